Background: an optimization exercise with open tools, aiming at small area. Do not read the settings as production practice. RTL that was checked went through simulation tests only; none was proved equivalent to the original. Order is by start time. A run may have started before the one above it ended, and the first run may already hold edits. Not every run is shown, and edits may drop behaviour that the tests do not exercise. Function not checked in runs 2 to 5: the RTL went through the layout flow alone. The flow treats the clock pin as an ideal source, which a real chip does not have. Power and IR drop assume default switching activity.

[flow/constraint.sdc]
create_clock -name core_clock -period 6.0 [get_ports {clock}]
set_input_delay 1.2000 -clock core_clock [delete_from_list [all_inputs] [get_ports {clock}]]
set_output_delay 1.2000 -clock core_clock [all_outputs]
set_load 0.01 [all_outputs]
[flow/config.mk]
export PLATFORM = sky130hd
export DESIGN_NAME = Control_unit
export DESIGN_NICKNAME = Control_unit
export VERILOG_FILES = /design/flow/design.v
export SDC_FILE = /design/flow/constraint.sdc
export NUM_CORES = 4
export LEC_CHECK = 0
export CAP_MARGIN = 20
export CORE_MARGIN = 2
export CORE_UTILIZATION = 40
export PLACE_DENSITY = 0.6
export SLEW_MARGIN = 20
[flow/design.v]
`timescale 1ns / 1ps
module encryption(
input [7:0] bin,
output [7:0] G);
assign G[7] = bin[7];
assign G[6] = bin[7] ^ bin[6];
assign G[5] = bin[6] ^ bin[5];
assign G[4] = bin[5] ^ bin[4];
assign G[3] = bin[4] ^ bin[3];
assign G[2] = bin[3] ^ bin[2];
assign G[1] = bin[2] ^ bin[1];
assign G[0] = bin[1] ^ bin[0];
endmodule
`timescale 1ns / 1ps
module decryption(
input [7:0] G,  
output [7:0] bin    
        );
assign bin[7] =  G[7];
assign bin[6] =  G[7] ^ G[6];
assign bin[5] =  G[7] ^ G[6] ^ G[5];
assign bin[4] =  G[7] ^ G[6] ^ G[5] ^ G[4];
assign bin[3] =  G[7] ^ G[6] ^ G[5] ^ G[4] ^ G[3];
assign bin[2] =  G[7] ^ G[6] ^ G[5] ^ G[4] ^ G[3] ^ G[2];
assign bin[1] =  G[7] ^ G[6] ^ G[5] ^ G[4] ^ G[3] ^ G[2] ^ G[1];
assign bin[0] =  G[7] ^ G[6] ^ G[5] ^ G[4] ^ G[3] ^ G[2] ^ G[1] ^ G[0];
endmodule
`timescale 1ns / 1ps
module winner(votecount1,votecount2,votecount3,votecount4,winner); 
input [7:0]  votecount1,votecount2,votecount3,votecount4;  
output reg [2:0] winner;
always @ (votecount1 or votecount2 or votecount3 or votecount4)
begin 
if((votecount1>votecount2)&(votecount1>votecount3)&(votecount1>votecount4))
winner=3'b001;
else if((votecount2>votecount3)&(votecount2>votecount4)&(votecount2>votecount1))
winner=3'b010;
else if((votecount3>votecount1)&(votecount3>votecount4)&(votecount3>votecount2))
winner=3'b011;
else if((votecount4>votecount1)&(votecount4>votecount2)&(votecount4>votecount3))
winner=3'b100;
else
winner=3'b111;
end 
endmodule
`timescale 1ns / 1ps
module debouncing(
    input clock,
    input Reset,
    input en,
    input din,
    output dout,
    output drise
    );
 reg A, B,C;
always@(posedge clock)
begin
    if(Reset==1)
        begin
            A<=0;
            B<=0;
            C<=0;
        end
    else if(en)
        begin
            A<=din;
            B<=A;
            C<=B;
        end
    end
assign dout=A & B & ~C;
assign drise=en & din & A & ~B;
endmodule
`timescale 1ns / 1ps
module validate_vote(clk,rst,en,person,valid);
input clk,rst,en,person;
output valid;
wire unused_rise;
debouncing ak(clk,rst,en,person,valid,unused_rise);
endmodule
`timescale 1ns / 1ps
module clockdivision(
    input nClk,
    input Reset,
    output Clk190
    );
reg [2:0] Clk_Div;
    always@(posedge nClk)
    begin
        if(Reset==1)
            Clk_Div<=0;
        else
            Clk_Div<=Clk_Div+1;
        end
assign Clk190=(Clk_Div==3'b011);
endmodule
`timescale 1ns / 1ps
module clockdivision_1(
    input clock,
    input reset,
    output Clk2
    );
reg [3:0] Clk_Div;
    always@(posedge clock)
    begin
        if(reset==1)
            Clk_Div<=0;
        else
            Clk_Div<=Clk_Div+1;
        end
assign Clk2=(Clk_Div==4'b0111);
endmodule
`timescale 1ns / 1ps
module balloting_unit(
input clock,
input reset,
input candidate1,
input candidate2,
input candidate3,
input candidate4,
output validvote1,
output validvote2,
output validvote3,
output validvote4);
wire Clk2;
clockdivision_1 da(clock,reset,Clk2);
validate_vote v1(clock,reset,Clk2,candidate1,validvote1);
validate_vote v2(clock,reset,Clk2,candidate2,validvote2);
validate_vote v3(clock,reset,Clk2,candidate3,validvote3);
validate_vote v4(clock,reset,Clk2,candidate4,validvote4);
endmodule
`timescale 1ns / 1ps
module lock(
    input clock,
    input Reset,
    input en,
    input B,
    output reg Correct,
    output reg Incorrect
    );
    reg[3:0] present_state,next_state;
    parameter S0=4'b0000,S1=4'b0001,S2=4'b0010,S3=4'b0011,S4=4'b0100,E1=4'b0101,E2=4'b0110,E3=4'b0111,E4=4'b1000;
    always@(posedge clock)
    begin
    if(Reset==1)
    present_state<=S0;
    else if(en)
    present_state<=next_state;
    end
    always@(*)
    begin
    case (present_state)
    S0:if(B==1)
        next_state=S1;
        else
        next_state=E1;
    S1: if(B==0)
        next_state=S2;
        else
        next_state=E2;
    S2: if(B==1)
        next_state=S3;
        else
        next_state=E3;
    S3: if(B==0)
        next_state=S4;
        else
        next_state=E4;
    S4:next_state=S0;
    E1:next_state=E2;
    E2:next_state=E3;
    E3:next_state=E4;
    E4:next_state=S0;
    default: next_state=S0;
    endcase
    end
    always@(present_state)
    begin
    if(present_state==S4)
    begin
    Correct=1'b1;
    Incorrect=1'b0;
    end
    else if(present_state==E4)
    begin
    Incorrect=1'b1;
    Correct=1'b0;
    end
    else
    begin
    Correct=1'b0;
    Incorrect=1'b0;
    end
    end
endmodule
`timescale 1ns / 1ps
module password(
input clock,
input Reset,
input B0,
input B1,
output Correct,
output Incorrect
    );
    wire Clk190;
    wire ClkFSM;
    wire ClkFSM_rise;
    wire B;
    assign B=B0|B1;
    clockdivision n1(clock, Reset, Clk190);
    debouncing n2(clock,Reset,Clk190,B,ClkFSM,ClkFSM_rise);
    lock n3(clock,Reset,ClkFSM_rise,B1,Correct,Incorrect);
endmodule
`timescale 1ns / 1ps
module Control_unit(clock,reset,candidate1,candidate2,candidate3,candidate4,mode,UID,enter,B0,B1,led,votecount,result,totalvotes,vvpat_votedfor,pwrst,e_total_votes_casted);
input clock,reset,candidate1,candidate2,candidate3,candidate4,mode,B0,B1,enter;
input [5:0] UID;
input pwrst;
output reg [7:0] led;
output reg [3:0]votecount;
output reg [2:0] result;
output reg [7:0] totalvotes;
output reg [7:0] vvpat_votedfor;
output [7:0]e_total_votes_casted;
parameter s0=8'b00000001,s1=8'b00000010,s2=8'b00000011,s3=8'b00000100;
reg open;
reg [63:0]count; 
reg validvoter;
reg [3:0] votecount1,votecount2,votecount3,votecount4;
wire validvote1,validvote2,validvote3,validvote4,validvote;
wire [7:0] e_UID;
wire [7:0]d_total_votes_casted;
wire [7:0] total_votes_casted;
wire [2:0] winner;
wire Clk2;
wire flag,flag2;
clockdivision_1 da(clock,reset,Clk2); 
balloting_unit BU(clock,reset,candidate1,candidate2,candidate3,candidate4,validvote1,validvote2,validvote3,validvote4);
assign validvote=validvote1|validvote2|validvote3|validvote4;
always@(*) 
begin
if(validvote & mode==1 & count[UID]==0 & validvoter)
led[0]<=1'b1;
else
led[0]<=1'b0;
end
always@(*) 
begin
if(mode==1'b1)
led[7]<=1'b1;
else
led[7]<=1'b0;
led[5:1]<=5'b00000; 
end
always@(posedge clock) 
begin
if(reset==1)
begin
 votecount1<=0;
 votecount2<=0;
 votecount3<=0;
 votecount4<=0;
 count<=0;
end
else if(Clk2 && mode==1)
begin
if(validvoter)
begin
if(count[UID]==0)
begin
if(validvote1)
begin
votecount1<=votecount1+1;
count[UID]<=1;
end
else if(validvote2)
begin
votecount2<=votecount2+1;
count[UID]<=1;
end
else if(validvote3)
begin
votecount3<=votecount3+1;
count[UID]<=1;
end
else if(validvote4)
begin
votecount4<=votecount4+1;
count[UID]<=1;
end
end
end
end
end
assign total_votes_casted=votecount1+votecount2+votecount3+votecount4;
encryption e1(total_votes_casted,e_total_votes_casted); 
decryption d1(e_total_votes_casted,d_total_votes_casted);
password pw(clock,pwrst,B0,B1,flag,flag2); 
winner win(votecount1,votecount2,votecount3,votecount4,winner); 
always@(*) 
begin 
if(mode==0 && flag==1)
begin
led[6]<=1'b1;
open<=1;
end
else
begin
led[6]<=1'b0;
open<=0;
end
end
always@(*) 
begin
if(mode==1'b0 && open==1)
begin
result<=winner;
totalvotes=d_total_votes_casted;
if(reset==1)
votecount<=0;
else if(candidate1==1)
votecount<=votecount1;
else if(candidate2==1)
votecount<=votecount2;
else if(candidate3==1)
votecount<=votecount3;
else if(candidate4==1)
votecount<=votecount4;
else 
votecount<=0;
end
else 
begin
result<=0;
totalvotes<=0;
votecount<=0;
end
end
encryption e3({2'b00,UID},e_UID); 
always @(*) 
    begin
    if(reset==1)
    begin
        validvoter=0;
    end
    else if(enter)
      begin
      validvoter=0;
        case(e_UID)
             8'h03:begin validvoter=1; end
             8'h06:begin validvoter=1; end
             8'h05:begin validvoter=1; end
             8'h0C:begin validvoter=1; end
             8'h0F:begin validvoter=1; end
             8'h04:begin validvoter=1; end
             8'h0A:begin validvoter=1; end
             8'h09:begin validvoter=1; end
             8'h18:begin validvoter=1; end
             8'h1B:begin validvoter=1; end
             8'h1E:begin validvoter=1; end
             8'h19:begin validvoter=1; end
             8'h1A:begin validvoter=1; end
             8'h1F:begin validvoter=1; end
             8'h17:begin validvoter=1; end
             8'h22:begin validvoter=1; end
             8'h11:begin validvoter=1; end
             8'h20:begin validvoter=1; end
             8'h13:begin validvoter=1; end
             8'h30:begin validvoter=1; end
             8'h33:begin validvoter=1; end
             8'h23:begin validvoter=1; end
             8'h35:begin validvoter=1; end
             8'h31:begin validvoter=1; end
             8'h32:begin validvoter=1; end
             8'h37:begin validvoter=1; end
             8'h24:begin validvoter=1; end
             8'h34:begin validvoter=1; end
             8'h3F:begin validvoter=1; end
             8'h3A:begin validvoter=1; end
             8'h39:begin validvoter=1; end
             8'h3E:begin validvoter=1; end
             8'h3B:begin validvoter=1; end
             8'h28:begin validvoter=1; end
             8'h29:begin validvoter=1; end
             8'h2A:begin validvoter=1; end 
         default:validvoter=0;                               
      endcase
      end
      else
      validvoter=0;
      end
always@(*) 
begin
if(mode)
begin
if(reset)
vvpat_votedfor<=0;
else if(validvote1 & count[UID]==0 & validvoter)
vvpat_votedfor<=s0;
else if(validvote2 & count[UID]==0 & validvoter)
vvpat_votedfor<=s1;
else if(validvote3 & count[UID]==0 & validvoter)
vvpat_votedfor<=s2;
else if(validvote4 & count[UID]==0 & validvoter)
vvpat_votedfor<=s3;
else 
vvpat_votedfor<=0;
end
else
vvpat_votedfor<=0;
end
endmodule
[flow/run.sh]
#!/bin/bash
# synth_recipe.tcl (not shown) runs the flow's synth.tcl, then flattens the netlist and writes it again
# the make line also repeats each setting of config.mk as NAME=value (left out here)
make -C /OpenROAD-flow-scripts/flow DESIGN_CONFIG=/design/flow/config.mk WORK_HOME=/design/flow/orfs CLKGATE_MAP_FILE= SYNTH_SCRIPT=/design/flow/synth_recipe.tcl finish
==> impl_metrics.toml, run 1 <==
[outcome]
status = "no timing/DRC/antenna violations"

[drt]
drtPass1Iterations = 5
vias = 5410
drtIter0Drc = 482
vias_per_cell = 5.43
post_drt_wl_per_cell_um = 16.2
ant_nets = 0
drc = 0
postRouteWirelength_um = 16200

[worst_hold_path]
whs_path_depth = 1
worstHoldStart = "pw.n1.Clk_Div[0]$_SDFF_PP0_"
min_path_type = "reg2reg"

[clock_network]
clk_latency_ns = 0.36
cts_num_sinks = 109
cts_buffers = 9
cts-htree-levels = 3
clockBufferDepth = 2
clkTransAtPathRegs_ns = 0.07
cts_root_buffer = "clkbuf_16"
cts_tree = "yes"

[critical_path]
r2r_cells = 7
required_ns = 4.80
worst_path_largest_cell_delay_ns = 0.62
crit_path_start_kind = "primary input"
path_common_cell = "clkdlybuf4s50_1"
reg2reg_from = "count[55]$_SDFFE_PP0P_"
cp_max_fo = 25
crit_type = "in2out"
end_kind = "output pin"
critPathLaunch = "UID[0]"
cp_top_family = "buffers and inverters"
arrival_ns = 4.57
cp.depth = 11
slowest_stage = "clkdlybuf4s50_1"
cp_cell_sequence = "clkdlybuf4s50_1 -> buf_12 -> inv_1 -> ha_1 -> a21o_1 -> a21oi_1 -> o211ai_1 -> o31a_1 -> or4b_4 -> a211oi_1 -> clkdlybuf4s50_1"
path_buf_inv = 4

[floorplanning]
die_h_um = 134
coreArea_um2 = 16600
die_w_um = 134
fp-row-count = 47
dieArea_um2 = 18000
ios = 56
initial_core_util_pct = 40.8

[place]
place_congestion = 0.919
io_buffers = 41
hpwl_um = 11900
place_ws_ns = -0.0498

[logic_synthesis]
synth.top_cells.by_area = "dfxtp_1 (32%), ha_1 (8.3%), nand2b_1 (6.2%)"
avgSynthCellArea_um2 = 8.98
synth.distinct_cells = 55
synth_compound_area_share_pct = 14.5
synth_top_family_by_area = "simple AND/OR/NAND/NOR gates"
muxShareOfSynthArea_pct = 10.3
synth_seq_cells = 109
syn_inst = 754
synth-xor-area-share_pct = 2.59
seq_area_frac_synth_pct = 32.2
synth_top_area_share_pct = 32.2
dominantRegCellSynth = "dfxtp_1"
synthesis.area_um2 = 6770
synthSimpleGateAreaFrac_pct = 21.6
synth_adder_area_share_pct = 10.7
async_flop_share_pct = 0
netlist_top_cells_count = "dfxtp_1 (109), nor2_1 (75), nand2b_1 (67), inv_1 (51), ha_1 (45)"
yosysMostFrequentCell = "dfxtp_1"
yosys_warnings = 10
yosys.area.top_type = "dfxtp_1"
synth-edff-count = 0

[power]
pwr_density_cell_nw_per_um2 = 190
irDropWorstVdd_mv = 0.145
leakage_nw = 2.81

[sta]
holdWs_ns = 0.427
max_slew_margin_pct = 45.9
timing.final.ws_setup_ns = 0.227
period_needed_ns = 5.77
period_share_pct = 96.2
finalHoldViolCount = 0
tightest_slew_ns = 0.806
final-setup-viol-count = 0
fin_skew_ns = 0.00886
rsz0062_at_grt = "no"
max_freq_mhz = 173
final-max-slew-violation-count = 0

[flow_run]
maxCapViolCount = 0

[global_route]
grt_max_degree = 77
grt_first_pass_wirelength_um = 26700
antenna_found_initial = 0
grt_overflow_total = 0
grtUsageTotal_pct = 18.6
grt_pass1_vias = 5365

[final_layout]
fin_nets = 842
drive_gt1_share_pct = 9.52
regArea_um2 = 2180
fillers = 1617
final_util_pct = 45.8
multiInputGateArea_um2 = 4110
diodes = 0
area_growth_pct = 12.2
[cell usage in the layout, fill, tap and decap left out, types with 11 or more instances in the layout]
cell               n
a21oi_1           16
nor2b_1           18
mux2i_1           18
nand3_1           11
conb_1            14
o21ai_0           19
mux2_2            16
inv_1             51
nand2b_1          67
nor3_1            15
o31ai_1           44
clkdlybuf4s50_1   40
o32ai_1           16
nand2_1           36
mux4_2            15
nor2_1            75
xnor2_1           13
ha_1              45
buf_4             16
dfxtp_1          109
nor4b_1           14
[power breakdown]
group	internal, W	switching, W
registers	0.000728	0.00000370
logic	0.0000561	0.0000850
clock network	0.000296	0.000276
[what timing repair did]
| item | in CTS | in global routing |
|---|---|---|
| setup endpoints to repair | 1 | 4 |
| hold buffers | 0 | 0 |
| resized for setup | 1 | 3 |
| buffers inserted | 0 | 0 |
| cloned | 0 | 0 |
[flip-flops by register name, summed over array words and instances (netlist names), 3 cells and up]
name                 flops
count                   64
BU.da.Clk_Div            4
da.Clk_Div               4
pw.n3.present_state      4
votecount1               4
votecount2               4
votecount3               4
votecount4               4
pw.n1.Clk_Div            3
[worst paths after layout]
kind,end,slack (ns)
worst max-delay path,vvpat_votedfor[0],0.23
worst min-delay path,pw.n1.Clk_Div[0]$_SDFF_PP0_,0.43
worst max register to register,count[8]$_SDFFE_PP0P_,3.43
worst min register to register,pw.n1.Clk_Div[0]$_SDFF_PP0_,0.43
[metrics by stage]
stage	total power, W	instance area (um^2)	cells	setup TNS [ns]
after floorplan	0.000853	6820	767	0
after global placement	0.000882	7290	981	-0.0340
after detailed placement	0.000887	7290	981	-0.0498
after CTS	0.00146	7580	997	0
after global routing	0.00151	7600	997	0
final	0.00145	7600	997	0
[final cells by class]
cell class | count | area share (%)
clock buffer | 10 | 3.15
clock inverter | 6 | 0.609
inverter | 51 | 2.52
multi-input combinational | 543 | 54.1
sequential | 109 | 28.7
tap | 220 | 3.62
timing repair buffer | 58 | 7.26
[layer usage]
metal	track usage, %	vias to the layer above	wire length [um]
met4	5.56	0	354
met3	3.97	29	708
met2	31.7	121	7860
li1	-	2685	-
met5	0	-	0
met1	23.8	2575	7230
[kinds of logic after synthesis]
group	Yosys count
and+or+nand+nor	272
AOI/OAI and AO/OA	135
buffers and inverters	115
DFF	109
adders and majority gates	53
muxes	49
xor gates and xnor gates	20
other	1
==> run 2, diff against run 1 <==
==> flow/design.v (replaced) <==
`timescale 1ns / 1ps
module Control_unit(clock,reset,candidate1,candidate2,candidate3,candidate4,mode,UID,enter,B0,B1,led,votecount,result,totalvotes,vvpat_votedfor,pwrst,e_total_votes_casted);
input clock,reset,candidate1,candidate2,candidate3,candidate4,mode,B0,B1,enter;
input [5:0] UID;
input pwrst;
output [7:0] led;
output [3:0] votecount;
output [2:0] result;
output [7:0] totalvotes;
output [7:0] vvpat_votedfor;
output [7:0] e_total_votes_casted;
function [3:0] inc4(input [3:0] v);
  inc4 = {v[3] ^ (v[2] & v[1] & v[0]), v[2] ^ (v[1] & v[0]), v[1] ^ v[0], ~v[0]};
endfunction
function gt4(input [3:0] a, input [3:0] b);
  reg c; integer i;
  begin
    c = a[0] & ~b[0];
    for (i = 1; i < 4; i = i + 1) c = (a[i] & ~b[i]) | ((a[i] | ~b[i]) & c);
    gt4 = c;
  end
endfunction
reg [3:0] vdiv;
always @(posedge clock)
  if (reset) vdiv <= 4'd0;
  else       vdiv <= inc4(vdiv);
wire vtick = (vdiv == 4'd7);
reg [3:0] dA, dB, dC;
always @(posedge clock) begin
  if (reset)      dA <= 4'd0;
  else if (vtick) dA <= {candidate4, candidate3, candidate2, candidate1};
  if (vtick) begin
    dB <= dA;
    dC <= dB;
  end
end
wire [3:0] vv = dA & dB & ~dC;
wire anyvote = |vv;
localparam [63:0] VALID = 64'hB10B_7CEF_643F_55D4;
wire [7:0] H, L;
genvar gi, gj;
generate for (gi = 0; gi < 8; gi = gi + 1) begin : g_dec
  assign H[gi] = (UID[5:3] == gi);
  assign L[gi] = (UID[2:0] == gi);
end endgenerate
wire cast;                        
wire [7:0] hc = H & {8{cast}};
wire [7:0] rd;                    
wire [7:0] kn;                    
generate for (gi = 0; gi < 8; gi = gi + 1) begin : g_hi
  wire [7:0] fq;
  for (gj = 0; gj < 8; gj = gj + 1) begin : g_lo
    if (VALID[gi*8+gj]) begin : g_v
      reg f;
      always @(posedge clock)
        f <= (f & ~reset) | (hc[gi] & L[gj]);
      assign fq[gj] = f;
    end else begin : g_n
      assign fq[gj] = 1'b0;
    end
  end
  assign rd[gi] = |(fq & L);
  assign kn[gi] = |(VALID[gi*8 +: 8] & L);
end endgenerate
wire voted = |(rd & H);
wire known = |(kn & H);
wire validvoter = enter & ~reset & known;
wire ok = mode & validvoter & ~voted;
assign cast = vtick & ok & anyvote;
reg [3:0] vc1, vc2, vc3, vc4;
always @(posedge clock)
  if (reset) begin
    vc1 <= 4'd0; vc2 <= 4'd0; vc3 <= 4'd0; vc4 <= 4'd0;
  end else if (cast) begin
    if (vv[0])      vc1 <= inc4(vc1);
    else if (vv[1]) vc2 <= inc4(vc2);
    else if (vv[2]) vc3 <= inc4(vc3);
    else            vc4 <= inc4(vc4);
  end
wire [5:0] total = vc1 + vc2 + vc3 + vc4;
assign e_total_votes_casted = {2'b00, total ^ (total >> 1)};
wire g12 = gt4(vc1, vc2), l12 = gt4(vc2, vc1);
wire g34 = gt4(vc3, vc4), l34 = gt4(vc4, vc3);
wire [3:0] m12 = l12 ? vc2 : vc1;
wire [3:0] m34 = l34 ? vc4 : vc3;
wire gf = gt4(m12, m34), lf = gt4(m34, m12);
wire w1 = gf & g12;
wire w2 = gf & l12;
wire w3 = lf & g34;
wire w4 = lf & l34;
wire [2:0] win = w1 ? 3'd1 : w2 ? 3'd2 : w3 ? 3'd3 : w4 ? 3'd4 : 3'd7;
reg [2:0] pdiv;
always @(posedge clock)
  if (pwrst) pdiv <= 3'd0;
  else       pdiv <= {pdiv[2] ^ (pdiv[1] & pdiv[0]), pdiv[1] ^ pdiv[0], ~pdiv[0]};
wire ptick = (pdiv == 3'd3);
reg pA, pB;
always @(posedge clock) begin
  if (pwrst)      pA <= 1'b0;
  else if (ptick) pA <= B0 | B1;
  if (ptick) pB <= pA;
end
wire press = ptick & (B0 | B1) & pA & ~pB;
reg [2:0] lp;
reg le;
always @(posedge clock)
  if (pwrst) begin
    lp <= 3'd0; le <= 1'b0;
  end else if (press) begin
    lp <= {lp[1] & lp[0], lp[1] ^ lp[0], ~lp[2] & ~lp[0]};
    le <= ~lp[2] & (le | (B1 == lp[0]));
  end
wire unlocked = lp[2] & ~le;
wire open = ~mode & unlocked;
assign led = {mode, open, 5'b00000, ok & anyvote};
assign result = open ? win : 3'd0;
assign totalvotes = open ? {2'b00, total} : 8'd0;
assign votecount = (open & ~reset) ?
                   (candidate1 ? vc1 : candidate2 ? vc2 : candidate3 ? vc3 : candidate4 ? vc4 : 4'd0) : 4'd0;
assign vvpat_votedfor = ok ? {5'b00000, vv[0] ? 3'd1 : vv[1] ? 3'd2 : vv[2] ? 3'd3 : vv[3] ? 3'd4 : 3'd0} : 8'd0;
endmodule
--- a/flow/config.mk
+++ b/flow/config.mk
@@ -6,4 +6,5 @@
 export NUM_CORES = 4
 export LEC_CHECK = 0
+export ABC_AREA = 1
 export CAP_MARGIN = 20
 export CORE_MARGIN = 2
==> run 2 against run 1 <==
Compared with the run above: count of clock-buffer cells in the layout is 1 lower; cell count is 17% lower; routed wire length is 32% lower; combinational power is 52% lower; fmax is 10% higher; sequential cell count is 32 lower; total power is 21% lower; sequential share of layout area is 2.0 points higher; first-iteration DRC count is 53% lower; hold slack better by 0.0015 ns; final area is 30% lower; synthesized cell count is 14% lower; critical path type unchanged; critical endpoint is now vvpat_votedfor[1]; highest routed layer unchanged.
==> impl_metrics.toml, run 2 <==
[outcome]
status = "no timing/DRC/antenna violations"

[sta]
timing.setup.tns_ns = 0
final-setup-viol-count = 0
period_share_pct = 87.2
fin_skew_ns = 0.00950
final-max-slew-violation-count = 0
finalHoldViolCount = 0
max_freq_mhz = 191
timing.final.ws_setup_ns = 0.768
rsz0062_at_grt = "no"
holdWs_ns = 0.428
tightest_slew_ns = 0.741
period_needed_ns = 5.23
max_slew_margin_pct = 50.4

[logic_synthesis]
synth-xor-area-share_pct = 2.90
synth-edff-count = 9
synthSimpleGateAreaFrac_pct = 29.7
synth_adder_area_share_pct = 9.62
muxShareOfSynthArea_pct = 0
yosys.area.top_type = "dfxtp_1"
synth_seq_cells = 77
synth_compound_area_share_pct = 10.8
synth_top_area_share_pct = 30.1
yosysMostFrequentCell = "nand2_1"
yosys_warnings = 1
synth.top_cells.by_area = "dfxtp_1 (30%), nand2_1 (13%), nor2_1 (6.4%)"
synth_top_family_by_area = "simple AND/OR/NAND/NOR gates"
synthesis.area_um2 = 4530
netlist_top_cells_count = "nand2_1 (158), nor2_1 (77), inv_1 (75), dfxtp_1 (68), nand3_1 (57)"
async_flop_share_pct = 0
avgSynthCellArea_um2 = 6.99
seq_area_frac_synth_pct = 36.1
dominantRegCellSynth = "dfxtp_1"
synth.distinct_cells = 33
syn_inst = 647

[floorplanning]
dieArea_um2 = 12200
die_w_um = 110
fp-row-count = 38
initial_core_util_pct = 41.4
die_h_um = 110
coreArea_um2 = 10900
ios = 56

[drt]
vias = 4130
drtPass1Iterations = 5
postRouteWirelength_um = 11000
ant_nets = 0
vias_per_cell = 4.98
post_drt_wl_per_cell_um = 13.2
drc = 0
drtIter0Drc = 226

[clock_network]
clockBufferDepth = 2
cts_num_sinks = 77
cts_resized = 0
cts_root_buffer = "clkbuf_16"
clk_latency_ns = 0.34
holdBufCountCts = 0
cts_setup_buffers = 0
clkTransAtPathRegs_ns = 0.07
cts-htree-levels = 3
cts_tree = "yes"
cts_buffers = 9

[worst_hold_path]
worstHoldStart = "pdiv[0]$_SDFF_PP0_"
holdPathEnd = "pdiv[0]$_SDFF_PP0_"
min_path_type = "reg2reg"
whs_path_depth = 1

[critical_path]
cp_cell_sequence = "clkdlybuf4s50_1 -> inv_2 -> nand2_1 -> nor2_1 -> nand2_1 -> nand3_1 -> o21ai_0 -> inv_1 -> nor2_2 -> inv_1 -> nor4_1 -> clkdlybuf4s50_1"
reg2reg_slack_ns = 3.66
r2r_cells = 10
reg2reg_from = "dB[2]$_DFFE_PN_"
cp_top_family = "buffers and inverters"
cp_max_fo = 15
required_ns = 4.80
crit_type = "in2out"
timing.rr.end = "vc1[0]$_SDFFE_PP0P_"
crit_path_start_kind = "primary input"
slowest_stage = "clkdlybuf4s50_1"
path_buf_inv = 5
critPathLaunch = "UID[0]"
worst_path_largest_cell_delay_ns = 0.82
end_kind = "output pin"
arrival_ns = 4.03

[final_layout]
max_flop_register = "g_hi.g_lo.g_v.f"
area_growth_pct = 17.2
drive_gt1_share_pct = 4.20
regArea_um2 = 1630
multiInputGateArea_um2 = 2450
final_cell_mix = "nand2_1 (158), nor2_1 (77), inv_1 (75), dfxtp_1 (68), nand3_1 (57)"
diodes = 0
fin_nets = 732
final_common_cell = "nand2_1"
largest_reg_flops = 36
fillers = 1124
final_cell_area_um2 = 5300

[global_route]
grt_pass1_vias = 3738
grt_max_degree = 39
antenna_found_initial = 0
grtUsageTotal_pct = 19.0
grt_overflow_total = 0
grt_first_pass_wirelength_um = 17800

[place]
place_ws_ns = 0.803
io_buffers = 41
hpwl_um = 8410
place_area_um2 = 5000
place_congestion = 0.952

[flow_run]
maxCapViolCount = 0

[power]
pwr_density_cell_nw_per_um2 = 214
leakage_nw = 2.26
irDropWorstVdd_mv = 0.149
==> run 2: cell types whose count changed after synthesis, sizes merged, moves of 16 or more <==
cell    delta
clkbuf    -25
inv       +27
nand3     +47
nand2    +122
o32ai     -16
o21ai     +31
mux2i     -18
dfxtp     -41
nor2b     -18
nand2b    -67
mux2      -16
o31ai     -47
ha        -23
==> run 2: where the power goes <==
| group | total (W) | switching, W | internal, W |
|---|---|---|---|
| Combinational | 0.0000682 | 0.0000462 | 0.0000219 |
| Sequential | 0.000526 | 0.00000205 | 0.000524 |
| Clock | 0.000542 | 0.000246 | 0.000295 |
| Total | 0.00114 | 0.000294 | 0.000841 |
==> run 2: worst register-to-register path: cells and delay by family (launching register included) <==
kind | cells | cell delay, ns
simple gates | 8 | 1.67
buf+inv | 1 | 0.15
compound gates | 1 | 0.11
flops | 1 | 0.35
==> run 2: per-layer routing <==
metal | track usage, % | wire (um) | up-vias
met5 | 0 | 0 | -
li1 | - | - | 2141
met2 | 31.6 | 5080 | 117
met3 | 2.65 | 473 | 12
met1 | 25.3 | 5230 | 1860
met4 | 6.34 | 166 | 0
==> run 2: cells by family (layout without fill, tap and decap cells) <==
family | Yosys count | count (layout)
other | 1 | 14
AO/OA/AOI/OAI | 93 | 93
AND/OR/NAND/NOR | 321 | 321
adder cells (fa/ha/maj) | 30 | 30
XOR/XNOR | 15 | 15
buffers and inverters | 110 | 140
flip-flops | 77 | 77
==> run 2: worst max-delay path by stage <==
stage,end,cells after the start
floorplan,vvpat_votedfor[1],12
global placement,vvpat_votedfor[2],14
detailed placement,vvpat_votedfor[1],12
CTS,vvpat_votedfor[1],12
global route,vvpat_votedfor[1],12
finish,vvpat_votedfor[1],12
==> run 2: cell type report <==
class                      count  share of cell area (%)
tap                          140                    3.30
sequential                    77                    30.8
inverter                      78                    5.52
timing repair buffer          46                    8.45
multi-input combinational    473                    46.3
clock buffer                   9                    4.25
clock inverter                 7                    1.42
==> run 2: stage by stage <==
step	instances	util, %	total power (W)
4_1_cts	830	48.5	0.00115
6_report	830	48.5	0.00114
2_1_floorplan	660	-	0.000587
3_3_place_gp	814	45.7	0.000604
5_1_grt	830	48.5	0.00117
3_5_place_dp	814	45.7	0.000606
==> run 3, diff against run 2 <==
==> flow/flow/run.sh (new file) <==
#!/bin/bash
# Standard ORFS layout, but synthesis maps the logic with an area-oriented
# ABC script (flow/abc_area.script) instead of ORFS's default one.
# Everything else (yosys passes, register mapping, flatten, renames) is the
# standard synthesis, so the registers keep their names and cells.
set -euo pipefail
WORK=$(pwd)
rm -rf "$WORK/myscripts"
cp -r "$FLOW_HOME/scripts" "$WORK/myscripts"
cp "$WORK/flow/abc_area.script" "$WORK/myscripts/abc_area.script"
bash standard.sh synth SCRIPTS_DIR="$WORK/myscripts" > "$WORK/synth.log" 2>&1
bash standard.sh > "$WORK/layout.log" 2>&1
==> flow/flow/abc_area.script (new file) <==
strash
dch -f
map -a
mfs2
strash
dch -f
map -a
mfs2
strash
dch -f
map -a
topo
==> flow/standard.sh (new file) <==
#!/bin/bash
# synth_recipe.tcl (not shown) runs the flow's synth.tcl, then flattens the netlist and writes it again
# the make line also repeats each setting of config.mk as NAME=value (left out here)
make -C /OpenROAD-flow-scripts/flow DESIGN_CONFIG=/design/flow/config.mk WORK_HOME=/design/flow/orfs CLKGATE_MAP_FILE= SYNTH_SCRIPT=/design/flow/synth_recipe.tcl "${@:-finish}"
removed: flow/run.sh
==> run 3 against run 2 <==
Compared with the run above: clock power is 29% lower; non-clock buffer count shrank 2; final area decreased by 9.3%; total power is 15% lower; die area shrank 9.3%; utilization up 0.27 points; sequential cell count unchanged; count of clock-buffer cells in the layout is the same; critical path depth unchanged; sequential power is essentially flat; first-iteration DRC count increased by 22%; combinational power fell by 13%.
==> impl_metrics.toml, run 3 <==
[floorplanning]
fp-row-count = 36
die_w_um = 105
die_h_um = 105
initial_core_util_pct = 41.5
dieArea_um2 = 11100
coreArea_um2 = 9860
ios = 56

[final_layout]
max_flop_register = "g_hi.g_lo.g_v.f"
final_common_cell = "clkinv_1"
final_util_pct = 48.8
drive_gt1_share_pct = 3.45
largest_reg_flops = 36
area_growth_pct = 17.6
diodes = 0
final_cell_area_um2 = 4810
fin_nets = 621
instances_no_fill = 712
fillers = 949
final_cell_mix = "clkinv_1 (91), dfxtp_1 (68), nor2_1 (65), nand2_1 (54), o21ai_0 (50)"

[clock_network]
holdBufCountCts = 0
cts_num_sinks = 77
cts-htree-levels = 3
clkTransAtPathRegs_ns = 0.08
clk_latency_ns = 0.36
cts_setup_buffers = 0
cts_root_buffer = "clkbuf_8"
cts_resized = 0
clockBufferDepth = 2
cts_buffers = 9
cts_tree = "yes"

[critical_path]
end_kind = "output pin"
cp_max_fo = 9
reg2reg_from = "g_hi[7].g_lo[5].g_v.f$_DFF_P_"
crit_type = "in2out"
critPathLaunch = "UID[2]"
arrival_ns = 4.06
required_ns = 4.80
crit_path_start_kind = "primary input"

[logic_synthesis]
synth_top_area_share_pct = 33.3
avgSynthCellArea_um2 = 7.84
synth-edff-count = 9
synth.distinct_cells = 29
synthesis.area_um2 = 4090
yosys.area.top_type = "dfxtp_1"
seq_area_frac_synth_pct = 39.9
async_flop_share_pct = 0
yosysMostFrequentCell = "clkinv_1"
yosys_warnings = 1
netlist_top_cells_count = "clkinv_1 (91), dfxtp_1 (68), nor2_1 (65), nand2_1 (54), o21ai_0 (50)"
syn_inst = 522
synth.top_cells.by_area = "dfxtp_1 (33%), clkinv_1 (8.3%), ha_1 (6.7%)"
dominantRegCellSynth = "dfxtp_1"
synth_seq_cells = 77

[drt]
ant_nets = 0
postRouteWirelength_um = 9820
drc = 0
drtIter0Drc = 275
vias_per_cell = 5.17
post_drt_wl_per_cell_um = 13.8
drtPass1Iterations = 4
vias = 3681

[sta]
timing.setup.tns_ns = 0
final-max-slew-violation-count = 0
max_freq_mhz = 190
final-setup-viol-count = 0
period_needed_ns = 5.26
fin_skew_ns = 0.00468
timing.final.ws_setup_ns = 0.741
rsz0062_at_grt = "no"
tightest_slew_ns = 0.932
period_share_pct = 87.7
finalHoldViolCount = 0
max_slew_margin_pct = 37.4

[global_route]
grt_pass1_vias = 3295
grtUsageTotal_pct = 17.8
grt_max_degree = 34
grt_overflow_total = 0
grt_first_pass_wirelength_um = 15800
antenna_found_initial = 0

[power]
leakage_nw = 1.72
clkPwrFrac_pct = 39.7
p_int_w = 0.000734
p_sw_share_pct = 24.4
p_sw_w = 0.000237
pwr_density_cell_nw_per_um2 = 202
irDropWorstVdd_mv = 0.117
pwr-share-comb_pct = 6.1
power_frac_seq_pct = 54.2

[place]
place_area_um2 = 4620
dp_cells = 696
place_ws_ns = 0.793
io_buffers = 41
hpwl_um = 7460
place_congestion = 0.904

[flow_run]
maxCapViolCount = 0

[worst_hold_path]
worstHoldStart = "pdiv[0]$_SDFF_PP0_"
min_path_type = "reg2reg"

[outcome]
status = "no timing/DRC/antenna violations"
## run 3: final timing paths
check	to	slack (ns)	cells after the start
setup reg to reg	vc2[3]$_SDFFE_PP0P_	3.13	16
setup / recovery	vvpat_votedfor[1]	0.74	12
hold / removal	pdiv[0]$_SDFF_PP0_	0.42	1
hold reg to reg	pdiv[0]$_SDFF_PP0_	0.42	1
## run 3: per-layer routing
| layer | GRT usage [%] | vias up | part of all wire, % |
|---|---|---|---|
| met3 | 4.55 | 13 | 5.1 |
| met1 | 23.8 | 1702 | 47 |
| met4 | 6.10 | 0 | 1.4 |
| met2 | 28.1 | 104 | 47 |
| met5 | 0 | - | 0 |
| li1 | - | 1862 | - |
## run 3: metrics by stage
step / power [W] / hold slack [ns]
final: 0.000971 / 0.420
after global routing: 0.00101 / 0.438
after CTS: 0.000979 / 0.424
after detailed placement: 0.000597 / 0.413
after global placement: 0.000596 / 0.407
after floorplan: 0.000575 / 0.395
## run 3: power by group through the flow
stage / Combinational, W / Sequential [W] / Clock [W]
2_1_floorplan: 0.0000380 / 0.000537 / 0
3_3_place_gp: 0.0000580 / 0.000538 / 0
3_5_place_dp: 0.0000589 / 0.000538 / 0
4_1_cts: 0.0000593 / 0.000526 / 0.000394
5_1_grt: 0.0000660 / 0.000526 / 0.000413
6_report: 0.0000596 / 0.000526 / 0.000385
## run 3: final cells by class
| cell class | count | area (um^2) | area share (%) |
|---|---|---|---|
| clock inverters | 7 | 66.3 | 1.38 |
| multi-input cells | 351 | 2050 | 42.6 |
| well taps | 133 | 166 | 3.46 |
| clock buffers | 9 | 124 | 2.58 |
| flip-flops and latches | 77 | 1630 | 33.9 |
| repair buffers | 44 | 433 | 9.00 |
| inverters | 91 | 342 | 7.10 |
## run 3: critical path, cell delays in order
cell             delay [ns]
clkdlybuf4s50_1        0.56
clkinv_1               0.18
nor2_1                 0.27
clkinv_1               0.31
nand2_1                0.14
a21oi_1                0.07
nand4_1                0.10
nand3_1                0.08
nor2_1                 0.21
clkinv_1               0.16
a211oi_1               0.21
clkdlybuf4s50_1        0.57
## run 3: kinds of logic after synthesis
family	share of synthesized area, %
and+or+nand+nor	16.1
AOI/OAI and AO/OA	20.3
buffers and inverters	11.3
DFF	39.9
adders and majority gates	10.6
xor gates and xnor gates	1.71
other	0.0917
==> run 4, diff against run 3 <==
==> flow/flow/run.sh (replaced) <==
#!/bin/bash
# Own layout flow: the standard ORFS flow (standard.sh) with these changes:
#  - synthesis maps the logic with an area-oriented ABC script
#    (flow/abc_area.script) and lets ABC pick only the smallest drive strength;
#    the yosys passes, register mapping, flatten and renames are the standard
#    synthesis, so the registers keep their names and cells;
#  - every port still gets a buffer, but the smallest one (buf_1);
#  - CTS uses small clock buffers and no dummy loads.
# Each tool's full output goes to a log of its own in this folder.
set -euo pipefail
WORK=$(pwd)
LIB=$FLOW_HOME/platforms/sky130hd/lib/sky130_fd_sc_hd__tt_025C_1v80.lib

rm -rf "$WORK/myscripts"
cp -r "$FLOW_HOME/scripts" "$WORK/myscripts"
cp "$WORK/flow/abc_area.script" "$WORK/myscripts/abc_area.script"

# Synthesis: drive strengths above 1 are don't-use for ABC only; the layout
# steps may still size cells up.
DU=$(grep -oE 'cell \("?sky130_fd_sc_hd__[a-z0-9_]+' "$LIB" | sed -E 's/cell \("?//' | grep -vE '_(0|1)$' | tr '\n' ' ')
DU="$DU sky130_fd_sc_hd__probe_p_8 sky130_fd_sc_hd__probec_p_8 sky130_fd_sc_hd__lpflow_bleeder_1 sky130_fd_sc_hd__lpflow_clkbufkapwr_1 sky130_fd_sc_hd__lpflow_clkinvkapwr_1 sky130_fd_sc_hd__lpflow_inputiso0n_1 sky130_fd_sc_hd__lpflow_inputiso0p_1 sky130_fd_sc_hd__lpflow_inputiso1n_1 sky130_fd_sc_hd__lpflow_inputiso1p_1 sky130_fd_sc_hd__lpflow_inputisolatch_1 sky130_fd_sc_hd__lpflow_isobufsrc_1 sky130_fd_sc_hd__lpflow_lsbuf_lh_hl_isowell_tap_1 sky130_fd_sc_hd__lpflow_lsbuf_lh_isowell_tap_1"
bash standard.sh synth SCRIPTS_DIR="$WORK/myscripts" "DONT_USE_CELLS=$DU" > "$WORK/synth.log" 2>&1

bash standard.sh \
  "BUFFER_PORTS_ARGS=-buffer_cell sky130_fd_sc_hd__buf_1" \
  "CTS_ARGS=-sink_clustering_enable -repair_clock_nets -buf_list sky130_fd_sc_hd__clkbuf_4 -root_buf sky130_fd_sc_hd__clkbuf_4 -dont_use_dummy_load" \
  > "$WORK/layout.log" 2>&1
==> run 4 against run 3 <==
Compared with the run above: the flow now stops in synthesis (1_2_yosys).
==> impl_metrics.toml, run 4 <==
[outcome]
status = "did not finish"
firstError = "ERROR: TCL interpreter returned an error: The step that buffers pass-through wires placed cells that are on DONT_USE_CELLS: 16 sky130_fd_sc_hd__buf_4 (a module's cells..."
haltStage = "synthesis (1_2_yosys)"

[logic_synthesis]
yosys_warnings = 1
==> run 5, diff against run 4 <==
--- a/flow/flow/run.sh
+++ b/flow/flow/run.sh
@@ -20,5 +20,5 @@
 DU=$(grep -oE 'cell \("?sky130_fd_sc_hd__[a-z0-9_]+' "$LIB" | sed -E 's/cell \("?//' | grep -vE '_(0|1)$' | tr '\n' ' ')
 DU="$DU sky130_fd_sc_hd__probe_p_8 sky130_fd_sc_hd__probec_p_8 sky130_fd_sc_hd__lpflow_bleeder_1 sky130_fd_sc_hd__lpflow_clkbufkapwr_1 sky130_fd_sc_hd__lpflow_clkinvkapwr_1 sky130_fd_sc_hd__lpflow_inputiso0n_1 sky130_fd_sc_hd__lpflow_inputiso0p_1 sky130_fd_sc_hd__lpflow_inputiso1n_1 sky130_fd_sc_hd__lpflow_inputiso1p_1 sky130_fd_sc_hd__lpflow_inputisolatch_1 sky130_fd_sc_hd__lpflow_isobufsrc_1 sky130_fd_sc_hd__lpflow_lsbuf_lh_hl_isowell_tap_1 sky130_fd_sc_hd__lpflow_lsbuf_lh_isowell_tap_1"
-bash standard.sh synth SCRIPTS_DIR="$WORK/myscripts" "DONT_USE_CELLS=$DU" > "$WORK/synth.log" 2>&1
+bash standard.sh synth SCRIPTS_DIR="$WORK/myscripts" "DONT_USE_CELLS=$DU" "MIN_BUF_CELL_AND_PORTS=sky130_fd_sc_hd__buf_1 A X" > "$WORK/synth.log" 2>&1
 
 bash standard.sh \
==> run 5 against run 4 <==
Compared with the run above: now clean on timing, DRC and antenna.
==> impl_metrics.toml, run 5 <==
[outcome]
status = "no timing/DRC/antenna violations"

[clock_network]
cts_buffers = 9
cts_root_buffer = "clkbuf_4"
cts_setup_buffers = 0
cts-htree-levels = 3
clockBufferDepth = 2
cts_tree = "yes"
holdBufCountCts = 0
clkTransAtPathRegs_ns = 0.12
cts_resized = 0
clk_latency_ns = 0.42
cts_num_sinks = 77

[drt]
vias_per_cell = 5.09
drtIter0Drc = 111
postRouteWirelength_um = 9200
drc = 0
vias = 3527
drtPass1Iterations = 5
ant_nets = 0
post_drt_wl_per_cell_um = 13.3

[logic_synthesis]
netlist_top_cells_count = "clkinv_1 (92), dfxtp_1 (68), nand2_1 (54), o22ai_1 (47), nor2_1 (46)"
seq_area_frac_synth_pct = 40.6
yosys.area.top_type = "dfxtp_1"
syn_inst = 510
synth_top_area_share_pct = 33.9
avgSynthCellArea_um2 = 7.87
async_flop_share_pct = 0
synth-edff-count = 9
synth.distinct_cells = 36
synth_seq_cells = 77
yosys_warnings = 1
dominantRegCellSynth = "dfxtp_1"
yosysMostFrequentCell = "clkinv_1"
synthesis.area_um2 = 4020
synth.top_cells.by_area = "dfxtp_1 (34%), clkinv_1 (8.6%), o22ai_1 (7.3%)"

[sta]
timing.setup.tns_ns = 0
max_slew_margin_pct = 49.4
tightest_slew_ns = 0.751
period_share_pct = 81.1
max_freq_mhz = 206
finalHoldViolCount = 0
fin_skew_ns = 0.0390
final-setup-viol-count = 0
final-max-slew-violation-count = 0
period_needed_ns = 4.87
rsz0062_at_grt = "no"
timing.final.ws_setup_ns = 1.13

[place]
dp_cells = 684
hpwl_um = 7030
place_ws_ns = 1.24
place_congestion = 0.891
io_buffers = 41

[final_layout]
instances_no_fill = 693
drive_gt1_share_pct = 2.14
max_flop_register = "g_hi.g_lo.g_v.f"
fin_nets = 609
area_growth_pct = 9.94
final_cell_mix = "clkinv_1 (92), dfxtp_1 (68), nand2_1 (54), o22ai_1 (47), nor2_1 (46)"
diodes = 0
largest_reg_flops = 36
final_common_cell = "clkinv_1"
fillers = 1055

[critical_path]
critPathLaunch = "vc2[1]$_SDFFE_PP0P_"
cp_max_fo = 8
reg2reg_slack_ns = 3.14
crit_type = "reg2out"
crit_path_start_kind = "register"
required_ns = 4.80
end_kind = "output pin"
reg2reg_from = "g_hi[4].g_lo[7].g_v.f$_DFF_P_"
arrival_ns = 3.67

[global_route]
grt_pass1_vias = 3361
grt_first_pass_wirelength_um = 15700
grt_overflow_total = 0
grtUsageTotal_pct = 17.5
grt_max_degree = 38
antenna_found_initial = 0

[floorplanning]
die_w_um = 104
die_h_um = 104
ios = 56
coreArea_um2 = 9770
initial_core_util_pct = 41.1
dieArea_um2 = 10900
fp-row-count = 36

[power]
irDropWorstVdd_mv = 0.101
finalPower_w = 0.000799
pwr_density_cell_nw_per_um2 = 181
leakage_nw = 1.58

[worst_hold_path]
worstHoldStart = "pdiv[0]$_SDFF_PP0_"
min_path_type = "reg2reg"

[flow_run]
maxCapViolCount = 0
-- run 5: power breakdown --
part	switching, W	leakage (nW)	internal [W]
sequential	0.00000223	0.630	0.000524
clock	0.000152	0.0414	0.0000699
combinational	0.0000376	0.913	0.0000133
total	0.000192	1.58	0.000607
-- run 5: final timing paths --
| kind | endpoint | cells past startpoint |
|---|---|---|
| setup reg to reg | vc2[3]$_SDFFE_PP0P_ | 14 |
| setup / recovery | result[2] | 15 |
| hold / removal | pdiv[0]$_SDFF_PP0_ | 1 |
| hold reg to reg | pdiv[0]$_SDFF_PP0_ | 1 |
-- run 5: critical path: stages, from the launching register on --
cell and delay [ns]:
dfxtp_1 0.48, clkinv_1 0.13, ha_1 0.20, o21ai_0 0.15, a21oi_1 0.08, o21ai_0 0.60
o21ai_0 0.24, o21ai_0 0.32, clkinv_1 0.11, a21o_1 0.16, nand2_1 0.06, clkinv_1 0.09
o21ai_0 0.13, nand2_1 0.11, a221oi_1 0.23, buf_1 0.18
-- run 5: final cells by class --
class	instances	area [um^2]	area share [%]
timing repair buffer	44	176	4.00
tap	133	166	3.77
clock buffer	9	67.6	1.53
sequential	77	1630	37.0
inverter	92	345	7.82
multi-input combinational	338	2030	45.9
-- run 5: logic make-up (layout without fill, tap and decap cells) --
logic type,after synthesis,count (layout),synth area share [%]
simple gates,143,143,15.2
fa+ha+maj,30,30,10.8
mux,1,1,0.249
other cells,1,14,0.0934
buf+inv,108,145,10.1
flops,77,77,40.6
xor+xnor,8,8,1.75
compound gates,142,142,21.2
-- run 5: stage by stage --
| stage | hold slack (ns) | util, % | cell area (um^2) |
|---|---|---|---|
| floorplan | 0.395 | - | 4060 |
| global placement | 0.408 | 44.5 | 4350 |
| detailed placement | 0.413 | 44.5 | 4350 |
| CTS | 0.431 | 45.2 | 4410 |
| global route | 0.448 | 45.2 | 4410 |
| finish | 0.427 | 45.2 | 4410 |
-- run 5: layer usage --
metal	global-route usage, %	share of wire, %
met1	22.1	47
met2	29.8	49
met3	4.64	2.4
met4	4.54	1.5
met5	0	0
==> run 6, diff against run 5 <==
--- a/flow/design.v
+++ b/flow/design.v
@@ -47,5 +47,4 @@
 wire [7:0] hc = H & {8{cast}};
 wire [7:0] rd;                    
-wire [7:0] kn;                    
 generate for (gi = 0; gi < 8; gi = gi + 1) begin : g_hi
   wire [7:0] fq;
@@ -57,14 +56,11 @@
       assign fq[gj] = f;
     end else begin : g_n
-      assign fq[gj] = 1'b0;
+      assign fq[gj] = 1'b1;
     end
   end
   assign rd[gi] = |(fq & L);
-  assign kn[gi] = |(VALID[gi*8 +: 8] & L);
 end endgenerate
-wire voted = |(rd & H);
-wire known = |(kn & H);
-wire validvoter = enter & ~reset & known;
-wire ok = mode & validvoter & ~voted;
+wire blocked = |(rd & H);          
+wire ok = mode & enter & ~reset & ~blocked;
 assign cast = vtick & ok & anyvote;
 reg [3:0] vc1, vc2, vc3, vc4;
==> flow/flow/run.sh (replaced) <==
#!/bin/bash
# Own layout flow: the standard ORFS flow (standard.sh) with these changes:
#  - synthesis maps the logic with an area-oriented ABC script
#    (flow/abc_area.script), lets ABC pick only the smallest drive strength,
#    and leaves adders to ABC instead of mapping them to full/half-adder cells;
#    the yosys passes, register mapping, flatten and renames are the standard
#    synthesis, so the registers keep their names and cells;
#  - every port still gets a buffer, but the smallest one (buf_1);
#  - CTS uses the clock buffers in flow/cts_args.txt and no dummy loads.
# Each tool's full output goes to a log of its own in this folder.
set -euo pipefail
WORK=$(pwd)
LIB=$FLOW_HOME/platforms/sky130hd/lib/sky130_fd_sc_hd__tt_025C_1v80.lib

rm -rf "$WORK/myscripts"
cp -r "$FLOW_HOME/scripts" "$WORK/myscripts"
cp "$WORK/flow/abc_area.script" "$WORK/myscripts/abc_area.script"

# Synthesis: drive strengths above 1 are don't-use for ABC only; the layout
# steps may still size cells up.
DU=$(grep -oE 'cell \("?sky130_fd_sc_hd__[a-z0-9_]+' "$LIB" | sed -E 's/cell \("?//' | grep -vE '_(0|1)$' | tr '\n' ' ')
DU="$DU sky130_fd_sc_hd__probe_p_8 sky130_fd_sc_hd__probec_p_8 sky130_fd_sc_hd__lpflow_bleeder_1 sky130_fd_sc_hd__lpflow_clkbufkapwr_1 sky130_fd_sc_hd__lpflow_clkinvkapwr_1 sky130_fd_sc_hd__lpflow_inputiso0n_1 sky130_fd_sc_hd__lpflow_inputiso0p_1 sky130_fd_sc_hd__lpflow_inputiso1n_1 sky130_fd_sc_hd__lpflow_inputiso1p_1 sky130_fd_sc_hd__lpflow_inputisolatch_1 sky130_fd_sc_hd__lpflow_isobufsrc_1 sky130_fd_sc_hd__lpflow_lsbuf_lh_hl_isowell_tap_1 sky130_fd_sc_hd__lpflow_lsbuf_lh_isowell_tap_1"
bash standard.sh synth SCRIPTS_DIR="$WORK/myscripts" "DONT_USE_CELLS=$DU" "MIN_BUF_CELL_AND_PORTS=sky130_fd_sc_hd__buf_1 A X" ADDER_MAP_FILE= > "$WORK/synth.log" 2>&1

bash standard.sh \
  "BUFFER_PORTS_ARGS=-buffer_cell sky130_fd_sc_hd__buf_1" \
  "CTS_ARGS=$(cat "$WORK/flow/cts_args.txt")" \
  > "$WORK/layout.log" 2>&1
==> flow/flow/cts_args.txt (new file) <==
-sink_clustering_enable -repair_clock_nets -buf_list sky130_fd_sc_hd__clkbuf_4 -root_buf sky130_fd_sc_hd__clkbuf_8 -dont_use_dummy_load -sink_clustering_size 8
==> run 6 against run 5 <==
Compared with the run above: still clean; routed wire length is 4.6% higher; via count is 4.8% higher; register-to-register slack better by 0.20 ns; first-iteration DRC count is 91% higher; hold slack worse by 0.0017 ns; largest cell class unchanged; largest power group unchanged; highest routed layer unchanged.
==> impl_metrics.toml, run 6 <==
[global_route]
grt_first_pass_wirelength_um = 15700
grtUsageTotal_pct = 19.3
antenna_found_initial = 0
grt_max_degree = 37
grt_pass1_vias = 3353
grt_overflow_total = 0

[logic_synthesis]
async_flop_share_pct = 0
dominantRegCellSynth = "dfxtp_1"
netlist_top_cells_count = "clkinv_1 (96), nand2_1 (78), dfxtp_1 (68), nor2_1 (62), o21ai_0 (52)"
yosys_warnings = 1
avgSynthCellArea_um2 = 7.09
yosysMostFrequentCell = "clkinv_1"
synth.distinct_cells = 33
yosys.area.top_type = "dfxtp_1"
seq_area_frac_synth_pct = 42.5
synth.top_cells.by_area = "dfxtp_1 (35%), clkinv_1 (9.4%), nand2_1 (7.6%)"
syn_inst = 541
synth_top_area_share_pct = 35.5
synth-edff-count = 9
synth_seq_cells = 77
synthesis.area_um2 = 3840

[worst_hold_path]
min_path_type = "reg2reg"
whs_path_depth = 1

[final_layout]
drive_gt1_share_pct = 2.20
final_cell_mix = "clkinv_1 (96), nand2_1 (78), dfxtp_1 (68), nor2_1 (62), o21ai_0 (52)"
fin_nets = 611
largest_reg_flops = 36
max_flop_register = "g_hi.g_lo.g_v.f"
final_cell_area_um2 = 4290
area_growth_pct = 11.9
diodes = 0
final_common_cell = "clkinv_1"

[clock_network]
cts_root_buffer = "clkbuf_8"
cts_num_sinks = 77
cts_tree = "yes"
clk_latency_ns = 0.35
clockBufferDepth = 2
clkTransAtPathRegs_ns = 0.06
cts_setup_buffers = 0
cts_resized = 0
cts-htree-levels = 3
holdBufCountCts = 0
cts_buffers = 9

[place]
place_area_um2 = 4170
io_buffers = 41
place_congestion = 0.913
hpwl_um = 7420

[critical_path]
cp_max_fo = 8
crit_path_start_kind = "primary input"
required_ns = 4.80
end_kind = "output pin"
arrival_ns = 3.49
r2r_cells = 14
crit_type = "in2out"

[sta]
finalHoldViolCount = 0
timing.setup.tns_ns = 0
period_share_pct = 78.2
max_freq_mhz = 213
period_needed_ns = 4.69
tightest_slew_ns = 0.665
max_slew_margin_pct = 55.2
rsz0062_at_grt = "no"
final-setup-viol-count = 0
final-max-slew-violation-count = 0
fin_skew_ns = 0.0298

[floorplanning]
initial_core_util_pct = 41.3
die_w_um = 102
coreArea_um2 = 9280
ios = 56
fp-row-count = 35
die_h_um = 102
dieArea_um2 = 10400

[drt]
postRouteWirelength_um = 9620
post_drt_wl_per_cell_um = 13.3
drc = 0
drtIter0Drc = 212
drtPass1Iterations = 5
vias_per_cell = 5.12
ant_nets = 0
vias = 3695

[power]
leakage_nw = 1.42
pwr_density_cell_nw_per_um2 = 204
irDropWorstVdd_mv = 0.120

[flow_run]
maxCapViolCount = 0

[outcome]
status = "no timing/DRC/antenna violations"
==> run 6: cell families (layout without fill, tap and decap cells) <==
group                    after synthesis  in the layout  synth area share [%]
AO/OA/AOI/OAI                        155            155                  23.4
other                                  1             14                0.0978
flip-flops                            77             77                  42.5
buffers and inverters                112            150                  11.0
XOR/XNOR                              14             14                  3.20
AND/OR/NAND/NOR                      180            180                  19.3
adder cells (fa/ha/maj)                2              2                 0.522
==> run 6: worst paths after layout <==
kind                                  from                   to  slack (ns)
max reg2reg  g_hi[2].g_lo[5].g_v.f$_DFF_P_  vc2[3]$_SDFFE_PP0P_        3.34
min reg2reg             vdiv[0]$_SDFF_PP0_   vdiv[0]$_SDFF_PP0_        0.43
min                     vdiv[0]$_SDFF_PP0_   vdiv[0]$_SDFF_PP0_        0.43
max                                 UID[2]    vvpat_votedfor[1]        1.31
==> run 6: cell type report <==
type	count	area [um^2]
fill	983	4990
clock buffer	9	124
timing repair buffer	45	184
inverter	96	360
tap	129	161
multi-input combinational	365	1830
sequential	77	1630
==> run 6: layer usage <==
layer / routed length [um] / global-route usage [%]
met5: 0 / 0
met4: 125 / 6.36
met3: 487 / 3.49
met2: 4560 / 32.9
met1: 4450 / 24.8
==> run 6: power breakdown <==
part            total, W  switching [W]  internal, W
Sequential      0.000526     0.00000224     0.000523
Clock           0.000300       0.000166     0.000134
Combinational  0.0000502      0.0000380    0.0000122
Total           0.000876       0.000206     0.000670
==> run 6: worst max-delay path, stage by stage <==
cell,delay (ns)
buf_1,0.21
clkinv_1,0.24
nor2_1,0.18
clkinv_1,0.10
nor2_1,0.17
clkinv_1,0.23
o21ai_0,0.20
o21ai_0,0.11
nand2_1,0.08
nand4_1,0.20
a2111oi_0,0.38
buf_1,0.19
==> run 6: metrics by stage <==
step                util (%)  cells  hold slack (ns)  power, W  worst slack, ns
floorplan                  -    554            0.395  0.000568             1.86
global placement        44.9    712            0.407  0.000586             1.46
detailed placement      44.9    712            0.414  0.000587             1.32
CTS                     46.3    721            0.428  0.000884             1.33
global route            46.3    721            0.445  0.000911             1.06
finish                  46.3    721            0.425  0.000876             1.31
==> run 7, diff against run 6 <==
--- a/flow/flow/run.sh
+++ b/flow/flow/run.sh
@@ -25,4 +25,5 @@
 bash standard.sh \
   "BUFFER_PORTS_ARGS=-buffer_cell sky130_fd_sc_hd__buf_1" \
+  SKIP_REPAIR_TIE_FANOUT=1 \
   "CTS_ARGS=$(cat "$WORK/flow/cts_args.txt")" \
   > "$WORK/layout.log" 2>&1
==> flow/flow/cts_args.txt (replaced) <==
-sink_clustering_enable -repair_clock_nets -buf_list sky130_fd_sc_hd__clkbuf_16 -root_buf sky130_fd_sc_hd__clkbuf_8 -dont_use_dummy_load -sink_clustering_size 20
==> run 7 against run 6 <==
Compared with the run above: still clean; cell count decreased by 1.8%; die area unchanged; sequential power about the same; clock power decreased by 3%; count of clock-buffer cells in the layout unchanged; non-clock buffer count unchanged; via count decreased by 0.68%; final area decreased by 1.1%; area after synthesis unchanged; register-to-register slack got worse by 0.10 ns; critical endpoint unchanged.
==> impl_metrics.toml, run 7 <==
[final_layout]
final_cell_area_um2 = 4250
area_growth_pct = 10.7
max_flop_register = "g_hi.g_lo.g_v.f"
drive_gt1_share_pct = 2.25
largest_reg_flops = 36
diodes = 0
final_util_pct = 45.7
final_cell_mix = "clkinv_1 (96), nand2_1 (78), dfxtp_1 (68), nor2_1 (62), o21ai_0 (52)"
final_common_cell = "clkinv_1"
fin_nets = 598

[clock_network]
holdBufCountCts = 0
clk_latency_ns = 0.34
cts_resized = 0
cts_root_buffer = "clkbuf_8"
cts_tree = "yes"
cts_buffers = 9
cts-htree-levels = 3
clkTransAtPathRegs_ns = 0.08
cts_num_sinks = 77
clockBufferDepth = 2
cts_setup_buffers = 0

[floorplanning]
dieArea_um2 = 10400
ios = 56
fp-row-count = 35
die_h_um = 102
die_w_um = 102
initial_core_util_pct = 41.3
coreArea_um2 = 9280

[sta]
max_slew_margin_pct = 57.2
final-setup-viol-count = 0
final-max-slew-violation-count = 0
finalHoldViolCount = 0
timing.final.ws_setup_ns = 1.21
period_needed_ns = 4.79
max_freq_mhz = 209
fin_skew_ns = 0.0312
period_share_pct = 79.8
tightest_slew_ns = 0.636
timing.setup.tns_ns = 0
rsz0062_at_grt = "no"

[critical_path]
cp_top_family = "buffers and inverters"
cp_cell_sequence = "buf_1 -> clkinv_1 -> nor2_1 -> clkinv_1 -> nor2_1 -> clkinv_1 -> o21ai_0 -> o21ai_0 -> nand2_1 -> nand4_1 -> a2111oi_0 -> buf_1"
arrival_ns = 3.59
reg2reg_from = "g_hi[5].g_lo[3].g_v.f$_DFF_P_"
worst_path_largest_cell_delay_ns = 0.51
critPathLaunch = "UID[0]"
slowest_stage = "a2111oi_0"
cp_max_fo = 8
path_buf_inv = 5
reg2reg_slack_ns = 3.24
required_ns = 4.80
crit_path_start_kind = "primary input"
crit_type = "in2out"
end_kind = "output pin"
path_common_cell = "clkinv_1"

[global_route]
grt_pass1_vias = 3333
grt_overflow_total = 0
grtUsageTotal_pct = 18.9
grt_first_pass_wirelength_um = 15400
antenna_found_initial = 0
grt_max_degree = 36

[logic_synthesis]
async_flop_share_pct = 0
synth_seq_cells = 77
seq_area_frac_synth_pct = 42.5
avgSynthCellArea_um2 = 7.09
synth.distinct_cells = 33
synth.top_cells.by_area = "dfxtp_1 (35%), clkinv_1 (9.4%), nand2_1 (7.6%)"
yosysMostFrequentCell = "clkinv_1"
netlist_top_cells_count = "clkinv_1 (96), nand2_1 (78), dfxtp_1 (68), nor2_1 (62), o21ai_0 (52)"
synthesis.area_um2 = 3840
yosys.area.top_type = "dfxtp_1"
dominantRegCellSynth = "dfxtp_1"
synth_top_area_share_pct = 35.5
synth-edff-count = 9
yosys_warnings = 1
syn_inst = 541

[drt]
postRouteWirelength_um = 9370
drtIter0Drc = 148
drtPass1Iterations = 5
drc = 0
post_drt_wl_per_cell_um = 13.2
vias_per_cell = 5.18
ant_nets = 0
vias = 3670

[worst_hold_path]
worstHoldStart = "vdiv[0]$_SDFF_PP0_"
min_path_type = "reg2reg"

[power]
leakage_nw = 1.38
irDropWorstVdd_mv = 0.122
pwr_density_cell_nw_per_um2 = 204

[place]
place_area_um2 = 4120
io_buffers = 41
place_congestion = 1.03
place_ws_ns = 1.22
hpwl_um = 7210

[outcome]
status = "no timing/DRC/antenna violations"

[flow_run]
maxCapViolCount = 0
[run 7: cell counts after synthesis]
No cell type changed its count.
[run 7: kinds of logic (layout without fill, tap and decap cells)]
| logic type | count (synthesis) | after routing | share of synthesized area, % |
|---|---|---|---|
| fa+ha+maj | 2 | 2 | 0.522 |
| xor+xnor | 14 | 14 | 3.20 |
| compound gates | 155 | 155 | 23.4 |
| other cells | 1 | 1 | 0.0978 |
| buf+inv | 112 | 150 | 11.0 |
| flops | 77 | 77 | 42.5 |
| simple gates | 180 | 180 | 19.3 |
[run 7: worst paths after layout]
| check | depth (start not counted) | end |
|---|---|---|
| hold / removal | 1 | vdiv[0]$_SDFF_PP0_ |
| setup / recovery | 12 | vvpat_votedfor[1] |
| setup reg to reg | 14 | vc2[3]$_SDFFE_PP0P_ |
| hold reg to reg | 1 | vdiv[0]$_SDFF_PP0_ |
[run 7: routing by layer]
metal | GRT usage (%) | vias to the layer above | share of wire, %
li1 | - | 1902 | -
met1 | 23.7 | 1634 | 46
met2 | 31.8 | 112 | 46
met3 | 4.45 | 22 | 5.7
met4 | 6.67 | 0 | 2.6
met5 | 0 | - | 0
[run 7: worst register-to-register path, delay by kind of cell, from the launching register on]
family | cells | cell delay [ns]
flops | 1 | 0.31
simple gates | 8 | 1.42
compound gates | 5 | 0.85
buf+inv | 1 | 0.10
[run 7: power by group]
group | switching, W | internal (W)
Clock | 0.000156 | 0.000134
Combinational | 0.0000373 | 0.0000122
Sequential | 0.00000218 | 0.000523
[run 7: cell type report]
type	count	area [um^2]
well taps	129	161
fillers	954	5040
multi-input cells	352	1780
flip-flops and latches	77	1630
clock buffers	9	124
inverters	96	360
repair buffers	45	184
[run 7: stage by stage]
step / power [W] / cells / hold WS (ns)
finish: 0.000865 / 708 / 0.432
global placement: 0.000585 / 699 / 0.406
CTS: 0.000877 / 708 / 0.437
global route: 0.000907 / 708 / 0.459
floorplan: 0.000568 / 541 / 0.395
detailed placement: 0.000586 / 699 / 0.416
==> run 8, diff against run 7 <==
==> flow/flow/cts_args.txt (replaced) <==
-sink_clustering_enable -repair_clock_nets -buf_list sky130_fd_sc_hd__clkbuf_4 -root_buf sky130_fd_sc_hd__clkbuf_8 -dont_use_dummy_load -sink_clustering_size 5 -sink_clustering_max_diameter 20 -sink_clustering_levels 2
==> run 8 against run 7 <==
Compared with the run above: hold slack stayed put; non-clock buffer count stayed put; still clean; clock skew stayed put; critical path type unchanged; critical endpoint unchanged; routed wire length stayed put; critical path depth stayed put; utilization stayed put.
==> impl_metrics.toml, run 8 <==
[logic_synthesis]
dominantRegCellSynth = "dfxtp_1"
synth_compound_area_share_pct = 23.4
synth.distinct_cells = 33
synth.top_cells.by_area = "dfxtp_1 (35%), clkinv_1 (9.4%), nand2_1 (7.6%)"
synth-xor-area-share_pct = 3.20
yosys_warnings = 1
syn_inst = 541
synth_top_area_share_pct = 35.5
synth_adder_area_share_pct = 0.522
synthesis.area_um2 = 3840
avgSynthCellArea_um2 = 7.09
muxShareOfSynthArea_pct = 0
async_flop_share_pct = 0
yosysMostFrequentCell = "clkinv_1"
synth-edff-count = 9
synth_top_family_by_area = "compound AO/OA/AOI/OAI gates"
yosys.area.top_type = "dfxtp_1"
synth_seq_cells = 77
synthSimpleGateAreaFrac_pct = 19.3
seq_area_frac_synth_pct = 42.5
netlist_top_cells_count = "clkinv_1 (96), nand2_1 (78), dfxtp_1 (68), nor2_1 (62), o21ai_0 (52)"

[final_layout]
drive_gt1_share_pct = 2.25
final_common_cell = "clkinv_1"
fillers = 954
area_growth_pct = 10.7
fin_nets = 598
diodes = 0
largest_reg_flops = 36
final_cell_mix = "clkinv_1 (96), nand2_1 (78), dfxtp_1 (68), nor2_1 (62), o21ai_0 (52)"
max_flop_register = "g_hi.g_lo.g_v.f"

[critical_path]
crit_type = "in2out"
reg2reg_slack_ns = 3.24
crit_path_start_kind = "primary input"
worst_path_largest_cell_delay_ns = 0.51
arrival_ns = 3.59
cp_cell_sequence = "buf_1 -> clkinv_1 -> nor2_1 -> clkinv_1 -> nor2_1 -> clkinv_1 -> o21ai_0 -> o21ai_0 -> nand2_1 -> nand4_1 -> a2111oi_0 -> buf_1"
cp_max_fo = 8
end_kind = "output pin"
slowest_stage = "a2111oi_0"
required_ns = 4.80
r2r_cells = 14
path_common_cell = "clkinv_1"
timing.rr.end = "vc2[3]$_SDFFE_PP0P_"
reg2reg_from = "g_hi[5].g_lo[3].g_v.f$_DFF_P_"

[clock_network]
cts_num_sinks = 77
cts_root_buffer = "clkbuf_8"
clockBufferDepth = 2
cts-htree-levels = 3
cts_resized = 0
cts_tree = "yes"
clkTransAtPathRegs_ns = 0.08
holdBufCountCts = 0
clk_latency_ns = 0.34
cts_buffers = 9
cts_setup_buffers = 0

[worst_hold_path]
worstHoldStart = "vdiv[0]$_SDFF_PP0_"
whs_path_depth = 1
holdPathEnd = "vdiv[0]$_SDFF_PP0_"
min_path_type = "reg2reg"

[floorplanning]
die_h_um = 102
fp-row-count = 35
die_w_um = 102
coreArea_um2 = 9280
dieArea_um2 = 10400
initial_core_util_pct = 41.3
ios = 56

[drt]
drtIter0Drc = 148
postRouteWirelength_um = 9370
post_drt_wl_per_cell_um = 13.2
dr_wl_met3_um = 532
met1Wirelength_um = 4330
drtPass1Iterations = 5
vias_per_cell = 5.18
drc = 0
wl_met2_um = 4270
vias = 3670
top_layer = "met4"
ant_nets = 0

[sta]
period_needed_ns = 4.79
tightest_slew_ns = 0.636
timing.setup.tns_ns = 0
rsz0062_at_grt = "no"
max_slew_margin_pct = 57.2
final-max-slew-violation-count = 0
fin_skew_ns = 0.0312
finalHoldViolCount = 0
final-setup-viol-count = 0
holdWs_ns = 0.432
max_freq_mhz = 209
period_share_pct = 79.8

[power]
irDropWorstVdd_mv = 0.122
pwr_density_cell_nw_per_um2 = 204
leakage_nw = 1.38

[global_route]
antenna_found_initial = 0
grt_first_pass_wirelength_um = 15400
grt_max_degree = 36
grt_overflow_total = 0
grtUsageTotal_pct = 18.9
grt_pass1_vias = 3333

[place]
hpwl_um = 7210
io_buffers = 41
place_congestion = 1.03

[flow_run]
maxCapViolCount = 0

[outcome]
status = "no timing/DRC/antenna violations"
==> run 8: cell counts in the layout (fill, tap and decap cells not counted) <==
Identical to the previous run, type by type.
==> run 8: worst max-delay path: cells and delay by family <==
| family | cells | cell delay [ns] |
|---|---|---|
| buffers and inverters | 5 | 0.99 |
| AOI/OAI and AO/OA | 3 | 0.81 |
| and+or+nand+nor | 4 | 0.58 |
==> run 8: cell families after synthesis <==
family,after synthesis
simple gates,180
compound gates,155
buf+inv,112
flops,77
xor+xnor,14
fa+ha+maj,2
other cells,1
==> run 8: worst max-delay path by stage <==
stage / from / endpoint / cells past startpoint
after global placement: UID[0] / vvpat_votedfor[1] / 12
after CTS: UID[2] / vvpat_votedfor[1] / 12
after detailed placement: UID[2] / vvpat_votedfor[1] / 12
after global routing: UID[2] / vvpat_votedfor[1] / 12
final: UID[0] / vvpat_votedfor[1] / 12
after floorplan: UID[2] / vvpat_votedfor[1] / 10
==> run 8: stage by stage <==
stage                     cell area (um^2)  utilization [%]  std cells  power [W]  setup slack [ns]
after floorplan                       3840                -        541   0.000568              1.86
after global placement                4120             44.4        699   0.000585              1.28
after detailed placement              4120             44.4        699   0.000586              1.22
after CTS                             4250             45.7        708   0.000877              1.21
after global routing                  4250             45.7        708   0.000907             0.920
final                                 4250             45.7        708   0.000865              1.21
==> run 8: where the power goes <==
part           internal (W)  total (W)  leakage [nW]  switching, W
clock network      0.000134   0.000290        0.0647      0.000156
logic             0.0000122  0.0000495         0.685     0.0000373
registers          0.000523   0.000526         0.629    0.00000218
==> run 8: layout make-up <==
type	instances	area, um^2	area share (%)
tap	129	161	3.80
sequential	77	1630	38.4
clock buffer	9	124	2.92
timing repair buffer	45	184	4.33
inverter	96	360	8.49
multi-input combinational	352	1780	42.0
==> run 8: layer usage <==
layer / up-vias / GRT usage (%)
met3: 22 / 4.45
met5: - / 0
met2: 112 / 31.8
li1: 1902 / -
met4: 0 / 6.67
met1: 1634 / 23.7
==> run 9, diff against run 8 <==
--- a/flow/flow/run.sh
+++ b/flow/flow/run.sh
@@ -7,5 +7,7 @@
 #    synthesis, so the registers keep their names and cells;
 #  - every port still gets a buffer, but the smallest one (buf_1);
-#  - CTS uses the clock buffers in flow/cts_args.txt and no dummy loads.
+#  - the constant outputs share the one tie cell synthesis gives them;
+#  - CTS uses the clock buffers in flow/cts_args.txt and no dummy loads, and
+#    flow/fix_clock.tcl then upsizes the leaf clock buffers with many sinks.
 # Each tool's full output goes to a log of its own in this folder.
 set -euo pipefail
@@ -23,7 +25,11 @@
 bash standard.sh synth SCRIPTS_DIR="$WORK/myscripts" "DONT_USE_CELLS=$DU" "MIN_BUF_CELL_AND_PORTS=sky130_fd_sc_hd__buf_1 A X" ADDER_MAP_FILE= > "$WORK/synth.log" 2>&1
 
-bash standard.sh \
-  "BUFFER_PORTS_ARGS=-buffer_cell sky130_fd_sc_hd__buf_1" \
-  SKIP_REPAIR_TIE_FANOUT=1 \
-  "CTS_ARGS=$(cat "$WORK/flow/cts_args.txt")" \
-  > "$WORK/layout.log" 2>&1
+LAYOUT_VARS=(
+  "BUFFER_PORTS_ARGS=-buffer_cell sky130_fd_sc_hd__buf_1"
+  SKIP_REPAIR_TIE_FANOUT=1
+  "CTS_ARGS=$(cat "$WORK/flow/cts_args.txt")"
+)
+bash standard.sh "${LAYOUT_VARS[@]}" cts > "$WORK/layout_to_cts.log" 2>&1
+RES="$WORK/orfs/results/sky130hd/Control_unit/base" FIX_FANOUT=10 \
+  openroad -no_init -exit "$WORK/flow/fix_clock.tcl" > "$WORK/fix_clock.log" 2>&1
+bash standard.sh "${LAYOUT_VARS[@]}" > "$WORK/layout.log" 2>&1
==> flow/flow/cts_args.txt (replaced) <==
-sink_clustering_enable -repair_clock_nets -buf_list sky130_fd_sc_hd__clkbuf_4 -root_buf sky130_fd_sc_hd__clkbuf_4 -dont_use_dummy_load
==> flow/flow/fix_clock.tcl (new file) <==
# After CTS: a clkbuf_4 leaf that drives many flip-flops gives them slow clock
# edges, so swap each leaf clock buffer with a large fanout for a clkbuf_8,
# then legalise the placement again.
read_db $::env(RES)/4_cts.odb
set block [ord::get_db_block]
set big [[ord::get_db] findMaster sky130_fd_sc_hd__clkbuf_8]
foreach inst [$block getInsts] {
  if {[[$inst getMaster] getName] eq "sky130_fd_sc_hd__clkbuf_4"} {
    set net [[$inst findITerm X] getNet]
    set fanout [expr {[llength [$net getITerms]] - 1}]
    if {$fanout >= $::env(FIX_FANOUT)} {
      puts "upsizing [$inst getName] (fanout $fanout)"
      $inst swapMaster $big
    }
  }
}
detailed_placement
check_placement -verbose
write_db $::env(RES)/4_cts.odb
--- a/flow/config.mk
+++ b/flow/config.mk
@@ -10,4 +10,5 @@
 export CORE_MARGIN = 2
 export CORE_UTILIZATION = 40
+export GPL_TIMING_DRIVEN = 0
 export PLACE_DENSITY = 0.6
 export SLEW_MARGIN = 20
==> run 9 against run 8 <==
Compared with the run above: still clean on timing, DRC and antenna; sequential share of layout area up 0.057 points; critical path depth unchanged; hold slack worse by 0.00077 ns; routed wire length decreased by 0.76%; area after synthesis unchanged; combinational power is 5.9% higher; fmax down 3.4%; sequential power about the same; non-clock buffer count rose by 12; clock power fell by 17%; count of clock-buffer cells in the layout is the same; critical path type unchanged; largest cell class unchanged.
==> impl_metrics.toml, run 9 <==
[global_route]
grt_pass1_vias = 3234
grtUsageTotal_pct = 18.7
antenna_found_initial = 0
grt_overflow_total = 0
grt_max_degree = 37
grt_first_pass_wirelength_um = 15300

[floorplanning]
die_w_um = 102
ios = 56
die_h_um = 102
fp-row-count = 35
coreArea_um2 = 9280
initial_core_util_pct = 41.3
dieArea_um2 = 10400

[power]
leakage_nw = 1.36
p_sw_share_pct = 23.3
pwr-share-comb_pct = 6.4
irDropWorstVdd_mv = 0.132
power_frac_seq_pct = 64.2
finalPower_w = 0.000819
p_int_w = 0.000628
clkPwrFrac_pct = 29.4
pwr_density_cell_nw_per_um2 = 193
p_sw_w = 0.000191

[final_layout]
largest_reg_flops = 36
fin_nets = 610
diodes = 0
area_growth_pct = 10.5
max_flop_register = "g_hi.g_lo.g_v.f"
drive_gt1_share_pct = 1.69
final_cell_mix = "clkinv_1 (96), nand2_1 (78), dfxtp_1 (68), nor2_1 (62), buf_1 (56)"
fillers = 1001
instances_no_fill = 720
final_common_cell = "clkinv_1"

[clock_network]
cts_resized = 0
clk_latency_ns = 0.39
cts_setup_buffers = 0
clkTransAtPathRegs_ns = 0.09
cts_num_sinks = 77
clockBufferDepth = 2
holdBufCountCts = 0
cts_root_buffer = "clkbuf_4"
cts_tree = "yes"
cts_buffers = 9
cts-htree-levels = 3

[drt]
drtIter0Drc = 109
ant_nets = 0
vias = 3688
drtPass1Iterations = 4
drc = 0
vias_per_cell = 5.12
postRouteWirelength_um = 9300
post_drt_wl_per_cell_um = 12.9

[sta]
finalHoldViolCount = 0
max_freq_mhz = 202
final-max-slew-violation-count = 0
rsz0062_at_grt = "no"
timing.setup.tns_ns = 0
max_slew_margin_pct = 31.1
holdWs_ns = 0.431
tightest_slew_ns = 1.03
period_needed_ns = 4.96
final-setup-viol-count = 0
fin_skew_ns = 0.0233
period_share_pct = 82.7

[logic_synthesis]
syn_inst = 541
synth-edff-count = 9
synth.top_cells.by_area = "dfxtp_1 (35%), clkinv_1 (9.4%), nand2_1 (7.6%)"
yosys_warnings = 1
yosys.area.top_type = "dfxtp_1"
synthesis.area_um2 = 3840
synth_top_area_share_pct = 35.5
async_flop_share_pct = 0
yosysMostFrequentCell = "clkinv_1"
netlist_top_cells_count = "clkinv_1 (96), nand2_1 (78), dfxtp_1 (68), nor2_1 (62), o21ai_0 (52)"
dominantRegCellSynth = "dfxtp_1"
synth.distinct_cells = 33
avgSynthCellArea_um2 = 7.09
synth_seq_cells = 77
seq_area_frac_synth_pct = 42.5

[worst_hold_path]
worstHoldStart = "vdiv[0]$_SDFF_PP0_"
min_path_type = "reg2reg"

[critical_path]
reg2reg_slack_ns = 3.20
crit_type = "in2out"
arrival_ns = 3.76
end_kind = "output pin"
required_ns = 4.80
cp_max_fo = 8
reg2reg_from = "g_hi[2].g_lo[5].g_v.f$_DFF_P_"
critPathLaunch = "UID[2]"
crit_path_start_kind = "primary input"

[place]
place_congestion = 0.908
hpwl_um = 7200
io_buffers = 41
dp_cells = 711

[flow_run]
maxCapViolCount = 0

[outcome]
status = "no timing/DRC/antenna violations"
run 9: logic make-up after synthesis:
logic type,synth area share (%)
xor+xnor,3.20
other cells,0.0978
fa+ha+maj,0.522
buf+inv,11.0
compound gates,23.4
flops,42.5
simple gates,19.3
run 9: final cells by class:
type	instances	area, um^2	area share [%]
Multi-Input combinational cell	352	1780	42.1
Sequential cell	77	1630	38.5
Inverter	96	360	8.50
Clock buffer	9	86.3	2.04
Tap cell	129	161	3.81
Buffer	16	60.1	1.42
Timing Repair Buffer	41	155	3.66
run 9: critical path, cell delays in order:
cell	delay, ns
buf_1	0.23
clkinv_1	0.27
nor2_1	0.18
clkinv_1	0.10
nor2_1	0.19
clkinv_1	0.27
o21ai_0	0.21
o21ai_0	0.11
nand2_1	0.08
nand4_1	0.19
a2111oi_0	0.51
buf_1	0.20
run 9: final timing paths:
| check | end | cells past startpoint |
|---|---|---|
| worst max register to register | vc1[3]$_SDFFE_PP0P_ | 12 |
| worst min register to register | vdiv[0]$_SDFF_PP0_ | 1 |
| worst max-delay path | vvpat_votedfor[1] | 12 |
| worst min-delay path | vdiv[0]$_SDFF_PP0_ | 1 |
run 9: metal layers:
layer | GRT usage (%) | vias up | wire, um
met5 | 0 | - | 0
met4 | 4.41 | 0 | 63
met3 | 3.97 | 4 | 413
met2 | 32.9 | 91 | 4410
met1 | 23.5 | 1656 | 4410
li1 | - | 1937 | -
run 9: power groups by stage:
stage / clock network (W) / logic (W) / registers [W]
5_1_grt: 0.000270 / 0.0000597 / 0.000526
6_report: 0.000241 / 0.0000524 / 0.000525
4_1_cts: 0.000229 / 0.0000521 / 0.000526
3_3_place_gp: 0 / 0.0000509 / 0.000537
3_5_place_dp: 0 / 0.0000518 / 0.000537
2_1_floorplan: 0 / 0.0000310 / 0.000537
run 9: through the flow:
step	setup slack (ns)	instance area (um^2)	util [%]
floorplan	1.86	3840	-
global placement	0.249	4150	44.7
detailed placement	1.07	4150	44.7
CTS	1.06	4220	45.5
global route	0.804	4240	45.7
finish	1.04	4240	45.7
==> run 10, diff against run 9 <==
--- a/flow/config.mk
+++ b/flow/config.mk
@@ -7,8 +7,8 @@
 export LEC_CHECK = 0
 export ABC_AREA = 1
-export CAP_MARGIN = 20
+export CAP_MARGIN = 5
 export CORE_MARGIN = 2
 export CORE_UTILIZATION = 40
 export GPL_TIMING_DRIVEN = 0
 export PLACE_DENSITY = 0.6
-export SLEW_MARGIN = 20
+export SLEW_MARGIN = 5
==> run 10 against run 9 <==
Compared with the run above: sequential power barely moved; worst setup slack did not move; area after synthesis did not move; hold slack did not move; first-iteration DRC count did not move; sequential share of layout area did not move; clock skew did not move; count of clock-buffer cells in the layout did not move; utilization did not move.
==> impl_metrics.toml, run 10 <==
[outcome]
status = "no timing/DRC/antenna violations"

[floorplanning]
initial_core_util_pct = 41.3
ios = 56
die_h_um = 102
coreArea_um2 = 9280
dieArea_um2 = 10400
fp-row-count = 35
die_w_um = 102

[final_layout]
fin_nets = 610
max_flop_register = "g_hi.g_lo.g_v.f"
final_cell_mix = "clkinv_1 (96), nand2_1 (78), dfxtp_1 (68), nor2_1 (62), buf_1 (56)"
largest_reg_flops = 36
fillers = 1001
drive_gt1_share_pct = 1.69
area_growth_pct = 10.5
final_common_cell = "clkinv_1"
diodes = 0
final_cell_area_um2 = 4240

[place]
hpwl_um = 7200
place_area_um2 = 4150
place_congestion = 0.908
io_buffers = 41
place_ws_ns = 1.07

[power]
pwr_density_cell_nw_per_um2 = 193
pwr-share-comb_pct = 6.4
clkPwrFrac_pct = 29.4
irDropWorstVdd_mv = 0.132
p_sw_share_pct = 23.3
power_frac_seq_pct = 64.2
leakage_nw = 1.36
p_int_w = 0.000628
p_sw_w = 0.000191

[sta]
final-setup-viol-count = 0
max_slew_margin_pct = 31.1
timing.setup.tns_ns = 0
timing.final.ws_setup_ns = 1.04
finalHoldViolCount = 0
period_share_pct = 82.7
max_freq_mhz = 202
tightest_slew_ns = 1.03
rsz0062_at_grt = "no"
period_needed_ns = 4.96
fin_skew_ns = 0.0233
final-max-slew-violation-count = 0

[logic_synthesis]
synthesis.area_um2 = 3840
avgSynthCellArea_um2 = 7.09
async_flop_share_pct = 0
synth.top_cells.by_area = "dfxtp_1 (35%), clkinv_1 (9.4%), nand2_1 (7.6%)"
dominantRegCellSynth = "dfxtp_1"
synth_seq_cells = 77
synth.distinct_cells = 33
synth-edff-count = 9
synth_top_area_share_pct = 35.5
seq_area_frac_synth_pct = 42.5
yosys.area.top_type = "dfxtp_1"
yosys_warnings = 1
syn_inst = 541
netlist_top_cells_count = "clkinv_1 (96), nand2_1 (78), dfxtp_1 (68), nor2_1 (62), o21ai_0 (52)"
yosysMostFrequentCell = "clkinv_1"

[critical_path]
end_kind = "output pin"
required_ns = 4.80
crit_path_start_kind = "primary input"
reg2reg_slack_ns = 3.20
cp_max_fo = 8
arrival_ns = 3.76
crit_type = "in2out"

[clock_network]
cts_buffers = 9
holdBufCountCts = 0
cts_num_sinks = 77
clockBufferDepth = 2
cts_root_buffer = "clkbuf_4"
clk_latency_ns = 0.39
clkTransAtPathRegs_ns = 0.09
cts-htree-levels = 3
cts_resized = 0
cts_setup_buffers = 0
cts_tree = "yes"

[global_route]
antenna_found_initial = 0
grt_max_degree = 37
grt_overflow_total = 0
grt_first_pass_wirelength_um = 15300
grtUsageTotal_pct = 18.7
grt_pass1_vias = 3234

[drt]
drtIter0Drc = 109
drtPass1Iterations = 4
vias_per_cell = 5.12
postRouteWirelength_um = 9300
ant_nets = 0
post_drt_wl_per_cell_um = 12.9
drc = 0
vias = 3688

[worst_hold_path]
min_path_type = "reg2reg"

[flow_run]
maxCapViolCount = 0
run 10: cell counts after synthesis:
No cell type changed its count.
run 10: final cells by class:
| cell class | instances | area [um^2] | share of cell area, % |
|---|---|---|---|
| timing repair buffer | 41 | 155 | 3.66 |
| tap | 129 | 161 | 3.81 |
| inverter | 96 | 360 | 8.50 |
| clock buffer | 9 | 86.3 | 2.04 |
| sequential | 77 | 1630 | 38.5 |
| buffer | 16 | 60.1 | 1.42 |
| multi-input combinational | 352 | 1780 | 42.1 |
run 10: power groups by stage:
| stage | clock [W] | combinational [W] | sequential (W) |
|---|---|---|---|
| after floorplan | 0 | 0.0000310 | 0.000537 |
| after global placement | 0 | 0.0000509 | 0.000537 |
| after detailed placement | 0 | 0.0000518 | 0.000537 |
| after CTS | 0.000229 | 0.0000521 | 0.000526 |
| after global routing | 0.000270 | 0.0000597 | 0.000526 |
| final | 0.000241 | 0.0000524 | 0.000525 |
run 10: worst paths after layout:
path	from	to	cells after the start
worst min register to register	vdiv[0]$_SDFF_PP0_	vdiv[0]$_SDFF_PP0_	1
worst max-delay path	UID[2]	vvpat_votedfor[1]	12
worst min-delay path	vdiv[0]$_SDFF_PP0_	vdiv[0]$_SDFF_PP0_	1
worst max register to register	g_hi[2].g_lo[5].g_v.f$_DFF_P_	vc1[3]$_SDFFE_PP0P_	12
run 10: critical path: stages:
cell,delay [ns]
buf_1,0.23
clkinv_1,0.27
nor2_1,0.18
clkinv_1,0.10
nor2_1,0.19
clkinv_1,0.27
o21ai_0,0.21
o21ai_0,0.11
nand2_1,0.08
nand4_1,0.19
a2111oi_0,0.51
buf_1,0.20
run 10: routing by layer:
metal  vias up  global-route usage, %  part of all wire (%)
met2        91                   32.9                    47
met1      1656                   23.5                    47
met5         -                      0                     0
li1       1937                      -                     -
met4         0                   4.41                  0.68
met3         4                   3.97                   4.4
run 10: kinds of logic (layout without fill, tap and decap cells):
group           count (synthesis)  in the layout  share of synthesized area, %
xor+xnor                       14             14                          3.20
flops                          77             77                          42.5
buf+inv                       112            162                          11.0
simple gates                  180            180                          19.3
compound gates                155            155                          23.4
fa+ha+maj                       2              2                         0.522
other cells                     1              1                        0.0978
run 10: per-stage QoR:
| stage | power (W) | hold slack (ns) | cells | utilization [%] |
|---|---|---|---|---|
| floorplan | 0.000568 | 0.395 | 541 | - |
| global placement | 0.000588 | 0.408 | 711 | 44.7 |
| detailed placement | 0.000589 | 0.416 | 711 | 44.7 |
| CTS | 0.000806 | 0.430 | 720 | 45.5 |
| global route | 0.000855 | 0.454 | 720 | 45.7 |
| finish | 0.000819 | 0.431 | 720 | 45.7 |
==> run 11, diff against run 10 <==
--- a/flow/config.mk
+++ b/flow/config.mk
@@ -7,8 +7,7 @@
 export LEC_CHECK = 0
 export ABC_AREA = 1
-export CAP_MARGIN = 5
+export CAP_MARGIN = 0
 export CORE_MARGIN = 2
 export CORE_UTILIZATION = 40
-export GPL_TIMING_DRIVEN = 0
 export PLACE_DENSITY = 0.6
-export SLEW_MARGIN = 5
+export SLEW_MARGIN = 0
==> run 11 against run 10 <==
Compared with the run above: clock power barely moved; worst setup slack improved by 0.17 ns; area after synthesis unchanged; largest cell class unchanged; synthesized cell count is the same; largest power group unchanged; combinational power shrank 5.5%; final area down 0.74%; critical path depth unchanged; sequential cell count stayed put.
==> impl_metrics.toml, run 11 <==
[worst_hold_path]
holdPathEnd = "vdiv[0]$_SDFF_PP0_"
worstHoldStart = "vdiv[0]$_SDFF_PP0_"
min_path_type = "reg2reg"
whs_path_depth = 1

[global_route]
antenna_found_initial = 0
grt_max_degree = 36
grt_first_pass_wirelength_um = 15300
grt_pass1_vias = 3342
grtUsageTotal_pct = 18.7
grt_overflow_total = 0

[clock_network]
clockBufferDepth = 2
clk_latency_ns = 0.41
cts-htree-levels = 3
cts_buffers = 9
cts_resized = 0
cts_setup_buffers = 0
cts_root_buffer = "clkbuf_4"
cts_tree = "yes"
cts_num_sinks = 77
holdBufCountCts = 0
clkTransAtPathRegs_ns = 0.08

[sta]
holdWs_ns = 0.432
rsz0062_at_grt = "no"
final-max-slew-violation-count = 0
max_slew_margin_pct = 57.1
final-setup-viol-count = 0
period_share_pct = 79.9
fin_skew_ns = 0.0256
tightest_slew_ns = 0.637
finalHoldViolCount = 0
period_needed_ns = 4.79
timing.setup.tns_ns = 0
max_freq_mhz = 209

[logic_synthesis]
synth.distinct_cells = 33
yosys_warnings = 1
synth_top_area_share_pct = 35.5
syn_inst = 541
yosys.area.top_type = "dfxtp_1"
async_flop_share_pct = 0
dominantRegCellSynth = "dfxtp_1"
synth-edff-count = 9
synth_seq_cells = 77
seq_area_frac_synth_pct = 42.5
yosysMostFrequentCell = "clkinv_1"
synth.top_cells.by_area = "dfxtp_1 (35%), clkinv_1 (9.4%), nand2_1 (7.6%)"
synthesis.area_um2 = 3840
netlist_top_cells_count = "clkinv_1 (96), nand2_1 (78), dfxtp_1 (68), nor2_1 (62), o21ai_0 (52)"
avgSynthCellArea_um2 = 7.09

[floorplanning]
dieArea_um2 = 10400
coreArea_um2 = 9280
fp-row-count = 35
die_h_um = 102
die_w_um = 102
initial_core_util_pct = 41.3
ios = 56

[final_layout]
largest_reg_flops = 36
max_flop_register = "g_hi.g_lo.g_v.f"
fin_nets = 598
drive_gt1_share_pct = 2.25
final_common_cell = "clkinv_1"
final_cell_mix = "clkinv_1 (96), nand2_1 (78), dfxtp_1 (68), nor2_1 (62), o21ai_0 (52)"
diodes = 0
area_growth_pct = 9.69

[drt]
vias = 3654
drtPass1Iterations = 5
post_drt_wl_per_cell_um = 13.2
postRouteWirelength_um = 9340
drc = 0
ant_nets = 0
vias_per_cell = 5.16
drtIter0Drc = 184

[outcome]
status = "no timing/DRC/antenna violations"

[critical_path]
end_kind = "output pin"
crit_type = "in2out"
r2r_cells = 14
required_ns = 4.80
cp_max_fo = 8
reg2reg_slack_ns = 3.23
crit_path_start_kind = "primary input"
arrival_ns = 3.59
reg2reg_from = "g_hi[5].g_lo[3].g_v.f$_DFF_P_"
timing.rr.end = "vc2[3]$_SDFFE_PP0P_"

[place]
place_congestion = 1.03
io_buffers = 41
hpwl_um = 7210

[power]
irDropWorstVdd_mv = 0.113
leakage_nw = 1.36
pwr_density_cell_nw_per_um2 = 194

[flow_run]
maxCapViolCount = 0
## run 11: cell families after synthesis
kind of cell,after synthesis,synth area share (%)
AND/OR/NAND/NOR,180,19.3
buffers and inverters,112,11.0
adder cells (fa/ha/maj),2,0.522
flip-flops,77,42.5
other,1,0.0978
AO/OA/AOI/OAI,155,23.4
XOR/XNOR,14,3.20
## run 11: where the power goes
| part | internal, W | switching, W | total (W) |
|---|---|---|---|
| clock network | 0.0000909 | 0.000151 | 0.000242 |
| logic | 0.0000122 | 0.0000372 | 0.0000495 |
| registers | 0.000523 | 0.00000218 | 0.000525 |
## run 11: per-stage QoR
stage | util [%] | total power, W | instances | setup WS (ns) | instance area [um^2]
floorplan | - | 0.000568 | 541 | 1.86 | 3840
global placement | 44.4 | 0.000585 | 699 | 1.28 | 4120
detailed placement | 44.4 | 0.000586 | 699 | 1.22 | 4120
CTS | 45.1 | 0.000806 | 708 | 1.19 | 4190
global route | 45.3 | 0.000857 | 708 | 0.905 | 4210
finish | 45.3 | 0.000816 | 708 | 1.21 | 4210
## run 11: worst max path at each step
stage | startpoint | to | slack [ns] | cells past startpoint
final | UID[2] | vvpat_votedfor[1] | 1.21 | 12
after global routing | vc1[0]$_SDFFE_PP0P_ | e_total_votes_casted[3] | 0.91 | 16
after CTS | vc1[0]$_SDFFE_PP0P_ | e_total_votes_casted[3] | 1.19 | 16
after detailed placement | UID[2] | vvpat_votedfor[1] | 1.22 | 12
after global placement | UID[0] | vvpat_votedfor[1] | 1.28 | 12
after floorplan | UID[2] | vvpat_votedfor[1] | 1.86 | 10
## run 11: per-layer routing
layer	share of wire [%]	vias up	GRT usage, %
met4	2.7	0	6.05
li1	-	1905	-
met2	46	99	31.9
met3	5.8	22	4.24
met1	46	1628	23.6
met5	0	-	0
## run 11: cell type report
class                      instances  area [um^2]
sequential                        77         1630
multi-input combinational        352         1780
inverter                          96          360
clock buffer                       9         86.3
tap                              129          161
fill                             965         5080
timing repair buffer              45          184
## run 11: worst max-delay path, stage by stage
cell and delay, ns:
buf_1 0.22, clkinv_1 0.24, nor2_1 0.19, clkinv_1 0.11, nor2_1 0.17, clkinv_1 0.21
o21ai_0 0.19, o21ai_0 0.10, nand2_1 0.08, nand4_1 0.17, a2111oi_0 0.51, buf_1 0.21
==> run 12, diff against run 11 <==
--- a/flow/config.mk
+++ b/flow/config.mk
@@ -7,7 +7,7 @@
 export LEC_CHECK = 0
 export ABC_AREA = 1
-export CAP_MARGIN = 0
+export CAP_MARGIN = 20
 export CORE_MARGIN = 2
 export CORE_UTILIZATION = 40
 export PLACE_DENSITY = 0.6
-export SLEW_MARGIN = 0
+export SLEW_MARGIN = 20
==> run 12 against run 11 <==
Compared with the run above: largest power group unchanged; first-iteration DRC count stayed put; sequential cell count stayed put; register-to-register slack hardly changed; via count stayed put; synthesized cell count stayed put; largest cell class unchanged; highest routed layer unchanged; total power stayed put.
==> impl_metrics.toml, run 12 <==
[floorplanning]
dieArea_um2 = 10400
die_w_um = 102
coreArea_um2 = 9280
ios = 56
die_h_um = 102
initial_core_util_pct = 41.3
fp-row-count = 35

[critical_path]
worst_path_largest_cell_delay_ns = 0.51
reg2reg_from = "g_hi[5].g_lo[3].g_v.f$_DFF_P_"
required_ns = 4.80
arrival_ns = 3.59
crit_type = "in2out"
crit_path_start_kind = "primary input"
timing.rr.end = "vc2[3]$_SDFFE_PP0P_"
critPathLaunch = "UID[2]"
reg2reg_slack_ns = 3.23
r2r_cells = 14
cp_max_fo = 8
path_common_cell = "clkinv_1"
cp_cell_sequence = "buf_1 -> clkinv_1 -> nor2_1 -> clkinv_1 -> nor2_1 -> clkinv_1 -> o21ai_0 -> o21ai_0 -> nand2_1 -> nand4_1 -> a2111oi_0 -> buf_1"
end_kind = "output pin"
slowest_stage = "a2111oi_0"

[sta]
finalHoldViolCount = 0
tightest_slew_ns = 0.637
period_share_pct = 79.9
period_needed_ns = 4.79
rsz0062_at_grt = "no"
final-setup-viol-count = 0
timing.setup.tns_ns = 0
final-max-slew-violation-count = 0
max_freq_mhz = 209
fin_skew_ns = 0.0256
max_slew_margin_pct = 57.1
holdWs_ns = 0.432

[final_layout]
area_growth_pct = 9.69
diodes = 0
fillers = 965
max_flop_register = "g_hi.g_lo.g_v.f"
regArea_um2 = 1630
largest_reg_flops = 36
final_cell_mix = "clkinv_1 (96), nand2_1 (78), dfxtp_1 (68), nor2_1 (62), o21ai_0 (52)"
drive_gt1_share_pct = 2.25
fin_nets = 598
final_common_cell = "clkinv_1"
multiInputGateArea_um2 = 1780

[logic_synthesis]
synth_seq_cells = 77
avgSynthCellArea_um2 = 7.09
seq_area_frac_synth_pct = 42.5
netlist_top_cells_count = "clkinv_1 (96), nand2_1 (78), dfxtp_1 (68), nor2_1 (62), o21ai_0 (52)"
synth-edff-count = 9
syn_inst = 541
synthesis.area_um2 = 3840
yosys.area.top_type = "dfxtp_1"
async_flop_share_pct = 0
yosys_warnings = 1
dominantRegCellSynth = "dfxtp_1"
synth.top_cells.by_area = "dfxtp_1 (35%), clkinv_1 (9.4%), nand2_1 (7.6%)"
yosysMostFrequentCell = "clkinv_1"
synth.distinct_cells = 33
synth_top_area_share_pct = 35.5

[clock_network]
cts_resized = 0
cts_num_sinks = 77
cts_root_buffer = "clkbuf_4"
cts_tree = "yes"
cts_buffers = 9
clk_latency_ns = 0.41
cts_setup_buffers = 0
clkTransAtPathRegs_ns = 0.08
cts-htree-levels = 3
holdBufCountCts = 0
clockBufferDepth = 2

[outcome]
status = "no timing/DRC/antenna violations"

[global_route]
grtUsageTotal_pct = 18.7
grt_first_pass_wirelength_um = 15300
grt_max_degree = 36
grtUsageMet2_pct = 31.9
grt-busiest-layer = "met2"
grt_pass1_vias = 3342
antenna_found_initial = 0
grt_overflow_total = 0
use_met3_pct = 4.24
met1_usage_pct = 23.6

[drt]
vias = 3654
postRouteWirelength_um = 9340
post_drt_wl_per_cell_um = 13.2
drtIter0Drc = 184
drtPass1Iterations = 5
vias_per_cell = 5.16
drc = 0
ant_nets = 0

[worst_hold_path]
worstHoldStart = "vdiv[0]$_SDFF_PP0_"
holdPathEnd = "vdiv[0]$_SDFF_PP0_"
whs_path_depth = 1
min_path_type = "reg2reg"

[place]
io_buffers = 41
place_congestion = 1.03
hpwl_um = 7210

[flow_run]
maxCapViolCount = 0

[power]
irDropWorstVdd_mv = 0.113
pwr_density_cell_nw_per_um2 = 194
leakage_nw = 1.36
==> run 12: worst max-delay path, delay by kind of cell <==
kind                   cells  cell delay, ns
AO/OA/AOI/OAI              3            0.80
buffers and inverters      5            0.99
AND/OR/NAND/NOR            4            0.61
==> run 12: layer usage <==
layer	up-vias	wire, um
met3	22	537
li1	1905	-
met4	0	248
met5	-	0
met1	1628	4270
met2	99	4290
==> run 12: layout make-up <==
cell class,instances,area share [%]
clock buffer,9,2.05
timing repair buffer,45,4.37
inverter,96,8.56
sequential,77,38.8
tap,129,3.84
multi-input combinational,352,42.4
==> run 12: kinds of logic (layout without fill, tap and decap cells) <==
kind of cell / after synthesis / count (layout) / share of synthesized area [%]
compound gates: 155 / 155 / 23.4
xor+xnor: 14 / 14 / 3.20
fa+ha+maj: 2 / 2 / 0.522
buf+inv: 112 / 150 / 11.0
flops: 77 / 77 / 42.5
other cells: 1 / 1 / 0.0978
simple gates: 180 / 180 / 19.3
==> run 12: stage by stage <==
stage          util [%]  area (um^2)  setup WS, ns  total power [W]  cells
5_1_grt            45.3         4210         0.905         0.000857    708
2_1_floorplan         -         3840          1.86         0.000568    541
4_1_cts            45.1         4190          1.19         0.000806    708
6_report           45.3         4210          1.21         0.000816    708
3_3_place_gp       44.4         4120          1.28         0.000585    699
3_5_place_dp       44.4         4120          1.22         0.000586    699
==> run 12: worst max-delay path by stage <==
stage,slack [ns],cells after the start,endpoint
4_1_cts,1.19,16,e_total_votes_casted[3]
3_5_place_dp,1.22,12,vvpat_votedfor[1]
5_1_grt,0.91,16,e_total_votes_casted[3]
3_3_place_gp,1.28,12,vvpat_votedfor[1]
2_1_floorplan,1.86,10,vvpat_votedfor[1]
6_report,1.21,12,vvpat_votedfor[1]
==> run 12: where the power goes <==
part           internal, W  switching (W)
clock network    0.0000909       0.000151
logic            0.0000122      0.0000372
registers         0.000523     0.00000218
total             0.000626       0.000190

## afterwards: timing with drivers on the ports
No port has a modelled driver above. Below, the same layouts with a new extraction and two added sets of constraints. Step 1 assumes that a clkbuf_16 drives the clock port and a buf_2 every other input. Step 2 adds t to the input delays and takes it off the output delays; t is the mean of the earliest and latest rising clock arrival at the registers after step 1. Input paths then give back, and output paths get back, about the clock's delay inside the block. Slacks: ideal ports / drivers / drivers and shift; pairs: ideal ports / drivers.
| run | t (ns) | setup slack, ns | worst setup path after step 2 | slew at the worst register clock pin (ns) | worst slew at a driven data input, ns |
|---|---|---|---|---|---|
| run 1 | 0.394 | 0.227 / 0.200 / 0.200 | input to output | 0.08 / 0.08 | 0.04 |
| run 2 | 0.374 | 0.768 / 0.745 / 0.745 | input to output | 0.07 / 0.07 | 0.03 |
| run 3 | 0.387 | 0.741 / 0.718 / 0.718 | input to output | 0.08 / 0.08 | 0.04 |
| run 5 | 0.423 | 1.135 / 1.107 / 1.158 | input to output | 0.13 / 0.13 | 0.03 |
| run 6 | 0.365 | 1.306 / 1.275 / 1.275 | input to output | 0.09 / 0.09 | 0.03 |
| run 7 | 0.359 | 1.211 / 1.184 / 1.184 | input to output | 0.08 / 0.08 | 0.03 |
| run 8 | 0.359 | 1.211 / 1.184 / 1.184 | input to output | 0.08 / 0.08 | 0.03 |
| run 9 | 0.410 | 1.041 / 1.018 / 1.018 | input to output | 0.10 / 0.10 | 0.03 |
| run 10 | 0.410 | 1.041 / 1.018 / 1.018 | input to output | 0.10 / 0.10 | 0.03 |
| run 11 | 0.427 | 1.206 / 1.179 / 1.179 | input to output | 0.10 / 0.10 | 0.03 |
| run 12 | 0.427 | 1.206 / 1.179 / 1.179 | input to output | 0.10 / 0.10 | 0.03 |
After both steps setup and hold are still met in every run listed. For run 6, which loses most, drivers alone change the setup slack by -0.031 ns; drivers and shift together by -0.031 ns.
